This design comes from an exercise in tuning for small area on the open sky130 flow, not from production work. Where RTL was checked, it was by simulation tests only, not by an equivalence proof against the original. Runs are listed by start time; runs that overlapped did not see each other's results, and the first one shown may already differ from the original design. Some runs may be left out. An edit can pass the tests and still lose a function that they never use. For run 2, only the layout was checked, not whether the RTL still works. The flow treats the clock pin as an ideal source. Dropping or thinning the clock tree relies on that and would not hold on a real chip. No activity file was given, so power comes from the tool's default toggle rates.

--- design.v ---
`timescale 1ns / 1ps
module Top_module(
    input clk,
    input reset,
    input rx,
    output tx,
    output [7:0] command,
    output data
);
    wire [7:0] w_tx_rdata, w_rx_wdata, w_fifo_rx_tx_data;
    wire w_tx_start, w_tx_done, w_rx_done;
    wire w_full_rd, w_empty_wr;
    wire [7:0] w_tx_rx_dataout;
    assign command = w_rx_wdata;
    assign data = w_rx_done;
    fifo_tx U_FIFO_TX (
        .clk(clk),
        .reset(reset),
        .wdata(w_fifo_rx_tx_data),
        .wr(~w_empty_wr),
        .full(w_full_rd),
        .rd(~w_tx_done & ~w_tx_start),
        .rdata(w_tx_rdata),
        .empty(w_tx_start)
    );
    fifo_rx U_FIFO_RX (
        .clk(clk),
        .reset(reset),
        .wdata(w_rx_wdata),
        .wr(w_rx_done),
        .full(),
        .rd(~w_full_rd),
        .rdata(w_fifo_rx_tx_data),
        .empty(w_empty_wr)
    );
    uart_fsm U_Uart_FSM (
        .clk(clk),          
        .rst(reset),          
        .btn_start(~w_tx_start),    
        .tx_data_in(w_tx_rx_dataout),
        .tx_done(w_tx_done),
        .tx(tx),   
        .rx(rx),   
        .rx_done(w_rx_done),      
        .rx_data(w_rx_wdata)
    );
    data_save U_Data_Save(
        .clk(clk),
        .reset(reset),
        .rd(~w_empty_wr),
        .data_in(w_fifo_rx_tx_data),
        .data_out(w_tx_rx_dataout)
    );
endmodule
module data_save(
    input clk,
    input reset,
    input rd,
    input [7:0] data_in,
    output [7:0] data_out
    );
    reg [7:0] data_reg,data_next;
    assign data_out = data_reg;
    always @(posedge clk) begin
        if (reset) begin
            data_reg <=0;
        end
        else begin
            data_reg <= data_next;
        end
    end
    always@(*) begin
        data_next = data_reg;
        if(rd) begin
            data_next = data_in;
        end
    end
endmodule
`timescale 1ns / 1ps
module fifo_rx (
    input clk,
    input reset,
    input [7:0] wdata,
    input wr,
    output full,
    input rd,
    output [7:0] rdata,
    output empty
);
    wire [3:0] waddr, raddr;
    register_file U_REG_FILE (
        .clk(clk),
        .waddr(waddr), 
        .wdata(wdata),
        .wr({~full&wr}),
        .raddr(raddr),
        .rdata(rdata)
    );
    fifo_control_unit U_FIFO_CU (
        .clk(clk),
        .reset(reset),
        .wr(wr),
        .waddr(waddr),
        .full(full),
        .rd(rd),
        .raddr(raddr),
        .empty(empty)
    );
endmodule
module fifo_tx (
    input clk,
    input reset,
    input [7:0] wdata,
    input wr,
    output full,
    input rd,
    output [7:0] rdata,
    output empty
);
    wire [3:0] waddr, raddr;
    register_file U_REG_FILE (
        .clk(clk),
        .waddr(waddr), 
        .wdata(wdata),
        .wr({~full&wr}),
        .raddr(raddr),
        .rdata(rdata)
    );
    fifo_control_unit U_FIFO_CU (
        .clk(clk),
        .reset(reset),
        .wr(wr),
        .waddr(waddr),
        .full(full),
        .rd(rd),
        .raddr(raddr),
        .empty(empty)
    );
endmodule
module register_file (
    input clk,
    input [3:0] waddr,   
    input [7:0] wdata,   
    input wr,
    input [3:0] raddr,
    output [7:0] rdata
);
    reg [7:0] mem[0:2**4-1];   
    always @(posedge clk) begin
        if (wr) begin
            mem[waddr] <= wdata;
        end
    end
    assign rdata = mem[raddr];
endmodule
module fifo_control_unit (
    input clk,
    input reset,
    input wr,
    output [3:0] waddr,  
    output full,
    input rd,
    output [3:0] raddr,
    output empty
);
    reg full_reg, full_next, empty_reg, empty_next;
    reg [3:0] wptr_reg, wptr_next, rptr_reg, rptr_next;
    assign waddr = wptr_reg;
    assign raddr = rptr_reg;
    assign full = full_reg;
    assign empty = empty_reg;
    always @(posedge clk, posedge reset) begin
        if (reset) begin
            full_reg  <= 0;
            empty_reg <= 1;  
            wptr_reg  <= 0;
            rptr_reg  <= 0;
        end else begin
            full_reg  <= full_next;
            empty_reg <= empty_next;
            wptr_reg  <= wptr_next;
            rptr_reg  <= rptr_next;
        end
    end
    always @(*) begin
        full_next  = full_reg;
        empty_next = empty_reg;
        wptr_next  = wptr_reg;
        rptr_next  = rptr_reg;
        case ({wr, rd})      
            2'b01: begin  
                if(empty_reg == 1'b0) begin
                    rptr_next = rptr_reg + 1;
                    full_next = 1'b0;
                    if (wptr_reg == rptr_next) begin
                        empty_next = 1'b1;
                    end
                end
            end 
            2'b10: begin     
                if (full_reg == 1'b0) begin
                    wptr_next = wptr_reg + 1;
                    empty_next = 1'b0;
                    if (wptr_next == rptr_reg) begin
                        full_next = 1'b1;
                    end
                end 
            end
            2'b11: begin
                if (empty_reg == 1'b1) begin     
                    wptr_next = wptr_reg + 1;
                    empty_next = 1'b0;
                end else if (full_reg == 1'b1) begin
                    rptr_next = rptr_reg + 1;
                    full_next = 1'b0;
                end else begin
                    wptr_next = wptr_reg + 1;
                    rptr_next = rptr_reg + 1;
                end
            end
        endcase
    end
endmodule
`timescale 1ns / 1ps
module uart_fsm (
    input        clk,          
    input        rst,          
    input        btn_start,    
    input  [7:0] tx_data_in,
    output       tx_done,
    output       tx,
    input        rx,
    output       rx_done,      
    output [7:0] rx_data
);
    wire w_tick;   
    uart_tx U_UART_TX (
        .clk(clk),
        .rst(rst),
        .tick(w_tick),
        .start_trigger(btn_start),
        .data_in(tx_data_in),   
        .o_tx_done(tx_done),
        .o_tx(tx)
    );
    uart_rx U_Uart_rx (
        .clk(clk),   
        .rst(rst),   
        .tick(w_tick),
        .rx(rx),
        .rx_done(rx_done),
        .rx_data(rx_data)
    );
    baud_tick_gen U_BAUD_Tick_Gen (
        .clk(clk),
        .rst(rst),
        .baud_tick(w_tick)   
    );
endmodule
module uart_tx (
    input clk,   
    input rst,   
    input tick,   
    input start_trigger,   
    input [7:0] data_in,   
    output o_tx_done,
    output o_tx   
);
    parameter IDLE = 0, SEND = 1, START = 2, DATA = 3, STOP = 4;
    reg [3:0] state, next;
    reg tx_reg, tx_next;
    reg tx_done_reg, tx_done_next;
    reg [2:0] bit_count_reg, bit_count_next;
    reg [3:0] tick_count_reg, tick_count_next;
    assign o_tx_done = tx_done_reg;
    assign o_tx = tx_reg;
    always @(posedge clk, posedge rst) begin
        if (rst) begin
            state <= 0;
            tx_reg <= 1'b1;
            tx_done_reg <= 0;
            bit_count_reg <= 0;
        end else begin
            state <= next;
            tx_reg <= tx_next;
            tx_done_reg <= tx_done_next;
            bit_count_reg <= bit_count_next;
            tick_count_reg <= tick_count_next;
        end
    end
    always @(*) begin
        next = state;
        tx_next = tx_reg;
        tx_done_next = tx_done_reg;
        bit_count_next = bit_count_reg;
        tick_count_next = tick_count_reg;
        case (state)
            IDLE: begin
                tx_next = 1'b1;
                tx_done_next = 1'b0;
                tick_count_next = 4'h0;
                if (start_trigger) begin
                    next = SEND;
                end
            end
            SEND: begin
                if (tick == 1'b1) begin
                    next = START;
                end
            end
            START: begin
                tx_done_next = 1'b1;
                tx_next = 1'b0;   
                if (tick == 1'b1) begin
                    if (tick_count_reg == 15) begin
                        next = DATA;
                        bit_count_next = 1'b0;
                        tick_count_next = 1'b0;
                    end else begin
                        tick_count_next = tick_count_reg + 1;
                    end
                end
            end
            DATA: begin
                if (tick == 1'b1) begin
                    tx_next = data_in[bit_count_reg];
                    if (tick_count_reg == 15) begin
                        tick_count_next = 0;  
                        if (bit_count_next == 7) begin
                            next = STOP;
                            bit_count_next = 0;
                        end else begin
                            next = DATA;
                            bit_count_next = bit_count_reg + 1;
                        end
                    end else begin
                        tick_count_next = tick_count_reg + 1;
                    end
                end
            end
            STOP: begin
                tx_next = 1'b1;
                if (tick == 1'b1) begin
                    if (tick_count_next == 15) begin
                        next = IDLE;
                        tick_count_next = 0;
                    end else begin
                        tick_count_next = tick_count_reg + 1;
                    end
                end
            end
        endcase
    end
endmodule
module uart_rx (
    input clk,   
    input rst,   
    input tick,
    input rx,
    output rx_done,
    output [7:0] rx_data
);
    localparam IDLE = 0, START = 1, DATA = 2, STOP = 3;
    reg [1:0] state, next;
    reg rx_done_reg, rx_done_next;
    reg [2:0] bit_count_reg, bit_count_next;
    reg [4:0] tick_count_reg, tick_count_next;  
    reg [7:0] rx_data_reg, rx_data_next;
    assign rx_done = rx_done_reg;
    assign rx_data = rx_data_reg;
    always @(posedge clk, posedge rst) begin
        if (rst) begin
            state <= 0;
            rx_done_reg <= 0;
            rx_data_reg <= 0;
            bit_count_reg <= 0;
            tick_count_reg <= 0;
        end else begin
            state <= next;
            rx_done_reg <= rx_done_next;
            rx_data_reg <= rx_data_next;
            bit_count_reg <= bit_count_next;
            tick_count_reg <= tick_count_next;
        end
    end
    always @(*) begin
        next = state;
        tick_count_next = tick_count_reg;
        bit_count_next = bit_count_reg;
        rx_data_next = rx_data_reg;
        rx_done_next = 1'b0;
        case (state)
            IDLE: begin
                tick_count_next = 0;
                bit_count_next = 0;
                rx_done_next = 1'b0;
                if (rx == 1'b0) begin
                    next = START;
                end
            end
            START: begin
                if (tick == 1'b1) begin
                    if (tick_count_reg == 7) begin
                        next = DATA;
                        tick_count_next = 0;
                    end else begin
                        tick_count_next = tick_count_reg + 1;
                    end
                end
            end
            DATA: begin
                if (tick == 1'b1) begin
                    if (tick_count_reg == 15) begin
                        rx_data_next [bit_count_reg] = rx;
                        if (bit_count_reg == 7) begin
                            next = STOP;
                            tick_count_next = 0;  
                        end else begin
                            next = DATA;    
                            bit_count_next = bit_count_reg + 1;
                            tick_count_next = 0;
                        end
                    end else begin
                        tick_count_next = tick_count_reg + 1;
                    end
                end
            end
            STOP: begin
                    if (tick == 1'b1) begin
                    if (tick_count_reg == 23) begin
                        rx_done_next = 1'b1;
                        next = IDLE;
                    end else begin
                        tick_count_next = tick_count_reg + 1;
                    end
                end
            end
        endcase
    end
endmodule
module baud_tick_gen (
    input  clk,        
    input  rst,        
    output baud_tick   
);
    parameter BAUD_RATE = 9600;   
    localparam BAUD_COUNT = (100_000_000 / BAUD_RATE)/16;  
    reg [$clog2(BAUD_COUNT)-1:0]
        count_reg, count_next;   
    reg tick_reg, tick_next;   
    assign baud_tick = tick_reg;   
    always @(posedge clk, posedge rst) begin
        if (rst == 1) begin
            count_reg <= 0;
            tick_reg  <= 0;
        end else begin
            count_reg <= count_next;
            tick_reg  <= tick_next;
        end
    end
    always @(*) begin
        count_next = count_reg;
        tick_next  = tick_reg;
        if (count_reg == BAUD_COUNT - 1) begin
            count_next = 0;
            tick_next  = 1'b1;   
        end else begin
            count_next = count_reg + 1;
            tick_next  = 1'b0;
        end
    end
endmodule
--- constraint.sdc ---
create_clock -name core_clock -period 10.0 [get_ports {clk}]
set_input_delay 2.0000 -clock core_clock [delete_from_list [all_inputs] [get_ports {clk}]]
set_output_delay 2.0000 -clock core_clock [all_outputs]
set_load 0.01 [all_outputs]
--- config.mk ---
export PLATFORM = sky130hd
export DESIGN_NAME = Top_module
export DESIGN_NICKNAME = Top_module
export VERILOG_FILES = /design/flow/design.v
export SDC_FILE = /design/flow/constraint.sdc
export NUM_CORES = 4
export LEC_CHECK = 0
export CAP_MARGIN = 20
export CORE_MARGIN = 2
export CORE_UTILIZATION = 40
export SLEW_MARGIN = 20
--- run.sh ---
#!/bin/bash
# synth_recipe.tcl (not shown) runs the flow's synth.tcl, then flattens the netlist and writes it again
# the make line also repeats each setting of config.mk as NAME=value (left out here)
make -C /OpenROAD-flow-scripts/flow DESIGN_CONFIG=/design/flow/config.mk WORK_HOME=/design/flow/orfs CLKGATE_MAP_FILE= SYNTH_SCRIPT=/design/flow/synth_recipe.tcl finish
==> summary.md, run 1 <==
| Metric | Value |
|---|---|
| CP Capture Type | `output port` |
| Worst-path clk slew | `0.07 ns` |
| Die height | `153 um` |
| Wirelength per Cell | `20.2 um` |
| Row Count | `54` |
| Synth Register Bits | `198` |
| Synth Flop Type | `edfxtp_1` |
| Fraction of final layout cells with drive strength greater than 1 | `0.142` |
| Worst Path Required | `8.00 ns` |
| Syn Inst Count | `599` |
| Async SR Flop Fraction | `0.293` |
| Slew Limit Fails | `0` |
| Reg2Reg Setup Slack | `7.66 ns` |
| Setup TNS | `0 ns` |
| Number of fill cells | `1922` |
| Initial DRC Count | `480` |
| Mapped Area | `8900 sq um` |
| CTS Buf Count | `17` |
| CTS max path bufs | `2` |
| Rel. slew slack | `0.279` |
| DRC violations left | `0` |
| Capturing point of the worst reg2reg path | `U_Data_Save.data_reg[0]$_SDFFE_PP0N_` |
| Hold depth | `2` |
| Crit path max fanout | `18` |
| Synth cell types | `75` |
| Crit path DAT | `1.81 ns` |
| Final worst path period share | `0.381` |
| Nets | `642` |
| Area grow syn2layout | `9.89%` |
| Fin crit period | `3.81 ns` |
| WHS | `0.476 ns` |
| Slowest stage delay, CP | `0.72 ns` |
| Global-route wire length before repair | `27.9 mm` |
| Area contributors post-synth | `edfxtp_1, dfrtp_1, mux2i_1` |
| Final Wtd Congestion | `0.833` |
| Ant diodes | `0` |
| Largest net degree at the start of global routing | `58` |
| Via count of the first global-routing pass | `4872` |
| Post-route ant nets | `0` |
| Synth top area share | `0.446` |
| Full die area | `23500 sq um` |
| Number of max-cap violations | `0` |
| Dpl cell area | `9220 sq um` |
| Crit path depth | `1` |
| Unrepaired setup endpoints after global routing | `no` |
| DR vias | `4931` |
| Port Buffers | `12` |
| Element type at the critical path start | `flip-flop` |
| GRT overflow | `0` |
| Final Hold Fails | `0` |
| Final-report setup violation count | `0` |
| Synth Net Count | `627` |
| All-layer global routing usage | `0.159` |
| Setup repair bufs after CTS | `0` |
| Design area | `9780 sq um` |
| Clock Skews | `0.00962 ns` |
| Hold endpoint | `U_Data_Save.data_reg[7]$_SDFFE_PP0N_` |
| Seq/Total Area, Yosys | `0.627` |
| CP max-delay cell | `dfrtp_1` |
| Yosys warns | `6` |
| Initial DRT Pass Iterations | `5` |
| Avg Inst Size Synth | `14.9 sq um` |
| H-tree levels | `4` |
| Register area | `5580 sq um` |
| Final non-filler cell total | `907` |
| Number of vias per cell | `5.44` |
| Area of the multi-input gates | `3080 sq um` |
| CTS Hold Bufs | `0` |
| Die X-Extent | `153 um` |
| Max frequency | `263 MHz` |
| R2R depth | `4` |
| Delay-heaviest family, CP | `flip-flops` |
| CP cell instances | `clkdlybuf4s50_1` |
| HP Class | `reg2reg` |
| TritonCTS clock tree | `built` |
| Initial antenna violation count | `0` |
| Post-synth EDFFs | `132` |
| Placed cells | `875` |
| Core footprint | `21800 sq um` |
| HPWL Detailed | `11.7 mm` |
| Synth area leader | `edfxtp_1` |
| CP Class | `reg2out` |
| Routed WL | `18.3 mm` |
| Crit path buf inv count | `1` |
| Status | `complete, no violations` |
| RR Startpoint | `U_FIFO_RX.U_FIFO_CU.rptr_reg[2]$_DFFE_PP0P_` |
| Slew @ Worst Pin | `1.08 ns` |
| Max FFs per register | `128` |
| Clock sinks | `198` |
| IO Count | `13` |
| Worst skew pair latency | `0.44 ns` |
| # resized after CTS | `0` |
| CTS root buffer | `clkbuf_16` |
| Min-delay src | `U_Data_Save.data_reg[7]$_SDFFE_PP0N_` |
| Effective utilization at floorplan | `0.408` |
[cell type report]
| type | instances | area share |
|---|---|---|
| flip-flops and latches | 198 | 0.571 |
| multi-input cells | 364 | 0.315 |
| clock buffers | 18 | 0.0439 |
| well taps | 280 | 0.0358 |
| repair buffers | 16 | 0.0154 |
| clock inverters | 14 | 0.0120 |
| inverters | 17 | 0.00653 |
[kinds of logic (layout without fill, tap and decap cells)]
family                   count (synthesis)  after routing  share of synthesized area
AO/OA/AOI/OAI                           81             81                     0.0675
multiplexers                            70             70                      0.108
buffers and inverters                   37             65                     0.0292
flip-flops                             198            198                      0.627
adder cells (fa/ha/maj)                 25             25                     0.0352
XOR/XNOR                                41             41                     0.0420
AND/OR/NAND/NOR                        147            147                     0.0907
[routing by layer]
layer	part of all wire	wire, um	global-route usage	vias to the layer above
li1	-	-	-	2307
met1	0.45	8150	0.208	2499
met2	0.49	8930	0.257	102
met3	0.047	860	0.0420	23
met4	0.019	353	0.0538	0
met5	0	0	0	-
[synth_stat cells (7+ instances only)]
master,instances
o21ai_0,14
a22oi_1,16
nand2_1,30
inv_1,16
nand3_1,18
mux4_2,14
and2_1,12
dfrtp_1,55
nor2_1,29
xor2_1,15
nor3_1,10
xnor2_1,24
edfxtp_1,132
o21ai_1,7
mux2i_1,43
dfxtp_1,8
a21oi_1,7
a32oi_1,8
ha_1,25
[per-stage QoR]
step | util | setup slack, ns
after detailed placement | 0.423 | 6.55
after global placement | 0.423 | 6.60
after CTS | 0.448 | 6.13
after global routing | 0.448 | 6.08
after floorplan | - | 6.58
final | 0.448 | 6.19
[placed cells by master, fill, tap and decap left out, types with 16 or more instances in the layout]
cell type	n
xnor2_1	24
mux2i_1	43
dfrtp_1	53
nor2_1	29
edfxtp_1	132
nand2_1	30
a22oi_1	16
clkbuf_16	17
ha_1	25
nand3_1	18
[worst max path at each step]
stage                                                          startpoint                                   endpoint  slack (ns)
after floorplan                                                     reset   U_FIFO_RX.U_FIFO_CU.full_reg$_DFFE_PP0P_        6.58
after global placement                                                 rx  U_Uart_FSM.U_Uart_rx.state[1]$_DFFE_PP0P_        6.60
after detailed placement                                               rx  U_Uart_FSM.U_Uart_rx.state[1]$_DFFE_PP0P_        6.55
after CTS                 U_Uart_FSM.U_Uart_rx.rx_data_reg[4]$_DFFE_PP0P_                                 command[4]        6.13
after global routing      U_Uart_FSM.U_Uart_rx.rx_data_reg[4]$_DFFE_PP0P_                                 command[4]        6.08
final                     U_Uart_FSM.U_Uart_rx.rx_data_reg[4]$_DFFE_PP0P_                                 command[4]        6.19
[worst reg2reg max path: cells and delay by family, from the launching register on]
family             cells  cell delay (ns)
AOI/OAI and AO/OA      3             0.58
and+or+nand+nor        1             0.68
DFF                    1             0.96
Power of run 1 is not shown: the default activity estimate is doubtful for this run.
==> run 2, diff against run 1 <==
==> design.v (replaced) <==
`timescale 1ns / 1ps
module Top_module(
    input clk,
    input reset,
    input rx,
    output tx,
    output [7:0] command,
    output data
);
    wire tick;
    wire [7:0] hold;
    baud_tick_gen U_BAUD (
        .clk(clk), .rst(reset), .baud_tick(tick)
    );
    uart_rx U_RX (
        .clk(clk), .rst(reset), .tick(tick), .rx(rx),
        .rx_done(data), .rx_data(command)
    );
    data_save U_HOLD (
        .clk(clk), .ld(data), .data_in(command), .data_out(hold)
    );
    uart_tx U_TX (
        .clk(clk), .rst(reset), .tick(tick), .byte_done(data),
        .data_in(hold), .o_tx(tx)
    );
endmodule
module data_save(
    input clk,
    input ld,
    input [7:0] data_in,
    output reg [7:0] data_out
);
    always @(posedge clk)
        if (ld) data_out <= data_in;
endmodule
`timescale 1ns / 1ps
`timescale 1ns / 1ps
module baud_tick_gen (
    input  clk,
    input  rst,
    output baud_tick
);
    reg [1:0] a;    
    reg [2:0] b;    
    reg [4:0] c;    
    always @(posedge clk, posedge rst) begin
        if (rst) begin
            a <= 2'b00;
            b <= 3'b100;
            c <= 5'b10000;
        end else begin
            a <= {~(a[1] & a[0]), a[1]};
            b <= {b[1:0], b[2] ^ b[1]};
            c <= {c[3:0], c[4] ^ c[2]};
        end
    end
    assign baud_tick = (a == 2'b01) & (b[1:0] == 2'b00) & (c[3:0] == 4'b0000);
endmodule
module uart_rx (
    input clk,
    input rst,
    input tick,
    input rx,
    output reg rx_done,
    output reg [7:0] rx_data
);
    reg [3:0] h, l;
    wire idle = (h == 4'd10);
    wire l15 = (l == 4'd15);
    wire fin = (h == 4'd9) & (l == 4'd7);
    always @(posedge clk, posedge rst) begin
        if (rst) begin
            h <= 4'd10;
            l <= 4'd8;
            rx_done <= 1'b0;
            rx_data <= 8'd0;
        end else begin
            rx_done <= tick & fin;
            if (idle) begin
                if (!rx) h <= 4'd15;
            end else if (tick) begin
                l <= l + 4'd1;
                if (l15 | fin) h <= h + 4'd1;
                if (l15 & ~h[3]) rx_data[h[2:0]] <= rx;
            end
        end
    end
endmodule
module uart_tx (
    input clk,
    input rst,
    input tick,
    input byte_done,
    input [7:0] data_in,
    output reg o_tx
);
    reg [3:0] h, l;
    reg pend;
    wire idle = (h == 4'd9);
    always @(posedge clk, posedge rst) begin
        if (rst) begin
            h <= 4'd9;
            l <= 4'd0;
            pend <= 1'b0;
            o_tx <= 1'b1;
        end else begin
            pend <= byte_done | (pend & ~(idle & tick));
            if (idle) begin
                o_tx <= 1'b1;
                if (tick & pend) h <= 4'd15;
            end else begin
                if (h == 4'd15) o_tx <= 1'b0;
                else if (h[3]) o_tx <= 1'b1;
                else if (tick) o_tx <= data_in[h[2:0]];
                if (tick) begin
                    l <= l + 4'd1;
                    if (l == 4'd15) h <= h + 4'd1;
                end
            end
        end
    end
endmodule
--- a/config.mk
+++ b/config.mk
@@ -7,2 +7,3 @@
 export LEC_CHECK = 0
+export ABC_AREA = 1
 export CAP_MARGIN = 20
==> run 2 against run 1 <==
Sequential share of layout area shrank 10 points. Via count shrank 66%. Critical path depth is the same. Non-clock buffer count shrank 3. Maximum frequency grew 10%. Die area shrank 74%. Critical endpoint is now data. First-iteration DRC count shrank 87%. Final area shrank 74%. Utilization grew 1.6 points. Still clean on timing, DRC and antenna.
==> summary.md, run 2 <==
| Metric | Value |
|---|---|
| CP Class | `reg2out` |
| Number of fill cells | `520` |
| Pleak | `1.22 nW` |
| Part of the power in the clock network | `0.360` |
| Effective utilization at floorplan | `0.411` |
| Status | `complete, no violations` |
| CTS Buf Count | `5` |
| Commonest non-fill, non-tap cell in the layout | `nand2_1` |
| Initial antenna violation count | `0` |
| CTS max path bufs | `2` |
| Number of vias per cell | `4.81` |
| Max VDD drop | `0.0000459 V` |
| CTS Hold Bufs | `0` |
| Slew Limit Fails | `0` |
| Core footprint | `5440 sq um` |
| Setup TNS | `0 ns` |
| Delay-heaviest family, CP | `buffers and inverters` |
| Slowest stage delay, CP | `0.61 ns` |
| HPWL Detailed | `2.89 mm` |
| Full die area | `6200 sq um` |
| H-tree levels | `2` |
| Crit path DAT | `1.45 ns` |
| Post-synth top cells | `nand2_1, nand3_1, dfrtp_1` |
| Yosys warns | `4` |
| Synth cell types | `27` |
| Final Hold Fails | `0` |
| All-layer global routing usage | `0.150` |
| Area grow syn2layout | `12.9%` |
| Most common cell in the netlist | `nand2_1` |
| Element type at the critical path start | `flip-flop` |
| Synth Net Count | `268` |
| Clock sinks | `45` |
| Rel. slew slack | `0.690` |
| Unrepaired setup endpoints after global routing | `no` |
| Max frequency | `290 MHz` |
| Setup repair bufs after CTS | `0` |
| CP Capture Type | `output port` |
| # resized after CTS | `0` |
| Avg Inst Size Synth | `8.76 sq um` |
| Seq/Total Area, Yosys | `0.527` |
| Post-route setup slack | `6.55 ns` |
| Main combinational cell family by area after synthesis | `simple AND/OR/NAND/NOR gates` |
| Async SR Flop Fraction | `0.822` |
| Synth Flop Type | `dfrtp_1` |
| Final Wtd Congestion | `0.798` |
| TritonCTS clock tree | `built` |
| Crit path max fanout | `10` |
| Post-synthesis compound-gate area fraction | `0.0409` |
| CP max-delay cell | `clkdlybuf4s50_1` |
| Clock Skews | `0.00495 ns` |
| Fin crit period | `3.45 ns` |
| Post-Synth Simple-Gate Area | `0.288` |
| Internal | `0.236 mW` |
| Die height | `78.7 um` |
| Wirelength per Cell | `11.7 um` |
| Fraction of final layout cells with drive strength greater than 1 | `0.106` |
| DR vias | `1659` |
| Global-route wire length before repair | `7.25 mm` |
| Comb pwr share | `0.018` |
| Synth top area share | `0.325` |
| Initial DRC Count | `64` |
| Post-synth EDFFs | `8` |
| Area contributors post-synth | `dfrtp_1, nand2_1, edfxtp_1` |
| Slew @ Worst Pin | `0.466 ns` |
| Reg power frac | `0.622` |
| Port Buffers | `12` |
| Synth area leader | `dfrtp_1` |
| Mapped Area | `2230 sq um` |
| Mux contribution to synthesized area | `0` |
| HP Class | `reg2reg` |
| DRC violations left | `0` |
| Worst Path Required | `8.00 ns` |
| IO Count | `13` |
| Sw Share | `0.212` |
| Post-route ant nets | `0` |
| Crit path buf inv count | `1` |
| Fin util | `0.464` |
| P_sw | `0.0635 mW` |
| Commonest cells after routing, fill and taps aside | `nand2_1, nand3_1, dfrtp_1` |
| Worst-path clk slew | `0.08 ns` |
| CP cell instances | `clkdlybuf4s50_1` |
| GRT overflow | `0` |
| Final worst path period share | `0.345` |
| CTS root buffer | `clkbuf_8` |
| Largest net degree at the start of global routing | `38` |
| Synth Area in Adders | `0.0560` |
| Nets | `285` |
| Die X-Extent | `78.7 um` |
| Number of max-cap violations | `0` |
| Initial DRT Pass Iterations | `4` |
| Post-Synth XOR/XNOR Area | `0.0353` |
| Power per cell area | `119 nW/um^2` |
| Final-report setup violation count | `0` |
| Synth Register Bits | `45` |
| Via count of the first global-routing pass | `1524` |
| Row Count | `27` |
| Routed WL | `4.02 mm` |
| Total power | `0.300 mW` |
| Dpl ws | `6.72 ns` |
| Syn Inst Count | `255` |
| Worst skew pair latency | `0.29 ns` |
| Ant diodes | `0` |
-- run 2: layer usage --
metal  global-route usage  up-vias  share of wire
met5                    0        -              0
met4               0.0561        0          0.011
met3               0.0409        4          0.044
met2                0.234       31           0.46
met1                0.200      764           0.48
li1                     -      860              -
-- run 2: through the flow --
step	hold WS [ns]	cells	cell area [sq um]
floorplan	0.354	255	2230
global placement	0.358	337	2440
detailed placement	0.363	337	2440
CTS	0.384	345	2520
global route	0.398	345	2520
finish	0.380	345	2520
-- run 2: cells by family after synthesis --
group,count (synthesis)
compound gates,18
buf+inv,31
fa+ha+maj,10
simple gates,142
flops,45
xor+xnor,9
-- run 2: worst register-to-register path: cells and delay by family, from the launching register on --
| kind | cells | cell delay (ns) |
|---|---|---|
| buffers and inverters | 3 | 0.34 |
| adders and majority gates | 1 | 0.24 |
| and+or+nand+nor | 4 | 0.31 |
| AOI/OAI and AO/OA | 2 | 0.24 |
| DFF | 1 | 0.60 |
-- run 2: layout make-up --
| type | count | area (sq um) | share of cell area |
|---|---|---|---|
| Sequential cell | 45 | 1180 | 0.467 |
| Multi-Input combinational cell | 179 | 938 | 0.372 |
| Timing Repair Buffer | 13 | 128 | 0.0506 |
| Inverter | 28 | 106 | 0.0422 |
| Tap cell | 72 | 90.1 | 0.0357 |
| Clock buffer | 6 | 72.6 | 0.0288 |
| Clock inverter | 2 | 10.0 | 0.00397 |
-- run 2: final timing paths --
path                                                to                    from  slack [ns]  depth (start not counted)
max in group asynchronous        U_RX.h[1]$_DFFE_PP1P_                   reset        7.53                          3
setup reg to reg           U_RX.rx_data[7]$_DFFE_PP0P_   U_RX.h[0]$_DFFE_PP0P_        8.17                         10
setup / recovery                                  data  U_RX.rx_done$_DFF_PP0_        6.55                          1
min in group asynchronous        U_BAUD.c[0]$_DFF_PP0_                   reset        2.11                          3
hold / removal                   U_BAUD.c[1]$_DFF_PP0_   U_BAUD.c[0]$_DFF_PP0_        0.38                          0
hold reg to reg                  U_BAUD.c[1]$_DFF_PP0_   U_BAUD.c[0]$_DFF_PP0_        0.38                          0
-- run 2: power groups by stage --
stage               Clock, mW  Sequential, mW  Combinational [mW]
detailed placement          0           0.190             0.00559
finish                  0.108           0.186             0.00532
global route            0.122           0.187             0.00637
global placement            0           0.190             0.00552
CTS                     0.114           0.187             0.00564
floorplan                   0           0.190             0.00277
==> run 3, diff against run 2 <==
--- a/design.v
+++ b/design.v
@@ -75,3 +75,2 @@
             rx_done <= 1'b0;
-            rx_data <= 8'd0;
         end else begin
@@ -83,3 +82,2 @@
                 if (l15 | fin) h <= h + 4'd1;
-                if (l15 & ~h[3]) rx_data[h[2:0]] <= rx;
             end
@@ -87,2 +85,11 @@
     end
+    wire samp = tick & l15 & ~h[3];
+    genvar i;
+    generate
+        for (i = 0; i < 8; i = i + 1) begin : g_bit
+            always @(posedge clk, posedge rst)
+                if (rst) rx_data[i] <= 1'b0;
+                else if (samp & (h[2:0] == i)) rx_data[i] <= rx;
+        end
+    endgenerate
 endmodule
==> run 3 against run 2 <==
Still clean. Worst setup slack improved by 0.0070 ns. Combinational power fell by 5.5%. Sequential power barely moved. Routed wire length fell by 6.5%. Utilization rose by 0.24 points. Clock skew rose by 0.0045 ns. Total power rose by 8.4%. Maximum frequency rose by 0.20%. Worst hold slack improved by 0.0038 ns. Register-to-register slack improved by 0.15 ns. Critical endpoint unchanged. Largest power group unchanged.
==> summary.md, run 3 <==
| Metric | Value |
|---|---|
| Delay-heaviest family, CP | `buffers and inverters` |
| Clock sinks | `45` |
| Power per cell area | `129 nW/um^2` |
| Slew Limit Fails | `0` |
| HPWL Detailed | `2.72 mm` |
| GRT overflow | `0` |
| Most common cell in the netlist | `nand2_1` |
| Post-synth EDFFs | `8` |
| Design area | `2520 sq um` |
| Initial DRT Pass Iterations | `4` |
| CTS Buf Count | `5` |
| Final worst path period share | `0.345` |
| Setup repair bufs after CTS | `0` |
| Final Wtd Congestion | `0.742` |
| Post-route setup slack | `6.55 ns` |
| Pleak | `1.20 nW` |
| Number of fill cells | `530` |
| CTS root buffer | `clkbuf_8` |
| Row Count | `27` |
| Synth cell types | `25` |
| Synth Register Bits | `45` |
| Seq/Total Area, Yosys | `0.532` |
| Syn Inst Count | `236` |
| Final-report setup violation count | `0` |
| Worst-path clk slew | `0.08 ns` |
| Via count of the first global-routing pass | `1423` |
| Die height | `78.3 um` |
| CP cell instances | `clkdlybuf4s50_1` |
| Synth top area share | `0.328` |
| Initial antenna violation count | `0` |
| Port Buffers | `12` |
| Initial DRC Count | `73` |
| CP Class | `reg2out` |
| Post-synth top cells | `nand2_1, nand3_1, dfrtp_1` |
| Post-route ant nets | `0` |
| DRC violations left | `0` |
| Fin crit period | `3.45 ns` |
| Final Hold Fails | `0` |
| Crit path DAT | `1.45 ns` |
| Dpl cell area | `2410 sq um` |
| Clock Skews | `0.00949 ns` |
| Slew @ Worst Pin | `0.462 ns` |
| Synth Flop Type | `dfrtp_1` |
| All-layer global routing usage | `0.141` |
| Rel. slew slack | `0.692` |
| Async SR Flop Fraction | `0.822` |
| Final non-filler cell total | `326` |
| Max frequency | `290 MHz` |
| Largest net degree at the start of global routing | `38` |
| Ant diodes | `0` |
| # resized after CTS | `0` |
| CTS Hold Bufs | `0` |
| Routed WL | `3.76 mm` |
| Crit path buf inv count | `1` |
| Nets | `266` |
| Dpl ws | `6.74 ns` |
| Avg Inst Size Synth | `9.36 sq um` |
| CP Capture Type | `output port` |
| WHS | `0.383 ns` |
| Synth area leader | `dfrtp_1` |
| Core footprint | `5410 sq um` |
| Placed cells | `318` |
| Unrepaired setup endpoints after global routing | `no` |
| Die X-Extent | `78.3 um` |
| Mapped Area | `2210 sq um` |
| Effective utilization at floorplan | `0.409` |
| HP Class | `reg2reg` |
| Fraction of final layout cells with drive strength greater than 1 | `0.154` |
| Global-route wire length before repair | `6.78 mm` |
| Area contributors post-synth | `dfrtp_1, edfxtp_1, nand2_1` |
| Setup TNS | `0 ns` |
| Element type at the critical path start | `flip-flop` |
| Synth Net Count | `249` |
| TritonCTS clock tree | `built` |
| Reg2Reg Setup Slack | `8.32 ns` |
| Status | `complete, no violations` |
| Max VDD drop | `0.0000511 V` |
| Full die area | `6130 sq um` |
| H-tree levels | `2` |
| Crit path max fanout | `10` |
| Slowest stage delay, CP | `0.61 ns` |
| Wirelength per Cell | `11.5 um` |
| Worst Path Required | `8.00 ns` |
| Commonest non-fill, non-tap cell in the layout | `nand2_1` |
| Number of max-cap violations | `0` |
| DR vias | `1515` |
| Worst skew pair latency | `0.30 ns` |
| Number of vias per cell | `4.65` |
| IO Count | `13` |
| Commonest cells after routing, fill and taps aside | `nand2_1, nand3_1, dfrtp_1` |
| CTS max path bufs | `2` |
| Yosys warns | `4` |
| CP max-delay cell | `clkdlybuf4s50_1` |
| Area grow syn2layout | `14.0%` |
-- run 3: where the power goes --
group	switching [mW]	internal, mW
Sequential	0.000166	0.186
Clock	0.0594	0.0742
Combinational	0.00361	0.00142
Total	0.0632	0.262
-- run 3: per-stage QoR --
step / total power [mW] / util
after detailed placement: 0.195 / 0.446
final: 0.325 / 0.466
after global routing: 0.338 / 0.466
after floorplan: 0.193 / -
after CTS: 0.328 / 0.466
after global placement: 0.195 / 0.446
-- run 3: per-layer routing --
metal  part of all wire  GRT usage  vias up
met5                  0          0        -
met4              0.016     0.0526        0
met3              0.027     0.0379        6
met2               0.44      0.204       16
met1               0.51      0.204      700
li1                   -          -      793
-- run 3: final timing paths --
path                                        startpoint               endpoint  depth (start not counted)
worst max-delay path            U_RX.rx_done$_DFF_PP0_                   data                          1
worst min-delay path             U_BAUD.c[1]$_DFF_PP0_  U_BAUD.c[2]$_DFF_PP0_                          0
worst max register to register   U_TX.h[0]$_DFFE_PP1P_  U_TX.h[1]$_DFFE_PP0P_                          8
worst min register to register   U_BAUD.c[1]$_DFF_PP0_  U_BAUD.c[2]$_DFF_PP0_                          0
max in group asynchronous                        reset  U_TX.h[3]$_DFFE_PP1P_                          3
min in group asynchronous                        reset  U_BAUD.b[1]$_DFF_PP0_                          3
-- run 3: logic make-up after synthesis --
group / synth area share
adders and majority gates: 0.0566
DFF: 0.532
and+or+nand+nor: 0.309
AOI/OAI and AO/OA: 0.00906
buffers and inverters: 0.0532
xor gates and xnor gates: 0.0396
-- run 3: layout make-up --
type / count / area [sq um] / area share
sequential: 45 / 1180 / 0.467
multi-input combinational: 161 / 916 / 0.364
timing repair buffer: 13 / 128 / 0.0507
inverter: 27 / 101 / 0.0402
tap: 72 / 90.1 / 0.0358
clock buffer: 6 / 72.6 / 0.0288
clock inverter: 2 / 35.0 / 0.0139
==> run 4, diff against run 3 <==
--- a/design.v
+++ b/design.v
@@ -66,9 +66,10 @@
 );
+    localparam [3:0] S = 4'd7, P2 = 4'd1, IDLE = 4'd2;
     reg [3:0] h, l;
-    wire idle = (h == 4'd10);
-    wire l15 = (l == 4'd15);
-    wire fin = (h == 4'd9) & (l == 4'd7);
+    wire idle = (h == IDLE);
+    wire c = tick & (&l);               
+    wire fin = tick & (h == P2) & (l == 4'd7);
     always @(posedge clk, posedge rst) begin
         if (rst) begin
-            h <= 4'd10;
+            h <= IDLE;
             l <= 4'd8;
@@ -76,8 +77,8 @@
         end else begin
-            rx_done <= tick & fin;
+            rx_done <= fin;
             if (idle) begin
-                if (!rx) h <= 4'd15;
-            end else if (tick) begin
-                l <= l + 4'd1;
-                if (l15 | fin) h <= h + 4'd1;
+                if (!rx) h <= S;
+            end else begin
+                if (tick) l <= l + 4'd1;
+                if (c | fin) h <= h + 4'd1;
             end
@@ -85,3 +86,2 @@
     end
-    wire samp = tick & l15 & ~h[3];
     genvar i;
@@ -91,3 +91,3 @@
                 if (rst) rx_data[i] <= 1'b0;
-                else if (samp & (h[2:0] == i)) rx_data[i] <= rx;
+                else if (c & (h == ((S + 1 + i) % 16))) rx_data[i] <= rx;
         end
@@ -103,8 +103,10 @@
 );
+    localparam [3:0] S = 4'd15, D0 = 4'd0, P = 4'd8, IDLE = 4'd9;
     reg [3:0] h, l;
     reg pend;
-    wire idle = (h == 4'd9);
+    wire idle = (h == IDLE);
+    wire [3:0] bit_idx = h - D0;
     always @(posedge clk, posedge rst) begin
         if (rst) begin
-            h <= 4'd9;
+            h <= IDLE;
             l <= 4'd0;
@@ -114,13 +116,10 @@
             pend <= byte_done | (pend & ~(idle & tick));
+            if (h == S) o_tx <= 1'b0;
+            else if (h == P) o_tx <= 1'b1;
+            else if (tick & ~idle) o_tx <= data_in[bit_idx[2:0]];
             if (idle) begin
-                o_tx <= 1'b1;
-                if (tick & pend) h <= 4'd15;
-            end else begin
-                if (h == 4'd15) o_tx <= 1'b0;
-                else if (h[3]) o_tx <= 1'b1;
-                else if (tick) o_tx <= data_in[h[2:0]];
-                if (tick) begin
-                    l <= l + 4'd1;
-                    if (l == 4'd15) h <= h + 4'd1;
-                end
+                if (tick & pend) h <= S;
+            end else if (tick) begin
+                l <= l + 4'd1;
+                if (&l) h <= h + 4'd1;
             end
==> flow/run.sh (new file) <==
#!/bin/bash
# Own layout flow: the standard flow, except that synthesis re-maps the
# logic with an area-oriented ABC script and without Yosys's adder
# extraction, and the ports are buffered with the smallest buffer.
# The registers must come out exactly as in the standard synthesis; if
# they do not, the standard synthesis netlist is used instead.
set -euo pipefail
W=$PWD
R=orfs/results/$FLOW_PLATFORM/Top_module/base

# 1. the standard synthesis, for reference
bash standard.sh synth > 1_standard_synth.log 2>&1
cp "$R/1_2_yosys.v" standard_netlist.v

# 2. our synthesis, in a work folder of its own
make -C "$FLOW_HOME" DESIGN_CONFIG="$W/config.mk" WORK_HOME="$W/own" \
  CLKGATE_MAP_FILE= SYNTH_SCRIPT="$W/flow/own_synth.tcl" synth \
  > 2_own_synth.log 2>&1 || true
OWN=own/results/$FLOW_PLATFORM/Top_module/base/1_2_yosys.v
NET=standard_netlist.v
if [[ -f $OWN ]] && python3 flow/regs.py standard_netlist.v "$OWN" > 3_register_check.log 2>&1; then
  cp "$OWN" own_netlist.v
  NET=own_netlist.v
fi
echo "netlist used: $NET" >> 3_register_check.log

# 3. the rest of the standard flow on that netlist
rm -rf orfs
bash standard.sh SYNTH_NETLIST_FILES="$W/$NET" \
  BUFFER_PORTS_ARGS="-buffer_cell sky130_fd_sc_hd__buf_1" finish > 4_layout.log 2>&1
==> flow/area.abc (new file) <==
strash
dch -f
amap -m
==> flow/own_synth.tcl (new file) <==
proc synth {args} { yosys synth -nofsm -noshare {*}$args }
set ::env(ADDER_MAP_FILE) ""
set my_abc_script [file join [file dirname [file normalize [info script]]] area.abc]
proc abc {args} {
  global my_abc_script
  set out {}
  set skip 0
  foreach a $args {
    if {$skip} { set skip 0; continue }
    if {$a eq "-script"} { set skip 1; continue }
    lappend out $a
  }
  yosys abc -script $my_abc_script {*}$out
}
source $::env(SCRIPTS_DIR)/synth.tcl
# left out here: clear keep_hierarchy, flatten, clean up, hide names made inside functions, write 1_2_yosys.v
==> flow/regs.py (new file) <==
"""Compare the registers (flip-flop instances: name and cell type without
drive strength) of two gate-level netlists. Exit 0 when they are the same."""
import re
import sys


def regs(path):
    text = open(path).read()
    out = {}
    for m in re.finditer(r'\b(sky130_fd_sc_hd__(\w+?)_\d+)\s+(\\\S+|\w+)\s*\(', text):
        base = m.group(2)
        if re.match(r'(s?e?df|dl)', base):
            out[m.group(3)] = base
    return out


a = regs(sys.argv[1])
b = regs(sys.argv[2])
print(f"registers: {len(a)} in {sys.argv[1]}, {len(b)} in {sys.argv[2]}")
diff = [k for k in sorted(set(a) | set(b)) if a.get(k) != b.get(k)]
for k in diff:
    print(f"differs: {k} {a.get(k)} {b.get(k)}")
print("same" if not diff and a else "DIFFERENT")
sys.exit(0 if not diff and a else 1)
==> standard.sh (new file) <==
#!/bin/bash
# synth_recipe.tcl (not shown) runs the flow's synth.tcl, then flattens the netlist and writes it again
# the make line also repeats each setting of config.mk as NAME=value (left out here)
make -C /OpenROAD-flow-scripts/flow DESIGN_CONFIG=/design/flow/config.mk WORK_HOME=/design/flow/orfs CLKGATE_MAP_FILE= SYNTH_SCRIPT=/design/flow/synth_recipe.tcl "${@:-finish}"
--- a/config.mk
+++ b/config.mk
@@ -7,3 +7,2 @@
 export LEC_CHECK = 0
-export ABC_AREA = 1
 export CAP_MARGIN = 20
@@ -12 +11,2 @@
 export SLEW_MARGIN = 20
+export SYNTH_HIERARCHICAL = 1
removed: run.sh
==> run 4 against run 3 <==
Routed wire length shrank 21%. Sequential share of layout area rose by 13 points. Final cell count is 25% lower. Utilization down 0.76 points. Largest power group unchanged.
==> summary.md, run 4 <==
| Metric | Value |
|---|---|
| Commonest non-fill, non-tap cell in the layout | `nor2_1` |
| Power per cell area | `152 nW/um^2` |
| Fin util | `0.458` |
| Routed WL | `2.96 mm` |
| Max frequency | `328 MHz` |
| Mapped Area | `1780 sq um` |
| Global-route wire length before repair | `5.20 mm` |
| CTS Hold Bufs | `0` |
| Syn Inst Count | `173` |
| DR vias | `1207` |
| Final Hold Fails | `0` |
| Worst skew pair latency | `0.30 ns` |
| R2R depth | `12` |
| Wirelength per Cell | `12.1 um` |
| Yosys warns | `0` |
| HPWL Detailed | `2.23 mm` |
| Status | `complete, no violations` |
| CTS root buffer | `clkbuf_8` |
| Ant diodes | `0` |
| Setup TNS | `0 ns` |
| Hold depth | `0` |
| GRT overflow | `0` |
| Worst-path clk slew | `0.08 ns` |
| Row Count | `24` |
| Clock Skews | `0.0104 ns` |
| Largest net degree at the start of global routing | `18` |
| Crit path depth | `1` |
| Post-route ant nets | `0` |
| Fraction of final layout cells with drive strength greater than 1 | `0.0777` |
| Core footprint | `4320 sq um` |
| CP Capture Type | `output port` |
| HP Class | `reg2reg` |
| Initial DRT Pass Iterations | `4` |
| Number of vias per cell | `4.93` |
| Rel. slew slack | `0.527` |
| Commonest cells after routing, fill and taps aside | `nor2_1, dfrtp_1, clkinv_1` |
| Crit path max fanout | `10` |
| All-layer global routing usage | `0.136` |
| Final worst path period share | `0.304` |
| Slew @ Worst Pin | `0.707 ns` |
| H-tree levels | `2` |
| Full die area | `5000 sq um` |
| Effective utilization at floorplan | `0.412` |
| Setup repair bufs after CTS | `0` |
| CP Class | `reg2out` |
| IO Count | `13` |
| Fin crit period | `3.04 ns` |
| DRC violations left | `0` |
| Die X-Extent | `70.7 um` |
| Initial antenna violation count | `0` |
| Clock sinks | `45` |
| Element type at the critical path start | `flip-flop` |
| Worst Path Required | `8.00 ns` |
| Area grow syn2layout | `11.2%` |
| Port Buffers | `12` |
| CP cell instances | `buf_1` |
| CP max-delay cell | `dfrtp_1` |
| Final-report setup violation count | `0` |
| Synth Net Count | `176` |
| Die height | `70.7 um` |
| Max VDD drop | `0.0000753 V` |
| Final Wtd Congestion | `0.823` |
| Crit path DAT | `1.04 ns` |
| Delay-heaviest family, CP | `flip-flops` |
| Unrepaired setup endpoints after global routing | `no` |
| Number of max-cap violations | `0` |
| Via count of the first global-routing pass | `1182` |
| Slew Limit Fails | `0` |
| Avg Inst Size Synth | `10.3 sq um` |
| Slowest stage delay, CP | `0.56 ns` |
| Crit path buf inv count | `1` |
| TritonCTS clock tree | `built` |
| # resized after CTS | `0` |
| Nets | `195` |
| Initial DRC Count | `28` |
| Pleak | `0.780 nW` |
| CTS max path bufs | `2` |
| CTS Buf Count | `5` |
run 4: cell count changes in the layout (fill, tap and decap cells not counted), moves of 16 or more:
cell and delta:
nand2_1 -47, nand3_1 -38, clkinv_1 +26, inv_1 -25, nor2_1 +24, a21oi_1 +16
run 4: layout make-up:
cell class / count / area, sq um
clock buffers: 5 / 68.8
clock inverters: 3 / 21.3
fillers: 422 / 2340
inverters: 26 / 97.6
multi-input cells: 102 / 509
flip-flops and latches: 45 / 1170
well taps: 52 / 65.1
repair buffers: 12 / 45.0
run 4: layer usage:
metal | track usage | routed length [um]
met1 | 0.156 | 1310
met4 | 0.0713 | 69
met3 | 0.0513 | 107
met2 | 0.222 | 1470
met5 | 0 | 0
run 4: worst register-to-register path: cells and delay by family, from the launching register on:
family | cells | cell delay, ns
and+or+nand+nor | 8 | 2.00
DFF | 1 | 0.41
buffers and inverters | 2 | 0.28
AOI/OAI and AO/OA | 2 | 0.21
run 4: final timing paths:
check | startpoint | to | slack (ns)
min in group asynchronous | reset | U_BAUD.c[0]$_DFF_PP0_ | 1.63
max in group asynchronous | reset | U_RX.l[3]$_DFFE_PP1P_ | 7.96
min reg2reg | U_BAUD.b[0]$_DFF_PP0_ | U_BAUD.b[1]$_DFF_PP0_ | 0.37
max | U_RX.rx_done$_DFF_PP0_ | data | 6.96
max reg2reg | U_BAUD.c[2]$_DFF_PP0_ | U_TX.h[3]$_DFFE_PP1P_ | 7.02
min | U_BAUD.b[0]$_DFF_PP0_ | U_BAUD.b[1]$_DFF_PP0_ | 0.37
run 4: through the flow:
stage / instance area (sq um) / setup slack [ns] / hold WS (ns) / total power [mW] / std cells
final: 1980 / 6.96 / 0.372 / 0.302 / 245
after CTS: 1980 / 6.92 / 0.378 / 0.309 / 245
after global routing: 1980 / 6.63 / 0.405 / 0.316 / 245
after global placement: 1890 / 6.83 / 0.358 / 0.194 / 237
after detailed placement: 1890 / 6.70 / 0.362 / 0.195 / 237
after floorplan: 1780 / 7.03 / 0.346 / 0.193 / 173
run 4: power breakdown:
part / total, mW / switching (mW) / internal, mW
Clock: 0.111 / 0.0617 / 0.0495
Sequential: 0.186 / 0.000147 / 0.186
Combinational: 0.00435 / 0.00380 / 0.000546
==> run 5, diff against run 4 <==
--- a/design.v
+++ b/design.v
@@ -45,3 +45,3 @@
     reg [4:0] c;    
-    always @(posedge clk, posedge rst) begin
+    always @(posedge clk) begin
         if (rst) begin
@@ -66,20 +66,22 @@
 );
-    localparam [3:0] S = 4'd7, P2 = 4'd1, IDLE = 4'd2;
     reg [3:0] h, l;
-    wire idle = (h == IDLE);
-    wire c = tick & (&l);               
-    wire fin = tick & (h == P2) & (l == 4'd7);
-    always @(posedge clk, posedge rst) begin
+    wire h9 = h[3] & h[0];                  
+    wire idle = h9 & ~h[1] & l[3];
+    wire fin = tick & h9 & ~l[3] & l[2] & l[1] & l[0];
+    wire c = tick & (&l);
+    wire st = idle & ~rx;
+    wire en = tick & ~idle;
+    always @(posedge clk, posedge rst)
+        if (rst) rx_done <= 1'b0;
+        else rx_done <= fin;
+    always @(posedge clk) begin
         if (rst) begin
-            h <= IDLE;
+            h <= 4'd9;
             l <= 4'd8;
-            rx_done <= 1'b0;
         end else begin
-            rx_done <= fin;
-            if (idle) begin
-                if (!rx) h <= S;
-            end else begin
-                if (tick) l <= l + 4'd1;
-                if (c | fin) h <= h + 4'd1;
-            end
+            l <= l + {3'd0, en};
+            h[0] <= h[0] ^ c;
+            h[1] <= (h[1] ^ (c & h[0])) | st;
+            h[2] <= (h[2] ^ (c & h[0] & h[1])) | st;
+            h[3] <= h[3] ^ (c & h[0] & h[1] & h[2]);
         end
@@ -91,3 +93,3 @@
                 if (rst) rx_data[i] <= 1'b0;
-                else if (c & (h == ((S + 1 + i) % 16))) rx_data[i] <= rx;
+                else if (c & ~h[3] & (h[2:0] == i)) rx_data[i] <= rx;
         end
@@ -103,24 +105,26 @@
 );
-    localparam [3:0] S = 4'd15, D0 = 4'd0, P = 4'd8, IDLE = 4'd9;
     reg [3:0] h, l;
     reg pend;
-    wire idle = (h == IDLE);
-    wire [3:0] bit_idx = h - D0;
-    always @(posedge clk, posedge rst) begin
+    wire idle = h[3] & h[0] & ~h[2];
+    wire c = tick & (&l);
+    wire go = idle & tick & pend;
+    wire en = tick & ~idle;
+    always @(posedge clk, posedge rst)
+        if (rst) o_tx <= 1'b1;
+        else if (~h[3]) begin
+            if (tick) o_tx <= data_in[h[2:0]];
+        end else if (h[2]) o_tx <= 1'b0;
+        else if (~h[0]) o_tx <= 1'b1;
+    always @(posedge clk) begin
         if (rst) begin
-            h <= IDLE;
+            h <= 4'd9;
             l <= 4'd0;
             pend <= 1'b0;
-            o_tx <= 1'b1;
         end else begin
             pend <= byte_done | (pend & ~(idle & tick));
-            if (h == S) o_tx <= 1'b0;
-            else if (h == P) o_tx <= 1'b1;
-            else if (tick & ~idle) o_tx <= data_in[bit_idx[2:0]];
-            if (idle) begin
-                if (tick & pend) h <= S;
-            end else if (tick) begin
-                l <= l + 4'd1;
-                if (&l) h <= h + 4'd1;
-            end
+            l <= l + {3'd0, en};
+            h[0] <= h[0] ^ c;
+            h[1] <= (h[1] ^ (c & h[0])) | go;
+            h[2] <= (h[2] ^ (c & h[0] & h[1])) | go;
+            h[3] <= h[3] ^ (c & h[0] & h[1] & h[2]);
         end
--- a/flow/run.sh
+++ b/flow/run.sh
@@ -3,3 +3,4 @@
 # logic with an area-oriented ABC script and without Yosys's adder
-# extraction, and the ports are buffered with the smallest buffer.
+# extraction, the ports are buffered with the smallest buffer, and clock tree
+# synthesis adds no dummy loads.
 # The registers must come out exactly as in the standard synthesis; if
@@ -29,2 +30,4 @@
 bash standard.sh SYNTH_NETLIST_FILES="$W/$NET" \
-  BUFFER_PORTS_ARGS="-buffer_cell sky130_fd_sc_hd__buf_1" finish > 4_layout.log 2>&1
+  BUFFER_PORTS_ARGS="-buffer_cell sky130_fd_sc_hd__buf_1" \
+  CTS_ARGS="-sink_clustering_enable -repair_clock_nets -dont_use_dummy_load" \
+  finish > 4_layout.log 2>&1
==> run 5 against run 4 <==
Via count is 0.99% higher. Sequential share of layout area is 3.3 points lower. Non-clock buffer count is 1 higher. Synthesized area is 6.7% lower. Total power is 2.1% lower. Critical endpoint is now U_RX.l[0]$_SDFF_PP0_. Largest cell class unchanged. Highest routed layer unchanged.
==> summary.md, run 5 <==
| Metric | Value |
|---|---|
| Crit path max fanout | `24` |
| Nets | `198` |
| Routed WL | `2.84 mm` |
| Number of vias per cell | `5.02` |
| Fraction of final layout cells with drive strength greater than 1 | `0.0363` |
| Syn Inst Count | `175` |
| Total power | `0.296 mW` |
| Die X-Extent | `68.5 um` |
| Avg Inst Size Synth | `9.49 sq um` |
| IO Count | `13` |
| Mapped Area | `1660 sq um` |
| Final Hold Fails | `0` |
| Final Wtd Congestion | `0.841` |
| Initial DRT Pass Iterations | `4` |
| Fin crit period | `3.47 ns` |
| CTS root buffer | `clkbuf_8` |
| CTS max path bufs | `2` |
| Rel. slew slack | `0.322` |
| Wirelength per Cell | `11.7 um` |
| Initial DRC Count | `42` |
| CP cell instances | `buf_1, clkinv_1, o21ai_0, a21oi_1` |
| Slowest stage delay, CP | `0.73 ns` |
| Global-route wire length before repair | `4.86 mm` |
| Effective utilization at floorplan | `0.415` |
| Clock sinks | `45` |
| Clock Skews | `0.00921 ns` |
| CTS Buf Count | `5` |
| Internal | `0.237 mW` |
| Crit path DAT | `3.65 ns` |
| Number of fill cells | `378` |
| Slew @ Worst Pin | `1.02 ns` |
| Comb pwr share | `0.034` |
| All-layer global routing usage | `0.145` |
| Register area | `1030 sq um` |
| Area grow syn2layout | `11.1%` |
| Worst skew pair latency | `0.29 ns` |
| CP max-delay cell | `buf_1` |
| Setup TNS | `0 ns` |
| Status | `complete, no violations` |
| HPWL Detailed | `2.08 mm` |
| Final worst path period share | `0.347` |
| CTS Hold Bufs | `0` |
| Port Buffers | `12` |
| Final-report setup violation count | `0` |
| Dpl cell area | `1780 sq um` |
| Max frequency | `288 MHz` |
| Reg power frac | `0.645` |
| Number of max-cap violations | `0` |
| Row Count | `23` |
| Slew Limit Fails | `0` |
| Die height | `68.5 um` |
| CP Capture Type | `flip-flop` |
| Worst-path clk slew | `0.07 ns` |
| Worst Path Required | `10.18 ns` |
| Setup repair bufs after CTS | `0` |
| Post-route ant nets | `0` |
| Unrepaired setup endpoints after global routing | `no` |
| Pleak | `0.659 nW` |
| HP Class | `reg2reg` |
| GRT overflow | `0` |
| Placed cells | `238` |
| Fin util | `0.461` |
| Core footprint | `4000 sq um` |
| Sw Share | `0.198` |
| CP Class | `in2reg` |
| # resized after CTS | `0` |
| DRC violations left | `0` |
| Commonest non-fill, non-tap cell in the layout | `nor2_1` |
| Largest net degree at the start of global routing | `25` |
| H-tree levels | `2` |
| Via count of the first global-routing pass | `1124` |
| Initial antenna violation count | `0` |
| P_sw | `0.0586 mW` |
| Commonest cells after routing, fill and taps aside | `nor2_1, dfxtp_1, clkinv_1` |
| WHS | `0.434 ns` |
| Element type at the critical path start | `input pin` |
| Area of the multi-input gates | `558 sq um` |
| Yosys warns | `0` |
| Design area | `1850 sq um` |
| Dpl ws | `6.20 ns` |
| Power per cell area | `160 nW/um^2` |
| Max VDD drop | `0.0000809 V` |
| Part of the power in the clock network | `0.320` |
| Post-route setup slack | `6.53 ns` |
| Ant diodes | `0` |
| Synth Net Count | `178` |
| Full die area | `4690 sq um` |
| DR vias | `1219` |
| TritonCTS clock tree | `built` |
| Final non-filler cell total | `243` |
==> run 5: cell count changes in the layout (fill, tap and decap cells not counted), moves of 3 or more <==
| cell | delta |
|---|---|
| nand2_1 | +3 |
| dfstp_2 | -6 |
| dfxtp_1 | +27 |
| dfrtp_1 | -21 |
| nor2b_1 | +3 |
| a211oi_1 | +3 |
| nor3_1 | -3 |
| o22a_1 | +3 |
| clkinv_1 | -7 |
==> run 5: worst max-delay path, delay by kind of cell <==
kind / cells / cell delay [ns]
buffers and inverters: 2 / 1.37
AOI/OAI and AO/OA: 2 / 0.26
==> run 5: layer usage <==
layer / up-vias / part of all wire / GRT usage
met3: 4 / 0.033 / 0.0543
met2: 14 / 0.45 / 0.215
met5: - / 0 / 0
met1: 564 / 0.50 / 0.188
met4: 0 / 0.020 / 0.0600
li1: 637 / - / -
==> run 5: cell type report <==
class | count | area share
Sequential cell | 45 | 0.559
Timing Repair Buffer | 13 | 0.0285
Tap cell | 50 | 0.0339
Multi-Input combinational cell | 111 | 0.302
Inverter | 19 | 0.0386
Clock buffer | 5 | 0.0373
==> run 5: power by group through the flow <==
stage	sequential (mW)	combinational (mW)	clock (mW)
after floorplan	0.194	0.00624	0
after global placement	0.194	0.00982	0
after detailed placement	0.195	0.0103	0
after CTS	0.191	0.0103	0.100
after global routing	0.191	0.0117	0.105
final	0.191	0.0102	0.0947
==> run 5: worst paths after layout <==
kind                                         from                          end  slack, ns  depth (start not counted)
min in group asynchronous                   reset       U_RX.rx_done$_DFF_PP0_       2.12                          2
setup reg to reg           U_BAUD.c[2]$_SDFF_PP0_         U_RX.h[3]$_SDFF_PP1_       7.44                         11
setup / recovery                            reset         U_RX.l[0]$_SDFF_PP0_       6.53                          4
hold / removal             U_BAUD.c[0]$_SDFF_PP0_       U_BAUD.c[1]$_SDFF_PP0_       0.43                          2
hold reg to reg            U_BAUD.c[0]$_SDFF_PP0_       U_BAUD.c[1]$_SDFF_PP0_       0.43                          2
max in group asynchronous                   reset  U_RX.rx_data[0]$_DFFE_PP0P_       7.65                          2
==> run 6, diff against run 5 <==
--- a/config.mk
+++ b/config.mk
@@ -9,3 +9,4 @@
 export CORE_MARGIN = 2
-export CORE_UTILIZATION = 40
+export CORE_UTILIZATION = 85
+export PLACE_DENSITY = 0.92
 export SLEW_MARGIN = 20
==> run 6 against run 5 <==
The flow now stops in global placement without I/O (3_1_place_gp_skip_io). Synthesized area did not move. Synthesized cell count did not move.
==> summary.md, run 6 <==
| Metric | Value |
|---|---|
| Status | `stopped before the end` |
| Stop err | `[ERROR GPL-0301] Utilization 102.847 % exceeds 100%.` |
| Effective utilization at floorplan | `0.932` |
| Avg Inst Size Synth | `9.49 sq um` |
| Mapped Area | `1660 sq um` |
| Synth Net Count | `178` |
| Yosys warns | `0` |
| Syn Inst Count | `175` |
| Fail Step | `global placement without I/O (3_1_place_gp_skip_io)` |
| Die height | `48.2 um` |
| Die X-Extent | `48.2 um` |
| Row Count | `15` |
==> run 7, diff against run 6 <==
--- a/config.mk
+++ b/config.mk
@@ -7,7 +7,7 @@
 export LEC_CHECK = 0
-export CAP_MARGIN = 20
+export CAP_MARGIN = 0
 export CORE_MARGIN = 2
-export CORE_UTILIZATION = 85
-export PLACE_DENSITY = 0.92
-export SLEW_MARGIN = 20
+export CORE_UTILIZATION = 70
+export PLACE_DENSITY = 0.85
+export SLEW_MARGIN = 0
 export SYNTH_HIERARCHICAL = 1
==> run 7 against run 6 <==
Synthesized cell count is the same. Synthesized area unchanged. Now clean on timing, DRC and antenna.
==> summary.md, run 7 <==
| Metric | Value |
|---|---|
| Status | `complete, no violations` |
| Fin crit period | `3.37 ns` |
| CTS Hold Bufs | `0` |
| TritonCTS clock tree | `built` |
| Post-route ant nets | `0` |
| Setup repair bufs after CTS | `0` |
| Area grow syn2layout | `7.53%` |
| Unrepaired setup endpoints after global routing | `no` |
| IO Count | `13` |
| # resized after CTS | `0` |
| Rel. slew slack | `0.355` |
| Commonest non-fill, non-tap cell in the layout | `nor2_1` |
| Fraction of final layout cells with drive strength greater than 1 | `0.0363` |
| CP Class | `in2reg` |
| Mapped Area | `1660 sq um` |
| Crit path max fanout | `24` |
| Avg Inst Size Synth | `9.49 sq um` |
| Total power | `0.271 mW` |
| Core footprint | `2230 sq um` |
| Global-route wire length before repair | `4.86 mm` |
| Sw Share | `0.206` |
| HPWL Detailed | `2.20 mm` |
| Slew @ Worst Pin | `0.967 ns` |
| Full die area | `2780 sq um` |
| Die height | `52.7 um` |
| Number of vias per cell | `5.75` |
| Reg power frac | `0.702` |
| Initial DRC Count | `30` |
| Element type at the critical path start | `input pin` |
| Initial DRT Pass Iterations | `4` |
| H-tree levels | `2` |
| Final Hold Fails | `0` |
| P_sw | `0.0558 mW` |
| DR vias | `1270` |
| Routed WL | `2.87 mm` |
| Power per cell area | `152 nW/um^2` |
| GRT overflow | `0` |
| Area of the multi-input gates | `558 sq um` |
| Slew Limit Fails | `0` |
| Nets | `198` |
| Final-report setup violation count | `0` |
| Commonest cells after routing, fill and taps aside | `nor2_1, dfxtp_1, clkinv_1` |
| Via count of the first global-routing pass | `1135` |
| Max VDD drop | `0.000138 V` |
| Ant diodes | `0` |
| Final Wtd Congestion | `0.822` |
| Wirelength per Cell | `13.0 um` |
| Effective utilization at floorplan | `0.744` |
| Part of the power in the clock network | `0.261` |
| CTS Buf Count | `5` |
| All-layer global routing usage | `0.250` |
| Die X-Extent | `52.7 um` |
| Yosys warns | `0` |
| Clock sinks | `45` |
| Comb pwr share | `0.037` |
| Synth Net Count | `178` |
| Final worst path period share | `0.337` |
| Pleak | `0.646 nW` |
| Max frequency | `296 MHz` |
| Worst Path Required | `10.23 ns` |
| Number of max-cap violations | `0` |
| Clock Skews | `0.00924 ns` |
| Crit path DAT | `3.61 ns` |
| Worst skew pair latency | `0.34 ns` |
| Syn Inst Count | `175` |
| Row Count | `17` |
| HP Class | `reg2reg` |
| Register area | `1030 sq um` |
| CTS root buffer | `clkbuf_4` |
| Internal | `0.216 mW` |
| CP Capture Type | `flip-flop` |
| Port Buffers | `12` |
| Initial antenna violation count | `0` |
| Number of fill cells | `147` |
| Worst-path clk slew | `0.10 ns` |
| DRC violations left | `0` |
| Setup TNS | `0 ns` |
| CTS max path bufs | `2` |
| Largest net degree at the start of global routing | `25` |
-- run 7: path summary, 6_finish.rpt --
path / start / end / slack [ns] / depth (start not counted)
max: reset / U_RX.l[0]$_SDFF_PP0_ / 6.63 / 4
min: U_BAUD.c[0]$_SDFF_PP0_ / U_BAUD.c[1]$_SDFF_PP0_ / 0.43 / 2
max reg2reg: U_BAUD.c[2]$_SDFF_PP0_ / U_RX.rx_data[7]$_DFFE_PP0P_ / 7.34 / 13
min reg2reg: U_BAUD.c[0]$_SDFF_PP0_ / U_BAUD.c[1]$_SDFF_PP0_ / 0.43 / 2
max in group asynchronous: reset / U_RX.rx_data[2]$_DFFE_PP0P_ / 7.73 / 2
min in group asynchronous: reset / U_RX.rx_done$_DFF_PP0_ / 2.04 / 2
-- run 7: metal layers --
| metal | up-vias | routed length [um] | share of wire | track usage |
|---|---|---|---|---|
| met4 | 0 | 35 | 0.012 | 0.0897 |
| met2 | 19 | 1440 | 0.50 | 0.419 |
| li1 | 646 | - | - | - |
| met1 | 599 | 1310 | 0.45 | 0.302 |
| met5 | - | 0 | 0 | 0 |
| met3 | 6 | 90 | 0.031 | 0.0771 |
-- run 7: layout make-up --
class,count,share of cell area
flip-flops and latches,45,0.578
multi-input cells,111,0.312
inverters,19,0.0399
repair buffers,13,0.0294
clock buffers,5,0.0210
well taps,28,0.0196
-- run 7: stage by stage --
stage	setup slack, ns	cell area, sq um	std cells	utilization	hold WS (ns)
after floorplan	7.41	1660	175	-	0.401
after global placement	6.36	1750	216	0.783	0.407
after detailed placement	6.25	1750	216	0.783	0.420
after CTS	6.61	1790	221	0.800	0.436
after global routing	6.42	1790	221	0.800	0.455
final	6.63	1790	221	0.800	0.431
-- run 7: power groups by stage --
stage / Sequential [mW] / Combinational [mW] / Clock, mW
CTS: 0.191 / 0.0101 / 0.0737
floorplan: 0.194 / 0.00624 / 0
finish: 0.191 / 0.00996 / 0.0708
detailed placement: 0.195 / 0.0101 / 0
global placement: 0.194 / 0.00953 / 0
global route: 0.191 / 0.0114 / 0.0808
-- run 7: critical path: stages --
cell and delay, ns:
buf_1 0.70, clkinv_1 0.63, o21ai_0 0.21, a21oi_1 0.06
==> run 8, diff against run 7 <==
--- a/config.mk
+++ b/config.mk
@@ -7,7 +7,8 @@
 export LEC_CHECK = 0
-export CAP_MARGIN = 0
+export CAP_MARGIN = 20
 export CORE_MARGIN = 2
-export CORE_UTILIZATION = 70
-export PLACE_DENSITY = 0.85
-export SLEW_MARGIN = 0
+export CORE_UTILIZATION = 78
+export GPL_TIMING_DRIVEN = 0
+export PLACE_DENSITY = 0.9
+export SLEW_MARGIN = 20
 export SYNTH_HIERARCHICAL = 1
==> run 8 against run 7 <==
Synthesized area is the same. Largest cell class unchanged. Largest power group unchanged. Via count grew 4.6%. Die area shrank 9.5%. Global-route usage grew 6.4 points.
==> summary.md, run 8 <==
| Metric | Value |
|---|---|
| Unrepaired setup endpoints after global routing | `no` |
| Wirelength per Cell | `15.2 um` |
| Slew Limit Fails | `0` |
| All-layer global routing usage | `0.314` |
| Fin util | `0.900` |
| Port Buffers | `12` |
| CTS Hold Bufs | `0` |
| Final Hold Fails | `0` |
| Initial DRT Pass Iterations | `4` |
| Fraction of final layout cells with drive strength greater than 1 | `0.0365` |
| DR vias | `1329` |
| Final-report setup violation count | `0` |
| HPWL Detailed | `2.39 mm` |
| Avg Inst Size Synth | `9.49 sq um` |
| Die height | `50.2 um` |
| Crit path DAT | `3.63 ns` |
| Largest net degree at the start of global routing | `25` |
| Final worst path period share | `0.339` |
| Worst-path clk slew | `0.10 ns` |
| Worst skew pair latency | `0.35 ns` |
| Nets | `197` |
| CP Capture Type | `flip-flop` |
| Worst Path Required | `10.24 ns` |
| CP max-delay cell | `buf_1` |
| WHS | `0.436 ns` |
| Initial antenna violation count | `0` |
| Area grow syn2layout | `7.38%` |
| Mapped Area | `1660 sq um` |
| CTS Buf Count | `5` |
| Slowest stage delay, CP | `0.71 ns` |
| GRT overflow | `0` |
| Commonest non-fill, non-tap cell in the layout | `nor2_1` |
| Effective utilization at floorplan | `0.838` |
| Commonest cells after routing, fill and taps aside | `nor2_1, dfxtp_1, clkinv_1` |
| Slew @ Worst Pin | `0.977 ns` |
| Syn Inst Count | `175` |
| IO Count | `13` |
| Via count of the first global-routing pass | `1263` |
| Fin crit period | `3.39 ns` |
| Setup TNS | `0 ns` |
| Status | `complete, no violations` |
| Initial DRC Count | `49` |
| Setup repair bufs after CTS | `0` |
| Pleak | `0.641 nW` |
| Synth Net Count | `178` |
| Ant diodes | `0` |
| # resized after CTS | `0` |
| Max frequency | `295 MHz` |
| Row Count | `16` |
| Routed WL | `3.32 mm` |
| Full die area | `2520 sq um` |
| CP Class | `in2reg` |
| Rel. slew slack | `0.349` |
| TritonCTS clock tree | `built` |
| Power per cell area | `154 nW/um^2` |
| Clock Skews | `0.0167 ns` |
| Post-route ant nets | `0` |
| Yosys warns | `0` |
| CTS max path bufs | `2` |
| Max VDD drop | `0.000163 V` |
| Die X-Extent | `50.2 um` |
| Element type at the critical path start | `input pin` |
| H-tree levels | `2` |
| Number of vias per cell | `6.07` |
| Clock sinks | `45` |
| HP Class | `reg2reg` |
| CTS root buffer | `clkbuf_4` |
| CP cell instances | `buf_1, clkinv_1, o21ai_0, a21oi_1` |
| Global-route wire length before repair | `5.60 mm` |
| Number of max-cap violations | `0` |
| DRC violations left | `0` |
| Core footprint | `1980 sq um` |
| Crit path max fanout | `24` |
| Final Wtd Congestion | `0.803` |
## run 8: cell types whose count changed in the layout (fill, tap and decap cells not counted), sizes merged
cell	delta
buf	-1
## run 8: metrics by stage
step,instance area [sq um],setup WS (ns),instances,power [mW]
after floorplan,1660,7.41,175,0.201
after global placement,1740,6.32,214,0.204
after detailed placement,1740,6.22,214,0.205
after CTS,1780,6.62,219,0.276
after global routing,1780,6.35,219,0.286
final,1780,6.61,219,0.275
## run 8: worst max-delay path: cells and delay by family
kind / cells / cell delay [ns]
buffers and inverters: 2 / 1.35
AOI/OAI and AO/OA: 2 / 0.28
## run 8: final timing paths
path / startpoint / endpoint / slack [ns] / depth (start not counted)
max: reset / U_RX.l[0]$_SDFF_PP0_ / 6.61 / 4
min: U_BAUD.c[0]$_SDFF_PP0_ / U_BAUD.c[1]$_SDFF_PP0_ / 0.44 / 2
max reg2reg: U_BAUD.c[2]$_SDFF_PP0_ / U_RX.rx_data[7]$_DFFE_PP0P_ / 7.09 / 12
min reg2reg: U_BAUD.c[0]$_SDFF_PP0_ / U_BAUD.c[1]$_SDFF_PP0_ / 0.44 / 2
max in group asynchronous: reset / U_RX.rx_data[7]$_DFFE_PP0P_ / 7.73 / 2
min in group asynchronous: reset / U_RX.rx_data[3]$_DFFE_PP0P_ / 2.02 / 2
## run 8: layer usage
layer | wire length, um | vias to the layer above | track usage
li1 | - | 641 | -
met1 | 1390 | 622 | 0.375
met2 | 1630 | 54 | 0.500
met3 | 190 | 12 | 0.0923
met4 | 120 | 0 | 0.190
met5 | 0 | - | 0
## run 8: layout make-up
cell class | instances | area, sq um
Sequential cell | 45 | 1030
Multi-Input combinational cell | 111 | 564
Fill cell | 94 | 198
Inverter | 19 | 71.3
Timing Repair Buffer | 12 | 45.0
Clock buffer | 5 | 37.5
Tap cell | 27 | 33.8
## run 8: power by group
part / internal [mW] / switching [mW] / leakage, nW
sequential: 0.188 / 0.00238 / 0.410
clock: 0.0236 / 0.0507 / 0.0230
combinational: 0.00361 / 0.00657 / 0.208
total: 0.215 / 0.0596 / 0.641
==> run 9, diff against run 8 <==
--- a/config.mk
+++ b/config.mk
@@ -9,5 +9,5 @@
 export CORE_MARGIN = 2
-export CORE_UTILIZATION = 78
+export CORE_UTILIZATION = 70
 export GPL_TIMING_DRIVEN = 0
-export PLACE_DENSITY = 0.9
+export PLACE_DENSITY = 0.85
 export SLEW_MARGIN = 20
==> run 9 against run 8 <==
First-iteration DRC count down 59%. Total power down 0.59%. Global-route usage down 5.7 points. Count of clock-buffer cells in the layout unchanged. Via count down 8.0%. Worst setup slack better by 0.0090 ns. Sequential power about the same. Highest routed layer unchanged. Worst hold slack worse by 0.0092 ns. Non-clock buffer count unchanged. Synthesized cell count unchanged. Still clean on timing, DRC and antenna. Critical path depth unchanged.
==> summary.md, run 9 <==
| Metric | Value |
|---|---|
| Largest net degree at the start of global routing | `25` |
| Mapped Area | `1660 sq um` |
| Final-report setup violation count | `0` |
| # resized after CTS | `0` |
| H-tree levels | `2` |
| Slew @ Worst Pin | `0.983 ns` |
| Number of fill cells | `162` |
| Unrepaired setup endpoints after global routing | `no` |
| Setup TNS | `0 ns` |
| GRT overflow | `0` |
| Number of vias per cell | `5.56` |
| Crit path max fanout | `24` |
| Setup repair bufs after CTS | `0` |
| CTS Hold Bufs | `0` |
| Element type at the critical path start | `input pin` |
| Fin crit period | `3.39 ns` |
| Ant diodes | `0` |
| Initial DRC Count | `20` |
| CTS max path bufs | `2` |
| Max VDD drop | `0.000156 V` |
| Area of the multi-input gates | `564 sq um` |
| Die X-Extent | `52.7 um` |
| Commonest cells after routing, fill and taps aside | `nor2_1, dfxtp_1, clkinv_1` |
| Routed WL | `2.89 mm` |
| Syn Inst Count | `175` |
| Final Wtd Congestion | `0.782` |
| Final Hold Fails | `0` |
| Row Count | `17` |
| HPWL Detailed | `2.14 mm` |
| Full die area | `2780 sq um` |
| Effective utilization at floorplan | `0.744` |
| Die height | `52.7 um` |
| Core footprint | `2230 sq um` |
| Initial antenna violation count | `0` |
| IO Count | `13` |
| Worst Path Required | `10.24 ns` |
| Initial DRT Pass Iterations | `4` |
| Rel. slew slack | `0.345` |
| CP max-delay cell | `buf_1` |
| Post-route ant nets | `0` |
| Clock sinks | `45` |
| Pleak | `0.641 nW` |
| Crit path DAT | `3.62 ns` |
| TritonCTS clock tree | `built` |
| Final worst path period share | `0.339` |
| Avg Inst Size Synth | `9.49 sq um` |
| Worst-path clk slew | `0.10 ns` |
| CTS Buf Count | `5` |
| Power per cell area | `153 nW/um^2` |
| Synth Net Count | `178` |
| Slowest stage delay, CP | `0.71 ns` |
| Global-route wire length before repair | `4.96 mm` |
| CP Class | `in2reg` |
| Wirelength per Cell | `13.1 um` |
| Clock Skews | `0.0260 ns` |
| CTS root buffer | `clkbuf_4` |
| Yosys warns | `0` |
| All-layer global routing usage | `0.257` |
| Fraction of final layout cells with drive strength greater than 1 | `0.0365` |
| HP Class | `reg2reg` |
| Commonest non-fill, non-tap cell in the layout | `nor2_1` |
| Area grow syn2layout | `7.45%` |
| Max frequency | `295 MHz` |
| Port Buffers | `12` |
| CP Capture Type | `flip-flop` |
| WHS | `0.427 ns` |
| Nets | `197` |
| DR vias | `1223` |
| Slew Limit Fails | `0` |
| DRC violations left | `0` |
| Worst skew pair latency | `0.35 ns` |
| Register area | `1030 sq um` |
| CP cell instances | `buf_1, clkinv_1, o21ai_0, a21oi_1` |
| Number of max-cap violations | `0` |
| Status | `complete, no violations` |
| Via count of the first global-routing pass | `1203` |
run 9: routing by layer:
| metal | GRT usage | wire (um) |
|---|---|---|
| met5 | 0 | 0 |
| met4 | 0.124 | 51 |
| met3 | 0.0771 | 103 |
| met2 | 0.423 | 1430 |
| met1 | 0.306 | 1310 |
run 9: critical path, delay by kind of cell:
kind                   cells  cell delay [ns]
AOI/OAI and AO/OA          2             0.27
buffers and inverters      2             1.34
run 9: report_power, final:
group          internal (mW)  switching (mW)
Sequential             0.188         0.00237
Clock                 0.0236          0.0492
Combinational        0.00361         0.00638
Total                  0.216          0.0580
run 9: path summary, 6_finish.rpt:
| kind | from | end | slack [ns] | cells after the start |
|---|---|---|---|---|
| setup / recovery | reset | U_RX.l[0]$_SDFF_PP0_ | 6.61 | 4 |
| hold / removal | U_BAUD.c[0]$_SDFF_PP0_ | U_BAUD.c[1]$_SDFF_PP0_ | 0.43 | 2 |
| min in group asynchronous | reset | U_RX.rx_data[0]$_DFFE_PP0P_ | 2.02 | 2 |
| max in group asynchronous | reset | U_RX.rx_data[5]$_DFFE_PP0P_ | 7.72 | 2 |
| hold reg to reg | U_BAUD.c[0]$_SDFF_PP0_ | U_BAUD.c[1]$_SDFF_PP0_ | 0.43 | 2 |
| setup reg to reg | U_BAUD.c[2]$_SDFF_PP0_ | U_RX.rx_data[7]$_DFFE_PP0P_ | 7.18 | 12 |
run 9: final cells by class:
| type | count | area share |
|---|---|---|
| tap | 28 | 0.0196 |
| timing repair buffer | 12 | 0.0252 |
| multi-input combinational | 111 | 0.316 |
| sequential | 45 | 0.578 |
| inverter | 19 | 0.0399 |
| clock buffer | 5 | 0.0210 |
run 9: stage by stage:
step	instance area, sq um	setup slack, ns	util	instances	power [mW]
2_1_floorplan	1660	7.41	-	175	0.201
3_3_place_gp	1740	6.29	0.780	215	0.204
3_5_place_dp	1740	6.17	0.780	215	0.205
4_1_cts	1780	6.55	0.797	220	0.275
5_1_grt	1790	6.33	0.799	220	0.284
6_report	1790	6.61	0.799	220	0.273
==> run 10, diff against run 9 <==
==> flow/run.sh (replaced) <==
#!/bin/bash
# Own layout flow: the standard flow, except that
# - synthesis re-maps the logic with area-oriented ABC scripts and without
#   Yosys's adder extraction (a few recipes; the smallest netlist whose
#   registers are exactly those of the standard synthesis is kept, else
#   the standard synthesis netlist is used),
# - the ports are buffered with the smallest buffer,
# - clock tree synthesis adds no dummy loads, and the clock port drives the
#   leaf clock buffers directly.
set -euo pipefail
W=$PWD
R=orfs/results/$FLOW_PLATFORM/Top_module/base

# 1. the standard synthesis, for reference
bash standard.sh synth > 1_standard_synth.log 2>&1
cp "$R/1_2_yosys.v" standard_netlist.v

# 2. our synthesis recipes, each in a work folder of its own
NET=standard_netlist.v
best=""
: > 3_register_check.log
i=0
for recipe in "1 amap" "0 amap" "1 mapa" "0 mapa"; do
  set -- $recipe
  i=$((i + 1))
  OWN_ABC_SCRIPT="$W/flow/$2.abc" make -C "$FLOW_HOME" DESIGN_CONFIG="$W/config.mk" \
    WORK_HOME="$W/own$i" CLKGATE_MAP_FILE= SYNTH_HIERARCHICAL=$1 \
    SYNTH_SCRIPT="$W/flow/own_synth.tcl" synth > "2_own_synth_$i.log" 2>&1 || continue
  OWN=own$i/results/$FLOW_PLATFORM/Top_module/base/1_2_yosys.v
  STAT=own$i/reports/$FLOW_PLATFORM/Top_module/base/synth_stat.txt
  [[ -f $OWN && -f $STAT ]] || continue
  area=$(grep "Chip area" "$STAT" | tail -1 | awk '{print $NF}')
  echo "recipe $i (hierarchical $1, $2): area $area" >> 3_register_check.log
  if python3 flow/regs.py standard_netlist.v "$OWN" >> 3_register_check.log 2>&1; then
    if [[ -z $best ]] || python3 -c "import sys; sys.exit(0 if float('$area') < float('$best') else 1)"; then
      best=$area
      cp "$OWN" own_netlist.v
      NET=own_netlist.v
    fi
  fi
done
echo "netlist used: $NET (area $best)" >> 3_register_check.log

# 3. the rest of the standard flow on that netlist
rm -rf orfs
bash standard.sh SYNTH_NETLIST_FILES="$W/$NET" \
  BUFFER_PORTS_ARGS="-buffer_cell sky130_fd_sc_hd__buf_1" \
  CTS_ARGS="-sink_clustering_enable -repair_clock_nets -dont_use_dummy_load" \
  POST_CTS_TCL="$W/flow/post_cts.tcl" \
  finish > 4_layout.log 2>&1
==> flow/amap.abc (new file) <==
strash
dch -f
amap -m
==> flow/mapa.abc (new file) <==
strash
dch -f
map -a
--- a/flow/own_synth.tcl
+++ b/flow/own_synth.tcl
@@ -2,3 +2,3 @@
 set ::env(ADDER_MAP_FILE) ""
-set my_abc_script [file join [file dirname [file normalize [info script]]] area.abc]
+set my_abc_script $::env(OWN_ABC_SCRIPT)
 proc abc {args} {
==> flow/post_cts.tcl (new file) <==
set block [ord::get_db_block]
set clk_net [$block findNet clk]
set root ""
set nloads 0
foreach it [$clk_net getITerms] {
  if {[$it isInputSignal] || [$it getIoType] == "INPUT"} {
    incr nloads
    set root [$it getInst]
  }
}
set done 0
if {$nloads == 1 && [string match "sky130_fd_sc_hd__clkbuf_*" [[$root getMaster] getName]]} {
  set out_net [[$root findITerm X] getNet]
  set leaves {}
  set ok 1
  foreach it [$out_net getITerms] {
    if {[$it getInst] == $root} { continue }
    set m [[[$it getInst] getMaster] getName]
    if {![string match "sky130_fd_sc_hd__clkbuf_*" $m] || [$it getMTerm] == "NULL" || [[$it getMTerm] getName] != "A"} { set ok 0 }
    lappend leaves $it
  }
  if {$ok && [llength $leaves] >= 1 && [llength $leaves] <= 4 && [llength [$out_net getBTerms]] == 0} {
    foreach it $leaves { $it disconnect; $it connect $clk_net }
    [$root findITerm A] disconnect
    odb::dbInst_destroy $root
    odb::dbNet_destroy $out_net
    set done 1
  }
}
puts "post_cts: root clock buffer removed: $done"
if {$done} {
  detailed_placement
  check_placement -verbose
  estimate_parasitics -placement
  report_worst_slack -max
  report_worst_slack -min
}
--- a/config.mk
+++ b/config.mk
@@ -10,3 +10,2 @@
 export CORE_UTILIZATION = 70
-export GPL_TIMING_DRIVEN = 0
 export PLACE_DENSITY = 0.85
removed: flow/area.abc
==> run 10 against run 9 <==
Total power fell by 4.9%. Sequential cell count did not move. Routed wire length fell by 0.38%. Global-route usage fell by 1.3 points. Final area fell by 0.35%. Sequential share of layout area rose by 0.20 points. Critical path type unchanged.
==> summary.md, run 10 <==
| Metric | Value |
|---|---|
| Status | `complete, no violations` |
| Nets | `197` |
| Final worst path period share | `0.355` |
| Register area | `1030 sq um` |
| DRC violations left | `0` |
| CP Class | `in2reg` |
| Ant diodes | `0` |
| Worst-path clk slew | `0.10 ns` |
| Port Buffers | `12` |
| Number of fill cells | `149` |
| Wirelength per Cell | `13.1 um` |
| GRT overflow | `0` |
| Effective utilization at floorplan | `0.744` |
| Max VDD drop | `0.000138 V` |
| Crit path max fanout | `24` |
| Commonest non-fill, non-tap cell in the layout | `nor2_1` |
| Unrepaired setup endpoints after global routing | `no` |
| Slew @ Worst Pin | `0.967 ns` |
| Setup TNS | `0 ns` |
| Via count of the first global-routing pass | `1122` |
| Die height | `52.7 um` |
| CP cell instances | `buf_1, clkinv_1, o21ai_0, a21oi_1` |
| Die X-Extent | `52.7 um` |
| Core footprint | `2230 sq um` |
| Crit path DAT | `3.61 ns` |
| Final Hold Fails | `0` |
| Commonest cells after routing, fill and taps aside | `nor2_1, dfxtp_1, clkinv_1` |
| Syn Inst Count | `175` |
| Mapped Area | `1660 sq um` |
| Worst Path Required | `10.06 ns` |
| Element type at the critical path start | `input pin` |
| Post-route ant nets | `0` |
| IO Count | `13` |
| Clock Skews | `0.0109 ns` |
| Delay-heaviest family, CP | `buffers and inverters` |
| Initial DRT Pass Iterations | `4` |
| Largest net degree at the start of global routing | `25` |
| Worst skew pair latency | `0.17 ns` |
| Initial antenna violation count | `0` |
| Fin crit period | `3.55 ns` |
| All-layer global routing usage | `0.244` |
| Clock sinks | `45` |
| Routed WL | `2.88 mm` |
| Avg Inst Size Synth | `9.49 sq um` |
| Final-report setup violation count | `0` |
| Row Count | `17` |
| Fraction of final layout cells with drive strength greater than 1 | `0.0313` |
| CP max-delay cell | `buf_1` |
| Slew Limit Fails | `0` |
| Reg2Reg Setup Slack | `7.34 ns` |
| Area of the multi-input gates | `558 sq um` |
| DR vias | `1253` |
| Synth Net Count | `178` |
| WHS | `0.431 ns` |
| Slowest stage delay, CP | `0.70 ns` |
| Rel. slew slack | `0.356` |
| HPWL Detailed | `2.20 mm` |
| Crit path buf inv count | `2` |
| Max frequency | `282 MHz` |
| Number of vias per cell | `5.70` |
| Pleak | `0.641 nW` |
| Full die area | `2780 sq um` |
| Number of max-cap violations | `0` |
| Final Wtd Congestion | `0.822` |
| Area grow syn2layout | `7.08%` |
| Yosys warns | `0` |
| HP Class | `reg2reg` |
| Global-route wire length before repair | `4.82 mm` |
| CP Capture Type | `flip-flop` |
| Fin util | `0.797` |
| Initial DRC Count | `30` |
| Power per cell area | `146 nW/um^2` |
run 10: layout make-up:
cell class                      count  share of cell area
Tap cell                           28              0.0197
Clock buffer                        4              0.0169
Multi-Input combinational cell    111               0.314
Timing Repair Buffer               13              0.0295
Sequential cell                    45               0.580
Inverter                           19              0.0401
run 10: where the power goes:
part	switching [mW]	internal (mW)	total, mW
Combinational	0.00630	0.00369	0.00999
Clock	0.0404	0.0192	0.0596
Sequential	0.00225	0.188	0.191
Total	0.0490	0.211	0.260
run 10: per-layer routing:
metal  share of wire  wire length, um  global-route usage
met1            0.46             1310               0.302
met2            0.50             1440               0.419
met3           0.029               83              0.0686
met4           0.014               39              0.0641
met5               0                0                   0
run 10: worst paths after layout:
path | start | end | cells past startpoint
worst min-delay path | U_BAUD.c[0]$_SDFF_PP0_ | U_BAUD.c[1]$_SDFF_PP0_ | 2
worst min register to register | U_BAUD.c[0]$_SDFF_PP0_ | U_BAUD.c[1]$_SDFF_PP0_ | 2
min in group asynchronous | reset | U_RX.rx_done$_DFF_PP0_ | 2
worst max register to register | U_BAUD.c[2]$_SDFF_PP0_ | U_RX.rx_data[7]$_DFFE_PP0P_ | 13
worst max-delay path | reset | U_RX.l[0]$_SDFF_PP0_ | 4
max in group asynchronous | reset | U_RX.rx_data[2]$_DFFE_PP0P_ | 2
run 10: through the flow:
stage	instance area, sq um	cells	worst slack, ns	power [mW]
final	1780	220	6.45	0.260
after global routing	1780	220	6.24	0.271
after detailed placement	1750	216	6.25	0.205
after global placement	1750	216	6.36	0.204
after floorplan	1660	175	7.41	0.201
run 10: tightest hold or removal path: stages (launching register included):
cell and delay (ns):
dfxtp_1 0.32, clkinv_1 0.05, nor2_1 0.03
==> run 11, diff against run 10 <==
--- a/flow/post_cts.tcl
+++ b/flow/post_cts.tcl
@@ -1 +1,3 @@
+# Run by ORFS's CTS step (POST_CTS_TCL), after the clock tree is built.
+set SLEW_TARGET 0.115
 set block [ord::get_db_block]
@@ -5,6 +7,4 @@
 foreach it [$clk_net getITerms] {
-  if {[$it isInputSignal] || [$it getIoType] == "INPUT"} {
-    incr nloads
-    set root [$it getInst]
-  }
+  incr nloads
+  set root [$it getInst]
 }
@@ -18,3 +18,3 @@
     set m [[[$it getInst] getMaster] getName]
-    if {![string match "sky130_fd_sc_hd__clkbuf_*" $m] || [$it getMTerm] == "NULL" || [[$it getMTerm] getName] != "A"} { set ok 0 }
+    if {![string match "sky130_fd_sc_hd__clkbuf_*" $m] || [[$it getMTerm] getName] != "A"} { set ok 0 }
     lappend leaves $it
@@ -30,8 +30,38 @@
 puts "post_cts: root clock buffer removed: $done"
-if {$done} {
+if {$done} { detailed_placement }
+
+proc leaf_slew {inst} {
+  set net [[$inst findITerm X] getNet]
+  set mx 0
+  foreach it [$net getITerms] {
+    if {[$it getInst] == $inst} { continue }
+    set pin [get_pins [[$it getInst] getName]/[[$it getMTerm] getName]]
+    set s [get_property $pin slew_max]
+    if {$s > $mx} { set mx $s }
+  }
+  return $mx
+}
+set sizes {sky130_fd_sc_hd__clkbuf_1 sky130_fd_sc_hd__clkbuf_2 sky130_fd_sc_hd__clkbuf_4 sky130_fd_sc_hd__clkbuf_8 sky130_fd_sc_hd__clkbuf_16}
+for {set pass 0} {$pass < 4} {incr pass} {
+  estimate_parasitics -placement
+  set changed 0
+  foreach it [$clk_net getITerms] {
+    set inst [$it getInst]
+    set m [[$inst getMaster] getName]
+    set k [lsearch $sizes $m]
+    if {$k < 0 || $k == [expr {[llength $sizes] - 1}]} { continue }
+    set s [leaf_slew $inst]
+    if {$s > $SLEW_TARGET} {
+      set new [lindex $sizes [expr {$k + 1}]]
+      puts "post_cts: [$inst getName] $m -> $new (clock slew [format %.1f [expr {$s * 1e3}]] ps)"
+      replace_cell [$inst getName] $new
+      set changed 1
+    }
+  }
+  if {!$changed} { break }
   detailed_placement
-  check_placement -verbose
-  estimate_parasitics -placement
-  report_worst_slack -max
-  report_worst_slack -min
 }
+check_placement -verbose
+estimate_parasitics -placement
+report_worst_slack -max
+report_worst_slack -min
--- a/config.mk
+++ b/config.mk
@@ -8,5 +8,4 @@
 export CAP_MARGIN = 20
-export CORE_MARGIN = 2
-export CORE_UTILIZATION = 70
-export PLACE_DENSITY = 0.85
+export CORE_AREA = 2.3 2.72 59.8 59.84
+export DIE_AREA = 0 0 62.1 62.56
 export SLEW_MARGIN = 20
==> run 11 against run 10 <==
Largest cell class unchanged. Final area grew 1.6%. Worst setup slack got worse by 0.046 ns. Combinational power is essentially flat. Highest routed layer unchanged. Critical path type unchanged. Die area is 40% higher. Synthesized area is the same. Clock power increased by about 10%. Routed wire length fell by 2.2%. Non-clock buffer count is the same. Final cell count grew 8.2%. Sequential share of layout area shrank 0.92 points. Critical path depth unchanged.
==> summary.md, run 11 <==
| Metric | Value |
|---|---|
| Status | `complete, no violations` |
| Worst-path clk slew | `0.09 ns` |
| Row Count | `21` |
| Number of fill cells | `301` |
| Largest net degree at the start of global routing | `25` |
| Synth Net Count | `178` |
| Crit path max fanout | `24` |
| Yosys warns | `0` |
| Commonest non-fill, non-tap cell in the layout | `nor2_1` |
| Min-delay src | `U_BAUD.a[0]$_SDFF_PP0_` |
| Final Wtd Congestion | `0.749` |
| HP Class | `reg2reg` |
| Crit path DAT | `3.64 ns` |
| Hold endpoint | `U_BAUD.a[1]$_SDFF_PP0_` |
| Number of max-cap violations | `0` |
| Avg Inst Size Synth | `9.49 sq um` |
| Fin crit period | `3.59 ns` |
| Die height | `62.6 um` |
| Pleak | `0.644 nW` |
| Commonest cells after routing, fill and taps aside | `nor2_1, dfxtp_1, clkinv_1` |
| Max VDD drop | `0.0000901 V` |
| Slew Limit Fails | `0` |
| Final Hold Fails | `0` |
| Effective utilization at floorplan | `0.506` |
| Routed WL | `2.81 mm` |
| Final worst path period share | `0.359` |
| GRT overflow | `0` |
| Reg2Reg Setup Slack | `7.35 ns` |
| Max frequency | `278 MHz` |
| R2R depth | `13` |
| Worst Path Required | `10.04 ns` |
| Full die area | `3880 sq um` |
| Fraction of final layout cells with drive strength greater than 1 | `0.0313` |
| CP Capture Type | `flip-flop` |
| Crit path from | `reset` |
| Mapped Area | `1660 sq um` |
| HPWL Detailed | `2.11 mm` |
| Clock Skews | `0.0163 ns` |
| CP Class | `in2reg` |
| Core footprint | `3280 sq um` |
| Nets | `197` |
| Via count of the first global-routing pass | `1183` |
| Port Buffers | `12` |
| Hold depth | `1` |
| WHS | `0.441 ns` |
| Global-route wire length before repair | `5.22 mm` |
| Area grow syn2layout | `8.81%` |
| Slew @ Worst Pin | `0.999 ns` |
| Capturing point of the worst reg2reg path | `U_RX.rx_data[7]$_DFFE_PP0P_` |
| Initial DRT Pass Iterations | `3` |
| RR Startpoint | `U_BAUD.b[1]$_SDFF_PP0_` |
| Setup TNS | `0 ns` |
| Syn Inst Count | `175` |
| Unrepaired setup endpoints after global routing | `no` |
| Worst skew pair latency | `0.16 ns` |
| Rel. slew slack | `0.334` |
| IO Count | `13` |
| Wirelength per Cell | `11.8 um` |
| DRC violations left | `0` |
| Final-report setup violation count | `0` |
| DR vias | `1208` |
| Ant diodes | `0` |
| Die X-Extent | `62.1 um` |
| Post-route ant nets | `0` |
| Total power | `0.266 mW` |
| Power per cell area | `147 nW/um^2` |
| All-layer global routing usage | `0.166` |
| Number of vias per cell | `5.08` |
| Clock sinks | `45` |
| Initial antenna violation count | `0` |
| Element type at the critical path start | `input pin` |
| Initial DRC Count | `34` |
==> run 11: per-layer routing <==
metal,up-vias,track usage,share of wire
met1,561,0.209,0.48
met3,4,0.0324,0.018
met4,0,0.0500,0.013
met5,-,0,0
met2,11,0.289,0.49
li1,632,-,-
==> run 11: final cells by class <==
type	instances	area (sq um)	share of cell area
clock buffer	4	36.3	0.0201
inverter	19	71.3	0.0394
multi-input combinational	111	558	0.309
sequential	45	1030	0.571
tap	46	57.6	0.0318
timing repair buffer	13	52.6	0.0291
==> run 11: worst max-delay path by stage <==
stage,endpoint,slack [ns],cells after the start
after floorplan,U_RX.h[3]$_SDFF_PP1_,7.41,10
after global placement,U_RX.l[0]$_SDFF_PP0_,6.29,4
after detailed placement,U_RX.l[0]$_SDFF_PP0_,6.14,4
after global routing,U_RX.l[0]$_SDFF_PP0_,6.07,4
final,U_RX.l[0]$_SDFF_PP0_,6.41,4
==> run 11: worst max-delay path, cell delays in order <==
cell and delay (ns):
buf_1 0.72, clkinv_1 0.63, o21ai_0 0.22, a21oi_1 0.05
==> run 11: stage by stage <==
step / util / instances / setup slack [ns] / instance area [sq um]
after floorplan: - / 175 / 7.41 / 1660
after global placement: 0.539 / 234 / 6.29 / 1770
after detailed placement: 0.539 / 234 / 6.14 / 1770
after global routing: 0.550 / 238 / 6.07 / 1810
final: 0.550 / 238 / 6.41 / 1810
==> run 11: where the power goes <==
part	internal [mW]	switching (mW)
Combinational	0.00370	0.00629
Sequential	0.188	0.00231
Clock	0.0236	0.0420
==> run 12, diff against run 11 <==
--- a/config.mk
+++ b/config.mk
@@ -10,2 +10,3 @@
 export DIE_AREA = 0 0 62.1 62.56
+export GPL_TIMING_DRIVEN = 0
 export SLEW_MARGIN = 20
==> run 12 against run 11 <==
Still clean. Via count fell by 2.6%. Clock power rose by 15%. Combinational power fell by 0.5%. Global-route usage fell by 0.12 points. Critical path type unchanged. Largest power group unchanged.
==> summary.md, run 12 <==
| Metric | Value |
|---|---|
| Met3 wire len | `74 um` |
| Effective utilization at floorplan | `0.506` |
| Area of the multi-input gates | `564 sq um` |
| Number of vias per cell | `4.96` |
| Row Count | `21` |
| Post-route ant nets | `0` |
| Final Hold Fails | `0` |
| Final Wtd Congestion | `0.777` |
| Clock Skews | `0.00964 ns` |
| CP max-delay cell | `buf_1` |
| Comb pwr share | `0.036` |
| Largest net degree at the start of global routing | `25` |
| IO Count | `13` |
| Syn Inst Count | `175` |
| CP Capture Type | `flip-flop` |
| Fin util | `0.554` |
| Wirelength per Cell | `11.4 um` |
| Fraction of final layout cells with drive strength greater than 1 | `0.0314` |
| Number of max-cap violations | `0` |
| CP cell instances | `buf_1, clkinv_1, o21ai_0, a21oi_1` |
| DRC violations left | `0` |
| Nets | `196` |
| P_sw | `0.0520 mW` |
| Max VDD drop | `0.0000987 V` |
| Ant diodes | `0` |
| Die height | `62.6 um` |
| GRT overflow | `0` |
| Worst skew pair latency | `0.15 ns` |
| Element type at the critical path start | `input pin` |
| Commonest cells after routing, fill and taps aside | `nor2_1, dfxtp_1, clkinv_1` |
| CP Class | `in2reg` |
| Routed WL | `2.71 mm` |
| Setup TNS | `0 ns` |
| Port Buffers | `12` |
| Crit path DAT | `3.65 ns` |
| Routed met2 length | `1.23 mm` |
| HPWL Detailed | `2.00 mm` |
| Metal-1 WL | `1.36 mm` |
| Final-report setup violation count | `0` |
| Max frequency | `277 MHz` |
| Fin crit period | `3.61 ns` |
| Full die area | `3880 sq um` |
| Crit path max fanout | `24` |
| Clock sinks | `45` |
| Worst-path clk slew | `0.08 ns` |
| Number of fill cells | `308` |
| Unrepaired setup endpoints after global routing | `no` |
| Yosys warns | `0` |
| Status | `complete, no violations` |
| Pleak | `0.644 nW` |
| WHS | `0.430 ns` |
| Synth Net Count | `178` |
| Internal | `0.224 mW` |
| Rel. slew slack | `0.327` |
| Slowest stage delay, CP | `0.73 ns` |
| Initial DRC Count | `67` |
| HP Class | `reg2reg` |
| Initial antenna violation count | `0` |
| Register area | `1030 sq um` |
| Initial DRT Pass Iterations | `4` |
| Slew Limit Fails | `0` |
| All-layer global routing usage | `0.164` |
| Commonest non-fill, non-tap cell in the layout | `nor2_1` |
| Worst Path Required | `10.04 ns` |
| Mapped Area | `1660 sq um` |
| DR vias | `1176` |
| Reg power frac | `0.690` |
| Via count of the first global-routing pass | `1161` |
| Sw Share | `0.188` |
| Part of the power in the clock network | `0.274` |
| Die X-Extent | `62.1 um` |
| Core footprint | `3280 sq um` |
| Power per cell area | `152 nW/um^2` |
| Slew @ Worst Pin | `1.01 ns` |
| Avg Inst Size Synth | `9.49 sq um` |
| Area grow syn2layout | `9.49%` |
| Global-route wire length before repair | `5.08 mm` |
| Uppermost layer routed | `met4` |
| Final worst path period share | `0.361` |
[run 12: cell count changes in the layout (fill, tap and decap cells not counted), sizes merged]
| cell | previous run | this run |
|---|---|---|
| buf | 13 | 12 |
[run 12: through the flow]
step	area [sq um]	setup slack [ns]	instances	power (mW)
final	1820	6.39	237	0.276
after global placement	1760	6.22	233	0.204
after global routing	1820	6.07	237	0.288
after floorplan	1660	7.41	175	0.201
after detailed placement	1760	6.14	233	0.205
[run 12: critical path: cells and delay by family]
family          cells  cell delay [ns]
buf+inv             2             1.38
compound gates      2             0.26
[run 12: final timing paths]
path	start	end	slack, ns	cells past startpoint
min	U_BAUD.c[0]$_SDFF_PP0_	U_BAUD.c[1]$_SDFF_PP0_	0.43	2
min reg2reg	U_BAUD.c[0]$_SDFF_PP0_	U_BAUD.c[1]$_SDFF_PP0_	0.43	2
max in group asynchronous	reset	U_RX.rx_data[7]$_DFFE_PP0P_	7.50	2
max reg2reg	U_BAUD.c[2]$_SDFF_PP0_	U_RX.rx_data[7]$_DFFE_PP0P_	7.14	12
max	reset	U_RX.l[0]$_SDFF_PP0_	6.39	4
min in group asynchronous	reset	U_RX.rx_done$_DFF_PP0_	2.26	2
[run 12: power by group through the flow]
stage	clock [mW]	combinational (mW)	sequential, mW
final	0.0756	0.00994	0.191
after global routing	0.0850	0.0114	0.191
after detailed placement	0	0.00993	0.195
after global placement	0	0.00965	0.194
after floorplan	0	0.00624	0.194
[run 12: metal layers]
layer,global-route usage,up-vias
met1,0.216,527
met3,0.0432,5
met4,0.0500,0
met2,0.269,9
met5,0,-
li1,-,635
[run 12: final cells by class]
| class | count | area share |
|---|---|---|
| Timing Repair Buffer | 12 | 0.0248 |
| Multi-Input combinational cell | 111 | 0.310 |
| Inverter | 19 | 0.0392 |
| Clock buffer | 4 | 0.0268 |
| Sequential cell | 45 | 0.567 |
| Tap cell | 46 | 0.0316 |
==> run 13, diff against run 12 <==
--- a/config.mk
+++ b/config.mk
@@ -10,3 +10,3 @@
 export DIE_AREA = 0 0 62.1 62.56
-export GPL_TIMING_DRIVEN = 0
+export PLACE_DENSITY = 0.95
 export SLEW_MARGIN = 20
==> run 13 against run 12 <==
Synthesized area did not move. Total power fell by 1.4%. Worst setup slack improved by 0.71 ns. Utilization rose by 0.076 points. Final area rose by 0.14%. Register-to-register slack improved by 0.28 ns. Worst hold slack got worse by 0.0035 ns. Critical path type is now reg2out. Critical endpoint is now data. Largest power group unchanged. Highest routed layer unchanged.
==> summary.md, run 13 <==
| Metric | Value |
|---|---|
| Status | `complete, no violations` |
| Pleak | `0.651 nW` |
| Final Wtd Congestion | `0.810` |
| Initial DRT Pass Iterations | `4` |
| Port Buffers | `12` |
| Number of fill cells | `275` |
| Slowest stage delay, CP | `0.56 ns` |
| Setup TNS | `0 ns` |
| DR vias | `1240` |
| Initial antenna violation count | `0` |
| Placed cells | `235` |
| CP max-delay cell | `dfrtp_1` |
| Yosys warns | `0` |
| CP Class | `reg2out` |
| Met1 Use GR | `0.200` |
| Rel. slew slack | `0.689` |
| Worst Path Required | `8.00 ns` |
| GRT overflow | `0` |
| WHS | `0.427 ns` |
| Core footprint | `3280 sq um` |
| Max frequency | `346 MHz` |
| Final-report setup violation count | `0` |
| Unrepaired setup endpoints after global routing | `no` |
| Delay-heaviest family, CP | `flip-flops` |
| Initial DRC Count | `90` |
| DRC violations left | `0` |
| Element type at the critical path start | `flip-flop` |
| GRT busiest layer | `met2` |
| Met3 Usage GRT | `0.0523` |
| Crit path DAT | `0.89 ns` |
| Effective utilization at floorplan | `0.506` |
| Die X-Extent | `62.1 um` |
| Commonest non-fill, non-tap cell in the layout | `nor2_1` |
| Max VDD drop | `0.0000666 V` |
| Synth Net Count | `178` |
| Full die area | `3880 sq um` |
| Syn Inst Count | `175` |
| CP cell instances | `buf_1` |
| Crit path buf inv count | `1` |
| Commonest cells after routing, fill and taps aside | `nor2_1, dfxtp_1, clkinv_1` |
| Routed WL | `3.10 mm` |
| Wirelength per Cell | `13.0 um` |
| CP Capture Type | `output port` |
| Power per cell area | `149 nW/um^2` |
| Die height | `62.6 um` |
| Nets | `198` |
| Final worst path period share | `0.289` |
| Via count of the first global-routing pass | `1273` |
| Fraction of final layout cells with drive strength greater than 1 | `0.0363` |
| Final non-filler cell total | `239` |
| Number of max-cap violations | `0` |
| Global-route wire length before repair | `5.39 mm` |
| Dpl cell area | `1780 sq um` |
| Clock Skews | `0.0286 ns` |
| Area grow syn2layout | `9.64%` |
| Fin util | `0.555` |
| Avg Inst Size Synth | `9.49 sq um` |
| Crit path max fanout | `10` |
| Final Hold Fails | `0` |
| Fin crit period | `2.89 ns` |
| Total power | `0.272 mW` |
| Global-route met2 utilization | `0.313` |
| Dpl ws | `6.92 ns` |
| HPWL Detailed | `2.28 mm` |
| IO Count | `13` |
| Design area | `1820 sq um` |
| Worst-path clk slew | `0.08 ns` |
| Slew @ Worst Pin | `0.463 ns` |
| All-layer global routing usage | `0.176` |
| Post-route ant nets | `0` |
| Largest net degree at the start of global routing | `25` |
| Ant diodes | `0` |
| Row Count | `21` |
| HP Class | `reg2reg` |
| Clock sinks | `45` |
| Slew Limit Fails | `0` |
| Worst skew pair latency | `0.16 ns` |
| Post-route setup slack | `7.11 ns` |
| Number of vias per cell | `5.19` |
| Mapped Area | `1660 sq um` |
-- run 13: metal layers --
layer / wire length, um / up-vias
li1: - / 636
met1: 1370 / 578
met2: 1580 / 24
met3: 124 / 2
met4: 30 / 0
met5: 0 / -
-- run 13: area by class of cell --
class | instances | area, sq um | share of cell area
inverters | 19 | 71.3 | 0.0391
well taps | 46 | 57.6 | 0.0316
clock buffers | 4 | 42.5 | 0.0234
multi-input cells | 111 | 558 | 0.306
repair buffers | 14 | 60.1 | 0.0330
flip-flops and latches | 45 | 1030 | 0.567
-- run 13: path summary, 6_finish.rpt --
kind / from / endpoint / slack, ns / depth (start not counted)
setup / recovery: U_RX.rx_done$_DFF_PP0_ / data / 7.11 / 1
hold / removal: U_BAUD.c[0]$_SDFF_PP0_ / U_BAUD.c[1]$_SDFF_PP0_ / 0.43 / 2
setup reg to reg: U_BAUD.c[2]$_SDFF_PP0_ / U_RX.rx_data[7]$_DFFE_PP0P_ / 7.42 / 13
hold reg to reg: U_BAUD.c[0]$_SDFF_PP0_ / U_BAUD.c[1]$_SDFF_PP0_ / 0.43 / 2
max in group asynchronous: reset / U_RX.rx_data[0]$_DFFE_PP0P_ / 7.79 / 3
min in group asynchronous: reset / U_RX.rx_data[6]$_DFFE_PP0P_ / 1.99 / 3
-- run 13: power by group --
group          switching [mW]  total, mW  internal (mW)  leakage (nW)
Sequential            0.00229      0.191          0.188         0.410
Clock                  0.0434     0.0713         0.0279        0.0236
Combinational         0.00646     0.0104        0.00394         0.218
Total                  0.0522      0.272          0.220         0.651
==> run 14, diff against run 13 <==
--- a/config.mk
+++ b/config.mk
@@ -10,3 +10,3 @@
 export DIE_AREA = 0 0 62.1 62.56
-export PLACE_DENSITY = 0.95
+export PLACE_DENSITY = 0.85
 export SLEW_MARGIN = 20
==> run 14 against run 13 <==
Still clean on timing, DRC and antenna. Sequential cell count unchanged. Via count decreased by 4.4%. Synthesized area unchanged. Critical endpoint unchanged. Largest cell class unchanged.
==> summary.md, run 14 <==
| Metric | Value |
|---|---|
| Final Wtd Congestion | `0.838` |
| Fin util | `0.551` |
| CP max-delay cell | `dfrtp_1` |
| Ant diodes | `0` |
| Yosys warns | `0` |
| Slowest stage delay, CP | `0.56 ns` |
| Die X-Extent | `62.1 um` |
| Hold endpoint | `U_BAUD.c[1]$_SDFF_PP0_` |
| CP Capture Type | `output port` |
| Initial DRC Count | `50` |
| Effective utilization at floorplan | `0.506` |
| Final-report setup violation count | `0` |
| Element type at the critical path start | `flip-flop` |
| Wirelength per Cell | `10.9 um` |
| Port Buffers | `12` |
| Min-delay src | `U_BAUD.c[0]$_SDFF_PP0_` |
| Crit path buf inv count | `1` |
| Clock Skews | `0.0172 ns` |
| Via count of the first global-routing pass | `1110` |
| Core footprint | `3280 sq um` |
| CP cell instances | `buf_1` |
| Setup TNS | `0 ns` |
| Reg power frac | `0.731` |
| Internal | `0.211 mW` |
| GRT overflow | `0` |
| Routed WL | `2.60 mm` |
| Nets | `198` |
| P_sw | `0.0494 mW` |
| Commonest non-fill, non-tap cell in the layout | `nor2_1` |
| Global-route wire length before repair | `4.71 mm` |
| Mapped Area | `1660 sq um` |
| Initial antenna violation count | `0` |
| Number of max-cap violations | `0` |
| Status | `complete, no violations` |
| Largest net degree at the start of global routing | `25` |
| Pleak | `0.646 nW` |
| Crit path max fanout | `10` |
| Reg2Reg Setup Slack | `7.43 ns` |
| R2R depth | `13` |
| Dpl ws | `6.90 ns` |
| Capturing point of the worst reg2reg path | `U_RX.rx_data[7]$_DFFE_PP0P_` |
| Fin crit period | `2.93 ns` |
| Clock sinks | `45` |
| Worst Path Required | `8.00 ns` |
| HP Class | `reg2reg` |
| DRC violations left | `0` |
| Hold depth | `2` |
| Initial DRT Pass Iterations | `4` |
| Worst-path clk slew | `0.11 ns` |
| CP Class | `reg2out` |
| Final Hold Fails | `0` |
| Die height | `62.6 um` |
| Avg Inst Size Synth | `9.49 sq um` |
| Area grow syn2layout | `8.89%` |
| Commonest cells after routing, fill and taps aside | `nor2_1, dfxtp_1, clkinv_1` |
| HPWL Detailed | `1.97 mm` |
| Number of vias per cell | `4.96` |
| Post-route ant nets | `0` |
| Post-route setup slack | `7.07 ns` |
| Fraction of final layout cells with drive strength greater than 1 | `0.0363` |
| DR vias | `1186` |
| Max VDD drop | `0.0000803 V` |
| All-layer global routing usage | `0.151` |
| Slew Limit Fails | `0` |
| Worst skew pair latency | `0.17 ns` |
| Syn Inst Count | `175` |
| Placed cells | `235` |
| RR Startpoint | `U_BAUD.c[2]$_SDFF_PP0_` |
| Max frequency | `342 MHz` |
| Row Count | `21` |
| Crit path DAT | `0.93 ns` |
| Delay-heaviest family, CP | `flip-flops` |
| Final worst path period share | `0.293` |
| Comb pwr share | `0.039` |
| Rel. slew slack | `0.690` |
| Final non-filler cell total | `239` |
| Full die area | `3880 sq um` |
| Part of the power in the clock network | `0.230` |
| Sw Share | `0.189` |
| Power per cell area | `144 nW/um^2` |
| Unrepaired setup endpoints after global routing | `no` |
| Slew @ Worst Pin | `0.461 ns` |
| Synth Net Count | `178` |
| IO Count | `13` |
==> run 14: cell count changes in the layout (fill, tap and decap cells not counted) <==
| cell | change |
|---|---|
| clkbuf_4 | +2 |
| clkbuf_8 | -2 |
==> run 14: per-stage QoR <==
step / instance area [sq um] / hold WS [ns] / power (mW)
floorplan: 1660 / 0.401 / 0.201
global placement: 1780 / 0.411 / 0.205
detailed placement: 1780 / 0.418 / 0.205
global route: 1810 / 0.459 / 0.272
finish: 1810 / 0.429 / 0.261
==> run 14: final cells by class <==
class / instances / area, sq um
Fill cell: 295 / 1480
Sequential cell: 45 / 1030
Multi-Input combinational cell: 111 / 558
Inverter: 19 / 71.3
Timing Repair Buffer: 14 / 60.1
Tap cell: 46 / 57.6
Clock buffer: 4 / 30.0
==> run 14: how the worst max path moves through the flow <==
stage                     cells past startpoint              startpoint              endpoint  slack (ns)
after floorplan                              10  U_BAUD.c[2]$_SDFF_PP0_  U_RX.h[3]$_SDFF_PP1_        7.41
after global placement                        5                   reset  U_RX.l[0]$_SDFF_PP0_        6.96
after detailed placement                      5                   reset  U_RX.l[0]$_SDFF_PP0_        6.90
after global routing                          5                   reset  U_RX.l[0]$_SDFF_PP0_        6.98
final                                         1  U_RX.rx_done$_DFF_PP0_                  data        7.07
==> run 14: routing by layer <==
metal	up-vias	track usage	share of wire
li1	638	-	-
met3	3	0.0432	0.033
met1	532	0.206	0.52
met2	13	0.236	0.44
met4	0	0.0444	0.012
met5	-	0	0
==> run 14: power by group through the flow <==
stage	Sequential, mW	Clock, mW	Combinational [mW]
3_3_place_gp	0.194	0	0.0101
5_1_grt	0.191	0.0691	0.0116
6_report	0.191	0.0601	0.0101
3_5_place_dp	0.195	0	0.0103
2_1_floorplan	0.194	0	0.00624
==> run 15, diff against run 14 <==
--- a/flow/run.sh
+++ b/flow/run.sh
@@ -22,3 +22,3 @@
 i=0
-for recipe in "1 amap" "0 amap" "1 mapa" "0 mapa"; do
+for recipe in "1 amap" "0 amap" "1 bal" "0 bal" "1 gdch" "0 gdch" "1 mapa" "0 mapa"; do
   set -- $recipe
==> flow/bal.abc (new file) <==
strash
balance
dch -f
amap -m
==> flow/gdch.abc (new file) <==
strash
&get -n
&dch -f
&put
amap -m
--- a/config.mk
+++ b/config.mk
@@ -10,3 +10,2 @@
 export DIE_AREA = 0 0 62.1 62.56
-export PLACE_DENSITY = 0.85
 export SLEW_MARGIN = 20
==> run 15 against run 14 <==
Sequential cell count unchanged. Maximum frequency down 1.1%. Sequential power about the same. Via count grew 1.3%. Register-to-register slack improved by 0.02 ns. Routed wire length rose by 12%. Synthesized cell count decreased by 1.7%. Count of clock-buffer cells in the layout did not move. Synthesized area is 0.38% lower. Sequential share of layout area up 0.20 points. Largest cell class unchanged.
==> summary.md, run 15 <==
| Metric | Value |
|---|---|
| Final-report setup violation count | `0` |
| Commonest non-fill, non-tap cell in the layout | `nor2_1` |
| Power per cell area | `148 nW/um^2` |
| Clock Skews | `0.0202 ns` |
| Unrepaired setup endpoints after global routing | `no` |
| Crit path max fanout | `25` |
| Final Wtd Congestion | `0.742` |
| Effective utilization at floorplan | `0.504` |
| Avg Inst Size Synth | `9.62 sq um` |
| Initial DRT Pass Iterations | `3` |
| Slew Limit Fails | `0` |
| Ant diodes | `0` |
| Synth Net Count | `175` |
| CP Class | `in2reg` |
| Setup TNS | `0 ns` |
| Dpl ws | `6.25 ns` |
| Max VDD drop | `0.0000915 V` |
| Port Buffers | `12` |
| Full die area | `3880 sq um` |
| CP cell instances | `clkbuf_2, clkinv_1, o221ai_1` |
| Syn Inst Count | `172` |
| Routed WL | `2.91 mm` |
| Die height | `62.6 um` |
| Via count of the first global-routing pass | `1164` |
| Initial antenna violation count | `0` |
| Slew @ Worst Pin | `0.486 ns` |
| Commonest cells after routing, fill and taps aside | `nor2_1, dfxtp_1, clkinv_1` |
| Post-route ant nets | `0` |
| Initial DRC Count | `41` |
| HP Class | `reg2reg` |
| Number of vias per cell | `5.11` |
| Worst skew pair latency | `0.17 ns` |
| Pleak | `0.637 nW` |
| Largest net degree at the start of global routing | `26` |
| Max frequency | `338 MHz` |
| Nets | `194` |
| DRC violations left | `0` |
| IO Count | `13` |
| Wirelength per Cell | `12.4 um` |
| Worst Path Required | `10.08 ns` |
| Slowest stage delay, CP | `0.46 ns` |
| Crit path DAT | `3.04 ns` |
| Status | `complete, no violations` |
| Worst-path clk slew | `0.09 ns` |
| WHS | `0.437 ns` |
| Final Hold Fails | `0` |
| Number of max-cap violations | `0` |
| Element type at the critical path start | `input pin` |
| Reg2Reg Setup Slack | `7.45 ns` |
| Number of fill cells | `296` |
| Yosys warns | `0` |
| Row Count | `21` |
| Area grow syn2layout | `8.92%` |
| Mapped Area | `1660 sq um` |
| Global-route wire length before repair | `5.03 mm` |
| Fin crit period | `2.96 ns` |
| Clock sinks | `45` |
| Final worst path period share | `0.296` |
| CP Capture Type | `flip-flop` |
| Die X-Extent | `62.1 um` |
| GRT overflow | `0` |
| CP max-delay cell | `clkinv_1` |
| Rel. slew slack | `0.676` |
| All-layer global routing usage | `0.162` |
| Fraction of final layout cells with drive strength greater than 1 | `0.0370` |
| Post-route setup slack | `7.04 ns` |
| Core footprint | `3280 sq um` |
| HPWL Detailed | `2.17 mm` |
| DR vias | `1201` |
-- run 15: changes by cell type in the layout (fill, tap and decap cells not counted), sizes merged, moves of 2 or more --
cell / delta
buf: -2
nor2: -2
clkinv: -2
a22oi: +2
-- run 15: cell type report --
cell class,count,area (sq um),share of cell area
inverter,17,63.8,0.0354
timing repair buffer,13,53.8,0.0298
sequential,45,1030,0.573
clock buffer,4,36.3,0.0201
multi-input combinational,110,559,0.310
tap,46,57.6,0.0319
-- run 15: through the flow --
stage | cell area (sq um) | total power [mW] | utilization | instances
2_1_floorplan | 1660 | 0.201 | - | 172
3_3_place_gp | 1770 | 0.204 | 0.538 | 231
3_5_place_dp | 1770 | 0.205 | 0.538 | 231
5_1_grt | 1800 | 0.279 | 0.549 | 235
6_report | 1800 | 0.267 | 0.549 | 235
-- run 15: path summary, 6_finish.rpt --
| path | endpoint | startpoint | depth (start not counted) |
|---|---|---|---|
| max reg2reg | U_RX.rx_data[3]$_DFFE_PP0P_ | U_BAUD.c[2]$_SDFF_PP0_ | 8 |
| min | U_BAUD.a[1]$_SDFF_PP0_ | U_BAUD.a[0]$_SDFF_PP0_ | 1 |
| max | U_RX.l[3]$_SDFF_PP1_ | reset | 3 |
| min in group asynchronous | U_RX.rx_data[2]$_DFFE_PP0P_ | reset | 2 |
| max in group asynchronous | U_RX.rx_data[6]$_DFFE_PP0P_ | reset | 2 |
| min reg2reg | U_BAUD.a[1]$_SDFF_PP0_ | U_BAUD.a[0]$_SDFF_PP0_ | 1 |
-- run 15: power breakdown --
| part | leakage [nW] | switching (mW) | total, mW | internal [mW] |
|---|---|---|---|---|
| clock network | 0.0210 | 0.0431 | 0.0667 | 0.0236 |
| registers | 0.410 | 0.00205 | 0.190 | 0.188 |
| logic | 0.206 | 0.00658 | 0.0103 | 0.00371 |
-- run 15: layer usage --
layer,vias to the layer above,track usage,part of all wire
li1,632,-,-
met1,558,0.198,0.48
met2,9,0.284,0.48
met3,2,0.0432,0.022
met4,0,0.0417,0.0083
met5,-,0,0
-- run 15: worst max-delay path: cells and delay by family --
kind                   cells  cell delay, ns
buffers and inverters      2            0.85
AOI/OAI and AO/OA          1            0.18
==> run 16, diff against run 15 <==
--- a/config.mk
+++ b/config.mk
@@ -10,2 +10,3 @@
 export DIE_AREA = 0 0 62.1 62.56
+export PLACE_DENSITY = 0.7
 export SLEW_MARGIN = 20
==> run 16 against run 15 <==
Via count up 1.2%. Synthesized area unchanged. Total power down 0.64%. Still clean. Critical path depth did not move. Clock skew is 0.0089 ns higher. Utilization about the same. Worst setup slack got worse by 0.56 ns. Largest cell class unchanged. First-iteration DRC count grew 37%. Final area about the same. Count of clock-buffer cells in the layout stayed put.
==> summary.md, run 16 <==
| Metric | Value |
|---|---|
| Reg power frac | `0.717` |
| CP cell instances | `buf_1, clkinv_1, o221ai_1` |
| Number of max-cap violations | `0` |
| Design area | `1800 sq um` |
| Via count of the first global-routing pass | `1197` |
| Worst Path Required | `10.06 ns` |
| IO Count | `13` |
| Rel. slew slack | `0.323` |
| Delay-heaviest family, CP | `buffers and inverters` |
| Internal | `0.216 mW` |
| Synth Net Count | `175` |
| Clock Skews | `0.0291 ns` |
| Mapped Area | `1660 sq um` |
| Crit path DAT | `3.58 ns` |
| P_sw | `0.0501 mW` |
| DR vias | `1215` |
| Final Hold Fails | `0` |
| Pleak | `0.634 nW` |
| Largest net degree at the start of global routing | `26` |
| Comb pwr share | `0.038` |
| Fin crit period | `3.52 ns` |
| Initial DRC Count | `56` |
| Slew @ Worst Pin | `1.01 ns` |
| Unrepaired setup endpoints after global routing | `no` |
| Slowest stage delay, CP | `0.73 ns` |
| Die X-Extent | `62.1 um` |
| Syn Inst Count | `172` |
| CP Capture Type | `flip-flop` |
| Worst-path clk slew | `0.09 ns` |
| Slew Limit Fails | `0` |
| HPWL Detailed | `2.15 mm` |
| Total power | `0.266 mW` |
| Wirelength per Cell | `12.2 um` |
| Final-report setup violation count | `0` |
| Fraction of final layout cells with drive strength greater than 1 | `0.0317` |
| Final Wtd Congestion | `0.782` |
| Power per cell area | `147 nW/um^2` |
| Routed WL | `2.86 mm` |
| Dpl cell area | `1770 sq um` |
| Register area | `1030 sq um` |
| Number of fill cells | `304` |
| Element type at the critical path start | `input pin` |
| Crit path buf inv count | `2` |
| HP Class | `reg2reg` |
| CP max-delay cell | `buf_1` |
| Core footprint | `3280 sq um` |
| Max VDD drop | `0.0000956 V` |
| Initial DRT Pass Iterations | `4` |
| Commonest cells after routing, fill and taps aside | `nor2_1, dfxtp_1, clkinv_1` |
| Port Buffers | `12` |
| Ant diodes | `0` |
| Area of the multi-input gates | `559 sq um` |
| Final worst path period share | `0.352` |
| Nets | `194` |
| Commonest non-fill, non-tap cell in the layout | `nor2_1` |
| CP Class | `in2reg` |
| Clock sinks | `45` |
| Crit path max fanout | `25` |
| Effective utilization at floorplan | `0.504` |
| Area grow syn2layout | `8.84%` |
| Avg Inst Size Synth | `9.62 sq um` |
| Die height | `62.6 um` |
| Global-route wire length before repair | `5.10 mm` |
| Status | `complete, no violations` |
| Worst skew pair latency | `0.17 ns` |
| Initial antenna violation count | `0` |
| Full die area | `3880 sq um` |
| All-layer global routing usage | `0.163` |
| GRT overflow | `0` |
| Sw Share | `0.189` |
| Post-route ant nets | `0` |
| Part of the power in the clock network | `0.245` |
| Number of vias per cell | `5.17` |
| Yosys warns | `0` |
| Setup TNS | `0 ns` |
| Row Count | `21` |
| DRC violations left | `0` |
| Max frequency | `284 MHz` |
run 16: path summary, 6_finish.rpt:
kind	start	end	slack, ns	cells past startpoint
setup reg to reg	U_BAUD.b[1]$_SDFF_PP0_	U_RX.rx_data[3]$_DFFE_PP0P_	7.47	8
hold / removal	U_BAUD.c[0]$_SDFF_PP0_	U_BAUD.c[1]$_SDFF_PP0_	0.42	2
max in group asynchronous	reset	U_RX.rx_data[3]$_DFFE_PP0P_	7.54	2
min in group asynchronous	reset	U_RX.rx_data[4]$_DFFE_PP0P_	2.23	2
setup / recovery	reset	U_RX.l[3]$_SDFF_PP1_	6.48	3
hold reg to reg	U_BAUD.c[0]$_SDFF_PP0_	U_BAUD.c[1]$_SDFF_PP0_	0.42	2
run 16: worst register-to-register path, cell delays in order (launching register included):
cell and delay, ns:
dfxtp_1 0.35, or4_1 0.52, nor4_1 0.21, buf_4 0.20
nand4_1 0.15, or4_1 0.62, nor3_1 0.23, nor2_1 0.06
a21oi_1 0.12
run 16: cell type report:
cell class	count	share of cell area
Multi-Input combinational cell	110	0.310
Timing Repair Buffer	13	0.0292
Tap cell	46	0.0319
Sequential cell	45	0.573
Inverter	17	0.0354
Clock buffer	4	0.0201
run 16: power groups by stage:
stage	registers, mW	clock network (mW)	logic [mW]
5_1_grt	0.191	0.0755	0.0118
2_1_floorplan	0.194	0	0.00634
3_5_place_dp	0.194	0	0.0104
3_3_place_gp	0.194	0	0.00999
6_report	0.190	0.0651	0.0102
run 16: routing by layer:
metal,up-vias,GRT usage,routed length [um],part of all wire
met5,-,0,0,0
met1,564,0.199,1320,0.46
met2,15,0.274,1390,0.49
met3,7,0.0432,87,0.030
met4,0,0.0722,59,0.021
li1,629,-,-,-
run 16: per-stage QoR:
stage,utilization,worst slack (ns),std cells,hold WS [ns]
6_report,0.549,6.48,235,0.423
5_1_grt,0.549,6.23,235,0.465
3_5_place_dp,0.538,6.26,231,0.415
3_3_place_gp,0.538,6.40,231,0.412
2_1_floorplan,-,7.41,172,0.401
==> run 17, diff against run 16 <==
--- a/config.mk
+++ b/config.mk
@@ -10,3 +10,3 @@
 export DIE_AREA = 0 0 62.1 62.56
-export PLACE_DENSITY = 0.7
+export PLACE_DENSITY = 0.8
 export SLEW_MARGIN = 20
==> run 17 against run 16 <==
Non-clock buffer count unchanged. Largest cell class unchanged. Total power about the same. Clock power about the same. Synthesized cell count unchanged. Still clean.
==> summary.md, run 17 <==
| Metric | Value |
|---|---|
| Met1 Use GR | `0.197` |
| Initial DRC Count | `38` |
| Post-route ant nets | `0` |
| Crit path DAT | `3.54 ns` |
| Slowest stage delay, CP | `0.71 ns` |
| Power per cell area | `147 nW/um^2` |
| Crit path max fanout | `25` |
| Clock Skews | `0.0236 ns` |
| IO Count | `13` |
| Synth Net Count | `175` |
| Final-report setup violation count | `0` |
| Nets | `194` |
| GRT busiest layer | `met2` |
| Max VDD drop | `0.0000793 V` |
| Max frequency | `287 MHz` |
| Port Buffers | `12` |
| Fraction of final layout cells with drive strength greater than 1 | `0.0317` |
| Wirelength per Cell | `11.0 um` |
| CP max-delay cell | `buf_1` |
| Final worst path period share | `0.348` |
| Worst Path Required | `10.06 ns` |
| Initial antenna violation count | `0` |
| Min-delay src | `U_BAUD.c[0]$_SDFF_PP0_` |
| Unrepaired setup endpoints after global routing | `no` |
| Part of the power in the clock network | `0.245` |
| CP Class | `in2reg` |
| Number of vias per cell | `5.10` |
| DR vias | `1199` |
| CP Capture Type | `flip-flop` |
| Yosys warns | `0` |
| DRC violations left | `0` |
| Commonest cells after routing, fill and taps aside | `nor2_1, dfxtp_1, clkinv_1` |
| Die X-Extent | `62.1 um` |
| Design area | `1800 sq um` |
| Avg Inst Size Synth | `9.62 sq um` |
| Global-route wire length before repair | `4.71 mm` |
| Clock sinks | `45` |
| Status | `complete, no violations` |
| Internal | `0.216 mW` |
| Element type at the critical path start | `input pin` |
| Syn Inst Count | `172` |
| Comb pwr share | `0.038` |
| Crit path from | `reset` |
| Dpl ws | `6.32 ns` |
| Effective utilization at floorplan | `0.504` |
| Largest net degree at the start of global routing | `26` |
| Met3 Usage GRT | `0.0432` |
| Dpl cell area | `1770 sq um` |
| Reg2Reg Setup Slack | `7.48 ns` |
| Worst skew pair latency | `0.16 ns` |
| Final Wtd Congestion | `0.724` |
| Via count of the first global-routing pass | `1108` |
| HPWL Detailed | `1.90 mm` |
| Global-route met2 utilization | `0.243` |
| Ant diodes | `0` |
| Die height | `62.6 um` |
| Setup TNS | `0 ns` |
| Pleak | `0.634 nW` |
| Reg power frac | `0.716` |
| Number of max-cap violations | `0` |
| Initial DRT Pass Iterations | `4` |
| Area grow syn2layout | `8.84%` |
| All-layer global routing usage | `0.150` |
| Routed WL | `2.59 mm` |
| Slew @ Worst Pin | `0.988 ns` |
| Core footprint | `3280 sq um` |
| Rel. slew slack | `0.341` |
| Sw Share | `0.188` |
| Fin crit period | `3.48 ns` |
| Mapped Area | `1660 sq um` |
| CP cell instances | `buf_1, clkinv_1, o221ai_1` |
| P_sw | `0.0500 mW` |
| Final Hold Fails | `0` |
| Commonest non-fill, non-tap cell in the layout | `nor2_1` |
| Slew Limit Fails | `0` |
| Row Count | `21` |
| Full die area | `3880 sq um` |
| GRT overflow | `0` |
| Post-route setup slack | `6.52 ns` |
| RR Startpoint | `U_BAUD.c[2]$_SDFF_PP0_` |
| HP Class | `reg2reg` |
| Worst-path clk slew | `0.10 ns` |
-- run 17: cell counts in the layout (fill, tap and decap cells not counted) --
No cell type changed its count.
-- run 17: power by group through the flow --
stage          registers [mW]  logic [mW]  clock network [mW]
3_5_place_dp            0.194      0.0102                   0
5_1_grt                 0.191      0.0118              0.0736
3_3_place_gp            0.194      0.0102                   0
2_1_floorplan           0.194     0.00634                   0
6_report                0.190      0.0101              0.0652
-- run 17: final cells by class --
| cell class | count | area (sq um) |
|---|---|---|
| fillers | 305 | 1480 |
| flip-flops and latches | 45 | 1030 |
| multi-input cells | 110 | 559 |
| inverters | 17 | 63.8 |
| well taps | 46 | 57.6 |
| repair buffers | 13 | 52.6 |
| clock buffers | 4 | 36.3 |
-- run 17: critical path: cells and delay by family --
| family | cells | cell delay (ns) |
|---|---|---|
| AOI/OAI and AO/OA | 1 | 0.20 |
| buffers and inverters | 2 | 1.33 |
-- run 17: final timing paths --
path                                               end  cells past startpoint
min in group asynchronous  U_RX.rx_data[6]$_DFFE_PP0P_                      2
hold reg to reg                 U_BAUD.c[1]$_SDFF_PP0_                      2
max in group asynchronous  U_RX.rx_data[1]$_DFFE_PP0P_                      2
setup / recovery                  U_RX.l[3]$_SDFF_PP1_                      3
hold / removal                  U_BAUD.c[1]$_SDFF_PP0_                      2
setup reg to reg           U_RX.rx_data[3]$_DFFE_PP0P_                      8
-- run 17: per-stage QoR --
stage | utilization | hold slack (ns) | total power, mW | cells
final | 0.549 | 0.428 | 0.266 | 235
after global routing | 0.549 | 0.454 | 0.276 | 235
after detailed placement | 0.538 | 0.416 | 0.204 | 231
after global placement | 0.538 | 0.414 | 0.204 | 231
after floorplan | - | 0.401 | 0.201 | 172
-- run 17: per-layer routing --
layer / part of all wire / up-vias
met5: 0 / -
met4: 0.017 / 0
met3: 0.032 / 6
met2: 0.46 / 11
met1: 0.49 / 552
li1: - / 630

afterwards: timing with drivers on the ports:
The flow's constraints put no driver on any port. The routed layouts listed below were extracted and timed again, unchanged, in two steps.
Step 1: set_driving_cell puts a clkbuf_16 on clk and a buf_2 on each other input, an assumption about the parent block.
Step 2, shift: input delay + t, output delay - t, t = (earliest + latest rising clock arrival at the registers) / 2. This alone moves slack from input paths to output paths.
Three values: no drivers, after step 1, after step 2; two values: the first two.
run	t, ns	slack for setup (ns)	slew at the worst register clock pin (ns)	worst slew at a driven data input, ns
run 1	0.483	6.194 / 6.146 / 6.516	0.08 / 0.08	0.05
run 2	0.320	6.547 / 6.518 / 6.676	0.08 / 0.08	0.03
run 3	0.319	6.554 / 6.527 / 6.730	0.08 / 0.08	0.03
run 4	0.324	6.955 / 6.929 / 6.692	0.09 / 0.09	0.03
run 5	0.306	6.527 / 6.526 / 6.219	0.07 / 0.07	0.03
run 7	0.354	6.625 / 6.619 / 6.265	0.11 / 0.11	0.03
run 8	0.369	6.606 / 6.593 / 6.224	0.12 / 0.12	0.03
run 9	0.363	6.615 / 6.610 / 6.247	0.12 / 0.12	0.03
run 10	0.208	6.452 / 6.468 / 6.260	0.11 / 0.11	0.03
run 11	0.196	6.405 / 6.420 / 6.224	0.10 / 0.10	0.03
run 12	0.190	6.394 / 6.415 / 6.225	0.08 / 0.08	0.03
run 13	0.201	7.106 / 7.055 / 6.946	0.10 / 0.10	0.03
run 14	0.204	7.073 / 7.032 / 6.943	0.11 / 0.11	0.03
run 15	0.197	7.040 / 7.032 / 6.862	0.11 / 0.11	0.03
run 16	0.200	6.483 / 6.502 / 6.302	0.11 / 0.11	0.03
run 17	0.194	6.519 / 6.534 / 6.340	0.10 / 0.10	0.03
After both steps setup and hold are still met in every run listed. For run 8, which loses most, drivers alone change the setup slack by -0.013 ns; drivers and shift together by -0.382 ns.
